From an optimization exercise on the open Yosys and OpenROAD flow, aimed at small area; shortcuts taken in it are not production practice.
Function was checked by simulation only, so behaviour that the tests miss may differ from the original.
Runs are listed by start time; runs that overlapped did not see each other's results, and the first one shown may already differ from the original design.
Not every run is shown, and edits may drop behaviour that the tests do not exercise.

<file path="flow/run.sh">
#!/bin/bash
# synth_recipe.tcl (not shown) runs the flow's synth.tcl, then flattens the netlist and writes it again
# the make line also repeats each setting of config.mk as NAME=value (left out here)
make -C /OpenROAD-flow-scripts/flow DESIGN_CONFIG=/design/flow/config.mk WORK_HOME=/design/flow/orfs CLKGATE_MAP_FILE= SYNTH_SCRIPT=/design/flow/synth_recipe.tcl finish
</file>
<file path="flow/config.mk">
export PLATFORM = sky130hd
export DESIGN_NAME = pe_chain
export DESIGN_NICKNAME = pe_chain
export VERILOG_FILES = /design/flow/design.v
export SDC_FILE = /design/flow/constraint.sdc
export NUM_CORES = 4
export LEC_CHECK = 0
export CAP_MARGIN = 20
export CORE_MARGIN = 2
export CORE_UTILIZATION = 40
export SLEW_MARGIN = 20
</file>
<file path="flow/constraint.sdc">
create_clock -name core_clock -period 10.0 [get_ports {clk}]
set_input_delay 2.0000 -clock core_clock [delete_from_list [all_inputs] [get_ports {clk}]]
set_output_delay 2.0000 -clock core_clock [all_outputs]
set_load 0.01 [all_outputs]
</file>
<file path="flow/design.v">
module PE #(
    parameter DATA_WIDTH = 8,
    parameter PSUM_WIDTH = 32
    )
    (
    input   clk,
    input   rst_n,
    input   [DATA_WIDTH-1:0]        ifmap_i,
    input   [DATA_WIDTH-1:0]        weight_i,
    input   [PSUM_WIDTH-1:0]        psum_i,
    input                           ifmap_en_i,
    input                           weight_en_i,
    input                           psum_en_i,
    output  [DATA_WIDTH-1:0]        ifmap_o,
    output  [DATA_WIDTH-1:0]        weight_o,
    output  [PSUM_WIDTH-1:0]        psum_o,
    output                          weight_en_o,
    output                          psum_en_o
    );
    reg     [DATA_WIDTH-1:0]        ifmap_r;
    reg     [DATA_WIDTH-1:0]        weight_r;
    reg     [PSUM_WIDTH-1:0]        psum_r;
    reg     [(DATA_WIDTH*2)-1:0]    product_r;       
    reg                             weight_en_r;
    reg                             psum_en_r;
    always @(posedge clk, negedge rst_n) begin
        if (!rst_n) begin
            weight_en_r <= 1'b0;
            psum_en_r   <= 1'b0;
        end else begin
            weight_en_r <= weight_en_i;
            psum_en_r   <= psum_en_i;
        end
    end
    always @(posedge clk, negedge rst_n) begin
        if (!rst_n) begin
            ifmap_r <= {(DATA_WIDTH){1'b0}};
        end
        else if (ifmap_en_i) begin
            ifmap_r <= ifmap_i;
        end
    end
    always @(posedge clk, negedge rst_n) begin
        if (!rst_n) begin
            weight_r <= {(DATA_WIDTH){1'b0}};
        end 
        else if (weight_en_i) begin
            weight_r <= weight_i;
        end
    end
    always @(posedge clk, negedge rst_n) begin
        if (!rst_n) begin
            psum_r <= {(PSUM_WIDTH){1'b0}};
        end
        else if (psum_en_i) begin
            psum_r <= psum_i;        
        end
    end
    always @(posedge clk, negedge rst_n) begin
        if (!rst_n) begin
            product_r <= {(DATA_WIDTH*2){1'b0}};
        end else if (weight_en_i) begin
            product_r <= ifmap_r * weight_i;
        end
    end
    assign psum_o = product_r + psum_r;
    assign ifmap_o  = ifmap_r;
    assign weight_o = weight_r;
    assign weight_en_o  = weight_en_r;
    assign psum_en_o    = psum_en_r;
endmodule
module pe_chain #(
    parameter NUM_PE     = 16,
    parameter DATA_WIDTH = 8,
    parameter PSUM_WIDTH = 32
    )
    (
    input                       clk,
    input                       rst_n,
    input  [DATA_WIDTH-1:0]     ifmap_i,
    input  [DATA_WIDTH-1:0]     weight_i,
    input  [PSUM_WIDTH-1:0]     psum_i,
    input                       ifmap_en_i,
    input                       weight_en_i,
    input                       psum_en_i,
    output [DATA_WIDTH-1:0]     ifmap_o,
    output [DATA_WIDTH-1:0]     weight_o,
    output [PSUM_WIDTH-1:0]     psum_o,
    output                      weight_en_o,
    output                      psum_en_o
    );
    wire [DATA_WIDTH-1:0] ifmap_w  [0:NUM_PE];
    wire [DATA_WIDTH-1:0] weight_w [0:NUM_PE];
    wire [PSUM_WIDTH-1:0] psum_w   [0:NUM_PE];
    wire                  wen_w    [0:NUM_PE];
    wire                  pen_w    [0:NUM_PE];
    assign ifmap_w[0]  = ifmap_i;
    assign weight_w[0] = weight_i;
    assign psum_w[0]   = psum_i;
    assign wen_w[0]    = weight_en_i;
    assign pen_w[0]    = psum_en_i;
    genvar g;
    generate
        for (g = 0; g < NUM_PE; g = g + 1) begin : g_pe
            PE #(
                .DATA_WIDTH  ( DATA_WIDTH ),
                .PSUM_WIDTH  ( PSUM_WIDTH )
            ) u_pe (
                .clk         ( clk          ),
                .rst_n       ( rst_n        ),
                .ifmap_i     ( ifmap_w[g]   ),
                .weight_i    ( weight_w[g]  ),
                .psum_i      ( psum_w[g]    ),
                .ifmap_en_i  ( ifmap_en_i   ),
                .weight_en_i ( wen_w[g]     ),
                .psum_en_i   ( pen_w[g]     ),
                .ifmap_o     ( ifmap_w[g+1] ),
                .weight_o    ( weight_w[g+1]),
                .psum_o      ( psum_w[g+1]  ),
                .weight_en_o ( wen_w[g+1]   ),
                .psum_en_o   ( pen_w[g+1]   )
            );
        end
    endgenerate
    assign ifmap_o     = ifmap_w[NUM_PE];
    assign weight_o    = weight_w[NUM_PE];
    assign psum_o      = psum_w[NUM_PE];
    assign weight_en_o = wen_w[NUM_PE];
    assign psum_en_o   = pen_w[NUM_PE];
endmodule
</file>
==> run summary, run 1 <==
Fin. Hold Viols=0; Tightest Pin Transition=1074 ps; most frequent CP cell=o21ai_0; wire length per cell=17.30 µm; WP buf/inv=2; FP Rows=172; unrepaired setup endpoints after global routing=false; startpoint class of the critical path=register; number of synthesized flops with an enable pin=0; Clock Skew=48.34 ps; CP endpoint kind=output port; Worst Path Max Fanout=6; syn avg cell area=9.879 µm²; H-tree levels=3; final setup vio count=0; # Post-CTS Setup Buffers=0; post-placement cell area=91,850 µm²; largest net degree at the start of global routing=165; fillers=20.88k; die width=472.6 µm; Cells after Synth=8,890; status=timing/DRC/antenna clean; Boundary Pins=103; first-pass GRT wire length=345,300 µm; NumNets Final=10.39k; synth-to-layout area growth=9.512%; Finished Core Util=0.4394; Finished Cell Area=96,180 µm²; die area=223,300 µm²; fin crit share=0.6691; max-slew violations=0; DP HPWL=157,000 µm; DRT Pass-1 Iters=5; grt total ovfl=0; starting density of the core=0.4013; gr usage total=0.1877; Clock Pin Slew Worst Setup and Hold Paths=60 ps; post-CTS sizing=0; ratio of cells with drive above 1 in the final layout=0.1072; DIE HEIGHT=472.6 µm; CTS Buf Count=119; root buf cell=clkbuf_16; First DRT Iteration DRCs=3,950; Synth Register Bits=1,056; setup TNS=0 ps; Yosys cell types=93; Seq/Total Area, Yosys=0.3009; Post-Syn Area=87,820 µm²; Main synth FF type=dfrtp_1; later-pin clock latency in the skew report=780 ps; CTS Sinks=1,056; via count normalized by instance count=5.238; Min-Delay Path Class=register to register; Worst Path Required=8000 ps; yosys warns=2; Max Fclk=149.4 MHz; delay-heaviest family, CP=compound AO/OA/AOI/OAI gates; initial antenna violation count=3; Final Critical Period=6691 ps; relative slew slack=0.2837; CTS tree=built; count leader, synth=dfrtp_1; port bufs=102; WP data arrival=4690 ps; CP Cell Sequence=ha_1 > inv_1 > fa_1 > nor2b_1 > o21ai_0 > a21boi_0 > o2111ai_1 > a31o_2 > a211oi_1 > o21ai_0 > xnor2_1 > clkdlybuf4s50_1; Crit path largest cell delay=830 ps; GPL Wtd Cong=0.8436; largest cells by area after synthesis=dfrtp_1 (30%), fa_1 (13%), ha_1 (12%); share of the synthesized area in the top cell type=0.3009; async set or reset register ratio after synthesis=1.000; post-route ant nets=0; cts hold-fix bufs=0; Worst path slowest cell=a211oi_1; core area=218,900 µm²; vias in the first global route=64.73k; commonest cells in the netlist=dfrtp_1 (1,056), inv_1 (1,013), ha_1 (832); Synth area leader=dfrtp_1; Clock Tree Buf Depth=3; maxcap violations=0; drt drc=0; DRT Wirelength=205,700 µm; syn_nets=10.37k; via count=62.26k; kind of critical path=register to output port
[per-layer routing]
layer	GRT usage	routed length [µm]	vias to the layer above	part of all wire
met3	0.02465	7231	287	0.035
met1	0.2642	99020	31040	0.48
met2	0.3037	94260	921	0.46
met4	0.04964	5164	2	0.025
li1	-	-	30020	-
met5	0	13	-	0.000063
[path summary, 6_finish.rpt]
| path | start | end | slack, ps | cells past startpoint |
|---|---|---|---|---|
| hold / removal | g_pe[2].u_pe.psum_r[10]$_DFFE_PN0P_ | g_pe[2].u_pe.psum_r[10]$_DFFE_PN0P_ | 490 | 2 |
| max in group asynchronous | rst_n | g_pe[1].u_pe.weight_en_r$_DFF_PN0_ | 6650 | 3 |
| hold reg to reg | g_pe[2].u_pe.psum_r[10]$_DFFE_PN0P_ | g_pe[2].u_pe.psum_r[10]$_DFFE_PN0P_ | 490 | 2 |
| setup / recovery | g_pe[15].u_pe.product_r[0]$_DFFE_PN0P_ | psum_o[28] | 3310 | 12 |
| setup reg to reg | g_pe[2].u_pe.weight_r[2]$_DFFE_PN0P_ | g_pe[3].u_pe.product_r[13]$_DFFE_PN0P_ | 5290 | 15 |
| min in group asynchronous | rst_n | g_pe[10].u_pe.psum_r[29]$_DFFE_PN0P_ | 1270 | 1 |
[placed cells by master (no fill, tap or decap), drive strengths merged, types with 272 or more instances in the layout]
cell / Yosys / final
dfrtp: 1056 / 1056
inv: 1013 / 1016
ha: 832 / 832
and2: 823 / 823
mux2: 663 / 663
fa: 592 / 592
nand2: 588 / 588
a21oi: 501 / 501
nor2: 430 / 430
xnor2: 376 / 376
o21ai: 272 / 272
[state kept, by name, summed over array words and instances (netlist names)]
register and count:
g_pe.u_pe.ifmap_r 128, g_pe.u_pe.weight_en_r 16, g_pe.u_pe.psum_r 512, g_pe.u_pe.product_r 256
g_pe.u_pe.weight_r 128, g_pe.u_pe.psum_en_r 16
[metrics by stage]
stage	setup slack, ps	hold slack (ps)	std cells
6_report	3309	493.0	11890
5_1_grt	2840	512.9	11890
4_1_cts	3241	499.4	11880
3_5_place_dp	3409	484.8	11660
3_3_place_gp	3426	480.6	11660
2_1_floorplan	4415	351.9	8890
[worst reg2reg max path, stage by stage, from the launching register on]
cell	delay, ps
dfrtp_1	550
and2_1	270
fa_1	430
fa_1	490
inv_1	50
fa_1	490
fa_1	500
inv_1	50
ha_1	330
o21ai_0	130
a21oi_1	260
o211ai_1	150
a21oi_1	260
nor3_1	110
xnor2_1	330
mux2_2	230
[cell families (layout without fill, tap and decap cells)]
| logic type | count (synthesis) | in the layout | share of synthesized area |
|---|---|---|---|
| other | 0 | 1 | 0 |
| buffers and inverters | 1252 | 1376 | 0.05381 |
| multiplexers | 698 | 698 | 0.08900 |
| adder cells (fa/ha/maj) | 1424 | 1424 | 0.2535 |
| AND/OR/NAND/NOR | 2505 | 2505 | 0.1467 |
| AO/OA/AOI/OAI | 1414 | 1414 | 0.1021 |
| XOR/XNOR | 541 | 541 | 0.05395 |
| flip-flops | 1056 | 1056 | 0.3009 |
[layout make-up]
class                           instances  area [µm²]  share of cell area
Multi-Input combinational cell       6582       56670              0.5892
Sequential cell                      1056       26440              0.2749
Inverter                             1017        3817             0.03969
Tap cell                             2871        3592             0.03735
Clock buffer                          163        3387             0.03522
Timing Repair Buffer                  137        1393             0.01448
Clock inverter                         59       877.1            0.009119
Antenna cell                            1       2.502          0.00002602
Power of run 1 is not shown: default switching activity piles up to over one toggle a cycle in this logic, so the estimate is an artifact.
==> run 2, diff against run 1 <==
==> flow/design.v (replaced) <==
module PE #(
    parameter LAST = 0,      
    parameter CW   = 0,      
    parameter CWO  = 1       
    )
    (
    input               clk,
    input               rst_n,
    input  [7:0]        ifmap_i,
    input  [7:0]        weight_i,
    input  [31+CW:0]    psum_i,      
    input               ifmap_en_i,
    input               weight_en_i,
    input               psum_en_i,
    output [7:0]        ifmap_o,
    output [7:0]        weight_o,
    output [15:0]       lo_o,
    output [15:0]       hi_o,
    output [CWO-1:0]    cnt_o,
    output              c_o,
    output              weight_en_o,
    output              psum_en_o
    );
    localparam [7:0] XR = 8'h00;
    reg  [7:0]     ifmap_r;
    reg  [7:0]     xc_r;
    reg  [7:0]     weight_r;
    reg  [31+CW:0] psum_r;
    reg            weight_en_r;
    reg            psum_en_r;
    always @(posedge clk, negedge rst_n) begin
        if (!rst_n) begin
            weight_en_r <= 1'b0;
            psum_en_r   <= 1'b0;
        end else begin
            weight_en_r <= weight_en_i;
            psum_en_r   <= psum_en_i;
        end
    end
    always @(posedge clk, negedge rst_n) begin
        if (!rst_n)
            ifmap_r <= XR;
        else if (ifmap_en_i)
            ifmap_r <= ifmap_i;
    end
    always @(posedge clk, negedge rst_n) begin
        if (!rst_n)
            xc_r <= XR;
        else if (weight_en_i)
            xc_r <= ifmap_r;
    end
    generate if (LAST) begin : g_last
        always @(posedge clk, negedge rst_n) begin
            if (!rst_n) begin
                weight_r <= XR;
                psum_r   <= {(32+CW){1'b0}};
            end else begin
                if (weight_en_i) weight_r <= weight_i;
                if (psum_en_i)   psum_r   <= psum_i;
            end
        end
    end else begin : g_mid
        always @(posedge clk) begin
            if (weight_en_i) weight_r <= weight_i;
            if (psum_en_i)   psum_r   <= psum_i;
        end
    end endgenerate
    wire [15:0] lo;
    wire        c;
    pe_mac u_mac (.x(xc_r), .w(weight_r), .s(psum_r[15:0]), .lo(lo), .c(c));
    assign ifmap_o     = ifmap_r;
    assign weight_o    = weight_r;
    assign lo_o        = lo;
    assign c_o         = c;
    assign weight_en_o = weight_en_r;
    assign psum_en_o   = psum_en_r;
    assign hi_o = psum_r[31:16];
    generate if (CW == 0) begin : g_c0
        assign cnt_o = c;
    end else begin : g_cn
        wire [CW:0] k;
        assign k[0] = c;
        genvar b;
        for (b = 0; b < CW; b = b + 1) begin : g_b
            assign cnt_o[b] = psum_r[32+b] ^ k[b];
            assign k[b+1]   = psum_r[32+b] & k[b];
        end
        if (CWO > CW) begin : g_top
            assign cnt_o[CW] = k[CW];
        end
    end endgenerate
endmodule
module pe_mac (
    input  [7:0]  x,
    input  [7:0]  w,
    input  [15:0] s,
    output [15:0] lo,
    output        c
);
    wire [63:0] pp;
    genvar i, j;
    generate for (i = 0; i < 8; i = i + 1) begin : g_i
        for (j = 0; j < 8; j = j + 1) begin : g_j
            assign pp[i*8+j] = x[i] & w[j];
        end
    end endgenerate
    wire t1;
    wire t2;
    wire t3;
    wire t4;
    wire t5;
    wire t6;
    wire t7;
    wire t8;
    wire t9;
    wire t10;
    wire t11;
    wire t12;
    wire t13;
    wire t14;
    wire t15;
    wire t16;
    wire t17;
    wire t18;
    wire t19;
    wire t20;
    wire t21;
    wire t22;
    wire t23;
    wire t24;
    wire t25;
    wire t26;
    wire t27;
    wire t28;
    wire t29;
    wire t30;
    wire t31;
    wire t32;
    wire t33;
    wire t34;
    wire t35;
    wire t36;
    wire t37;
    wire t38;
    wire t39;
    wire t40;
    wire t41;
    wire t42;
    wire t43;
    wire t44;
    wire t45;
    wire t46;
    wire t47;
    wire t48;
    wire t49;
    wire t50;
    wire t51;
    wire t52;
    wire t53;
    wire t54;
    wire t55;
    wire t56;
    wire t57;
    wire t58;
    wire t59;
    wire t60;
    wire t61;
    wire t62;
    wire t63;
    wire t64;
    wire t65;
    wire t66;
    wire t67;
    wire t68;
    wire t69;
    wire t70;
    wire t71;
    wire t72;
    wire t73;
    wire t74;
    wire t75;
    wire t76;
    wire t77;
    wire t78;
    wire t79;
    wire t80;
    wire t81;
    wire t82;
    wire t83;
    wire t84;
    wire t85;
    wire t86;
    wire t87;
    wire t88;
    wire t89;
    wire t90;
    wire t91;
    wire t92;
    wire t93;
    wire t94;
    wire t95;
    wire t96;
    wire t97;
    wire t98;
    wire t99;
    wire t100;
    wire t101;
    wire t102;
    wire t103;
    wire t104;
    wire t105;
    wire t106;
    wire t107;
    wire t108;
    wire t109;
    wire t110;
    wire t111;
    wire t112;
    wire t113;
    wire t114;
    wire t115;
    wire t116;
    wire t117;
    wire t118;
    wire t119;
    wire t120;
    wire t121;
    wire t122;
    wire t123;
    wire t124;
    wire t125;
    wire t126;
    wire t127;
    wire t128;
    wire t129;
    wire t130;
    wire t131;
    wire t132;
    wire t133;
    wire t134;
    wire t135;
    wire t136;
    wire t137;
    wire t138;
    wire t139;
    wire t140;
    wire t141;
    wire t142;
    wire t143;
    wire t144;
    assign t1 = s[0] ^ pp[0];
    assign t2 = s[0] & pp[0];
    assign t3 = s[1] ^ pp[1] ^ pp[8];
    assign t4 = (s[1] & pp[1]) | (pp[8] & (s[1] ^ pp[1]));
    assign t5 = t2 ^ t3;
    assign t6 = t2 & t3;
    assign t7 = s[2] ^ pp[16] ^ pp[2];
    assign t8 = (s[2] & pp[16]) | (pp[2] & (s[2] ^ pp[16]));
    assign t9 = pp[9] ^ t4 ^ t7;
    assign t10 = (pp[9] & t4) | (t7 & (pp[9] ^ t4));
    assign t11 = t6 ^ t9;
    assign t12 = t6 & t9;
    assign t13 = s[3] ^ pp[10] ^ pp[17];
    assign t14 = (s[3] & pp[10]) | (pp[17] & (s[3] ^ pp[10]));
    assign t15 = pp[24] ^ pp[3] ^ t8;
    assign t16 = (pp[24] & pp[3]) | (t8 & (pp[24] ^ pp[3]));
    assign t17 = t13 ^ t10 ^ t15;
    assign t18 = (t13 & t10) | (t15 & (t13 ^ t10));
    assign t19 = t12 ^ t17;
    assign t20 = t12 & t17;
    assign t21 = s[4] ^ pp[11] ^ pp[18];
    assign t22 = (s[4] & pp[11]) | (pp[18] & (s[4] ^ pp[11]));
    assign t23 = pp[25] ^ pp[32] ^ pp[4];
    assign t24 = (pp[25] & pp[32]) | (pp[4] & (pp[25] ^ pp[32]));
    assign t25 = t14 ^ t21 ^ t23;
    assign t26 = (t14 & t21) | (t23 & (t14 ^ t21));
    assign t27 = t16 ^ t25 ^ t18;
    assign t28 = (t16 & t25) | (t18 & (t16 ^ t25));
    assign t29 = t20 ^ t27;
    assign t30 = t20 & t27;
    assign t31 = s[5] ^ pp[12] ^ pp[19];
    assign t32 = (s[5] & pp[12]) | (pp[19] & (s[5] ^ pp[12]));
    assign t33 = pp[26] ^ pp[33] ^ pp[40];
    assign t34 = (pp[26] & pp[33]) | (pp[40] & (pp[26] ^ pp[33]));
    assign t35 = pp[5] ^ t22 ^ t24;
    assign t36 = (pp[5] & t22) | (t24 & (pp[5] ^ t22));
    assign t37 = t31 ^ t33 ^ t26;
    assign t38 = (t31 & t33) | (t26 & (t31 ^ t33));
    assign t39 = t35 ^ t37 ^ t28;
    assign t40 = (t35 & t37) | (t28 & (t35 ^ t37));
    assign t41 = t30 ^ t39;
    assign t42 = t30 & t39;
    assign t43 = s[6] ^ pp[13] ^ pp[20];
    assign t44 = (s[6] & pp[13]) | (pp[20] & (s[6] ^ pp[13]));
    assign t45 = pp[27] ^ pp[34] ^ pp[41];
    assign t46 = (pp[27] & pp[34]) | (pp[41] & (pp[27] ^ pp[34]));
    assign t47 = pp[48] ^ pp[6] ^ t32;
    assign t48 = (pp[48] & pp[6]) | (t32 & (pp[48] ^ pp[6]));
    assign t49 = t34 ^ t43 ^ t45;
    assign t50 = (t34 & t43) | (t45 & (t34 ^ t43));
    assign t51 = t36 ^ t47 ^ t49;
    assign t52 = (t36 & t47) | (t49 & (t36 ^ t47));
    assign t53 = t38 ^ t51 ^ t40;
    assign t54 = (t38 & t51) | (t40 & (t38 ^ t51));
    assign t55 = t42 ^ t53;
    assign t56 = t42 & t53;
    assign t57 = s[7] ^ pp[14] ^ pp[21];
    assign t58 = (s[7] & pp[14]) | (pp[21] & (s[7] ^ pp[14]));
    assign t59 = pp[28] ^ pp[35] ^ pp[42];
    assign t60 = (pp[28] & pp[35]) | (pp[42] & (pp[28] ^ pp[35]));
    assign t61 = pp[49] ^ pp[56] ^ pp[7];
    assign t62 = (pp[49] & pp[56]) | (pp[7] & (pp[49] ^ pp[56]));
    assign t63 = t44 ^ t46 ^ t57;
    assign t64 = (t44 & t46) | (t57 & (t44 ^ t46));
    assign t65 = t59 ^ t61 ^ t48;
    assign t66 = (t59 & t61) | (t48 & (t59 ^ t61));
    assign t67 = t50 ^ t63 ^ t65;
    assign t68 = (t50 & t63) | (t65 & (t50 ^ t63));
    assign t69 = t52 ^ t67 ^ t54;
    assign t70 = (t52 & t67) | (t54 & (t52 ^ t67));
    assign t71 = t56 ^ t69;
    assign t72 = t56 & t69;
    assign t73 = s[8] ^ pp[15] ^ pp[22];
    assign t74 = (s[8] & pp[15]) | (pp[22] & (s[8] ^ pp[15]));
    assign t75 = pp[29] ^ pp[36] ^ pp[43];
    assign t76 = (pp[29] & pp[36]) | (pp[43] & (pp[29] ^ pp[36]));
    assign t77 = pp[50] ^ pp[57] ^ t58;
    assign t78 = (pp[50] & pp[57]) | (t58 & (pp[50] ^ pp[57]));
    assign t79 = t60 ^ t62 ^ t73;
    assign t80 = (t60 & t62) | (t73 & (t60 ^ t62));
    assign t81 = t75 ^ t64 ^ t77;
    assign t82 = (t75 & t64) | (t77 & (t75 ^ t64));
    assign t83 = t79 ^ t66 ^ t81;
    assign t84 = (t79 & t66) | (t81 & (t79 ^ t66));
    assign t85 = t68 ^ t83 ^ t70;
    assign t86 = (t68 & t83) | (t70 & (t68 ^ t83));
    assign t87 = t72 ^ t85;
    assign t88 = t72 & t85;
    assign t89 = s[9] ^ pp[23] ^ pp[30];
    assign t90 = (s[9] & pp[23]) | (pp[30] & (s[9] ^ pp[23]));
    assign t91 = pp[37] ^ pp[44] ^ pp[51];
    assign t92 = (pp[37] & pp[44]) | (pp[51] & (pp[37] ^ pp[44]));
    assign t93 = pp[58] ^ t74 ^ t76;
    assign t94 = (pp[58] & t74) | (t76 & (pp[58] ^ t74));
    assign t95 = t89 ^ t91 ^ t78;
    assign t96 = (t89 & t91) | (t78 & (t89 ^ t91));
    assign t97 = t80 ^ t93 ^ t82;
    assign t98 = (t80 & t93) | (t82 & (t80 ^ t93));
    assign t99 = t95 ^ t84 ^ t97;
    assign t100 = (t95 & t84) | (t97 & (t95 ^ t84));
    assign t101 = t99 ^ t86 ^ t88;
    assign t102 = (t99 & t86) | (t88 & (t99 ^ t86));
    assign t103 = s[10] ^ pp[31] ^ pp[38];
    assign t104 = (s[10] & pp[31]) | (pp[38] & (s[10] ^ pp[31]));
    assign t105 = pp[45] ^ pp[52] ^ pp[59];
    assign t106 = (pp[45] & pp[52]) | (pp[59] & (pp[45] ^ pp[52]));
    assign t107 = t90 ^ t92 ^ t103;
    assign t108 = (t90 & t92) | (t103 & (t90 ^ t92));
    assign t109 = t105 ^ t94 ^ t107;
    assign t110 = (t105 & t94) | (t107 & (t105 ^ t94));
    assign t111 = t96 ^ t109 ^ t98;
    assign t112 = (t96 & t109) | (t98 & (t96 ^ t109));
    assign t113 = t100 ^ t111 ^ t102;
    assign t114 = (t100 & t111) | (t102 & (t100 ^ t111));
    assign t115 = s[11] ^ pp[39] ^ pp[46];
    assign t116 = (s[11] & pp[39]) | (pp[46] & (s[11] ^ pp[39]));
    assign t117 = pp[53] ^ pp[60] ^ t104;
    assign t118 = (pp[53] & pp[60]) | (t104 & (pp[53] ^ pp[60]));
    assign t119 = t106 ^ t115 ^ t108;
    assign t120 = (t106 & t115) | (t108 & (t106 ^ t115));
    assign t121 = t117 ^ t110 ^ t119;
    assign t122 = (t117 & t110) | (t119 & (t117 ^ t110));
    assign t123 = t121 ^ t112 ^ t114;
    assign t124 = (t121 & t112) | (t114 & (t121 ^ t112));
    assign t125 = s[12] ^ pp[47] ^ pp[54];
    assign t126 = (s[12] & pp[47]) | (pp[54] & (s[12] ^ pp[47]));
    assign t127 = pp[61] ^ t116 ^ t125;
    assign t128 = (pp[61] & t116) | (t125 & (pp[61] ^ t116));
    assign t129 = t118 ^ t127 ^ t120;
    assign t130 = (t118 & t127) | (t120 & (t118 ^ t127));
    assign t131 = t122 ^ t129 ^ t124;
    assign t132 = (t122 & t129) | (t124 & (t122 ^ t129));
    assign t133 = s[13] ^ pp[55] ^ pp[62];
    assign t134 = (s[13] & pp[55]) | (pp[62] & (s[13] ^ pp[55]));
    assign t135 = t126 ^ t133 ^ t128;
    assign t136 = (t126 & t133) | (t128 & (t126 ^ t133));
    assign t137 = t135 ^ t130 ^ t132;
    assign t138 = (t135 & t130) | (t132 & (t135 ^ t130));
    assign t139 = s[14] ^ pp[63] ^ t134;
    assign t140 = (s[14] & pp[63]) | (t134 & (s[14] ^ pp[63]));
    assign t141 = t139 ^ t136 ^ t138;
    assign t142 = (t139 & t136) | (t138 & (t139 ^ t136));
    assign t143 = s[15] ^ t140 ^ t142;
    assign t144 = (s[15] & t140) | (t142 & (s[15] ^ t140));
    assign lo[0] = t1;
    assign lo[1] = t5;
    assign lo[2] = t11;
    assign lo[3] = t19;
    assign lo[4] = t29;
    assign lo[5] = t41;
    assign lo[6] = t55;
    assign lo[7] = t71;
    assign lo[8] = t87;
    assign lo[9] = t101;
    assign lo[10] = t113;
    assign lo[11] = t123;
    assign lo[12] = t131;
    assign lo[13] = t137;
    assign lo[14] = t141;
    assign lo[15] = t143;
    assign c = t144;
endmodule
module pe_chain (
    input         clk,
    input         rst_n,
    input  [7:0]  ifmap_i,
    input  [7:0]  weight_i,
    input  [31:0] psum_i,
    input         ifmap_en_i,
    input         weight_en_i,
    input         psum_en_i,
    output [7:0]  ifmap_o,
    output [7:0]  weight_o,
    output [31:0] psum_o,
    output        weight_en_o,
    output        psum_en_o
    );
    wire [7:0] if_w [0:16];
    wire [7:0] w_w  [0:16];
    wire       wen_w [0:16];
    wire       pen_w [0:16];
    assign if_w[0]  = ifmap_i;
    assign w_w[0]   = weight_i;
    assign wen_w[0] = weight_en_i;
    assign pen_w[0] = psum_en_i;
    wire [15:0] lo0, hi0;
    wire [0:0] cnt0;
    wire        c0;
    PE #(.LAST(0), .CW(0), .CWO(1)) u_pe0 (
        .clk(clk), .rst_n(rst_n),
        .ifmap_i(if_w[0]), .weight_i(w_w[0]), .psum_i(psum_i),
        .ifmap_en_i(ifmap_en_i), .weight_en_i(wen_w[0]), .psum_en_i(pen_w[0]),
        .ifmap_o(if_w[1]), .weight_o(w_w[1]), .lo_o(lo0), .hi_o(hi0), .cnt_o(cnt0), .c_o(c0),
        .weight_en_o(wen_w[1]), .psum_en_o(pen_w[1]));
    wire [15:0] lo1, hi1;
    wire [1:0] cnt1;
    wire        c1;
    PE #(.LAST(0), .CW(1), .CWO(2)) u_pe1 (
        .clk(clk), .rst_n(rst_n),
        .ifmap_i(if_w[1]), .weight_i(w_w[1]), .psum_i({cnt0[0:0], hi0, lo0}),
        .ifmap_en_i(ifmap_en_i), .weight_en_i(wen_w[1]), .psum_en_i(pen_w[1]),
        .ifmap_o(if_w[2]), .weight_o(w_w[2]), .lo_o(lo1), .hi_o(hi1), .cnt_o(cnt1), .c_o(c1),
        .weight_en_o(wen_w[2]), .psum_en_o(pen_w[2]));
    wire [15:0] lo2, hi2;
    wire [1:0] cnt2;
    wire        c2;
    PE #(.LAST(0), .CW(2), .CWO(2)) u_pe2 (
        .clk(clk), .rst_n(rst_n),
        .ifmap_i(if_w[2]), .weight_i(w_w[2]), .psum_i({cnt1[1:0], hi1, lo1}),
        .ifmap_en_i(ifmap_en_i), .weight_en_i(wen_w[2]), .psum_en_i(pen_w[2]),
        .ifmap_o(if_w[3]), .weight_o(w_w[3]), .lo_o(lo2), .hi_o(hi2), .cnt_o(cnt2), .c_o(c2),
        .weight_en_o(wen_w[3]), .psum_en_o(pen_w[3]));
    wire [15:0] lo3, hi3;
    wire [2:0] cnt3;
    wire        c3;
    PE #(.LAST(0), .CW(2), .CWO(3)) u_pe3 (
        .clk(clk), .rst_n(rst_n),
        .ifmap_i(if_w[3]), .weight_i(w_w[3]), .psum_i({cnt2[1:0], hi2, lo2}),
        .ifmap_en_i(ifmap_en_i), .weight_en_i(wen_w[3]), .psum_en_i(pen_w[3]),
        .ifmap_o(if_w[4]), .weight_o(w_w[4]), .lo_o(lo3), .hi_o(hi3), .cnt_o(cnt3), .c_o(c3),
        .weight_en_o(wen_w[4]), .psum_en_o(pen_w[4]));
    wire [15:0] lo4, hi4;
    wire [2:0] cnt4;
    wire        c4;
    PE #(.LAST(0), .CW(3), .CWO(3)) u_pe4 (
        .clk(clk), .rst_n(rst_n),
        .ifmap_i(if_w[4]), .weight_i(w_w[4]), .psum_i({cnt3[2:0], hi3, lo3}),
        .ifmap_en_i(ifmap_en_i), .weight_en_i(wen_w[4]), .psum_en_i(pen_w[4]),
        .ifmap_o(if_w[5]), .weight_o(w_w[5]), .lo_o(lo4), .hi_o(hi4), .cnt_o(cnt4), .c_o(c4),
        .weight_en_o(wen_w[5]), .psum_en_o(pen_w[5]));
    wire [15:0] lo5, hi5;
    wire [2:0] cnt5;
    wire        c5;
    PE #(.LAST(0), .CW(3), .CWO(3)) u_pe5 (
        .clk(clk), .rst_n(rst_n),
        .ifmap_i(if_w[5]), .weight_i(w_w[5]), .psum_i({cnt4[2:0], hi4, lo4}),
        .ifmap_en_i(ifmap_en_i), .weight_en_i(wen_w[5]), .psum_en_i(pen_w[5]),
        .ifmap_o(if_w[6]), .weight_o(w_w[6]), .lo_o(lo5), .hi_o(hi5), .cnt_o(cnt5), .c_o(c5),
        .weight_en_o(wen_w[6]), .psum_en_o(pen_w[6]));
    wire [15:0] lo6, hi6;
    wire [2:0] cnt6;
    wire        c6;
    PE #(.LAST(0), .CW(3), .CWO(3)) u_pe6 (
        .clk(clk), .rst_n(rst_n),
        .ifmap_i(if_w[6]), .weight_i(w_w[6]), .psum_i({cnt5[2:0], hi5, lo5}),
        .ifmap_en_i(ifmap_en_i), .weight_en_i(wen_w[6]), .psum_en_i(pen_w[6]),
        .ifmap_o(if_w[7]), .weight_o(w_w[7]), .lo_o(lo6), .hi_o(hi6), .cnt_o(cnt6), .c_o(c6),
        .weight_en_o(wen_w[7]), .psum_en_o(pen_w[7]));
    wire [15:0] lo7, hi7;
    wire [3:0] cnt7;
    wire        c7;
    PE #(.LAST(0), .CW(3), .CWO(4)) u_pe7 (
        .clk(clk), .rst_n(rst_n),
        .ifmap_i(if_w[7]), .weight_i(w_w[7]), .psum_i({cnt6[2:0], hi6, lo6}),
        .ifmap_en_i(ifmap_en_i), .weight_en_i(wen_w[7]), .psum_en_i(pen_w[7]),
        .ifmap_o(if_w[8]), .weight_o(w_w[8]), .lo_o(lo7), .hi_o(hi7), .cnt_o(cnt7), .c_o(c7),
        .weight_en_o(wen_w[8]), .psum_en_o(pen_w[8]));
    wire [15:0] lo8, hi8;
    wire [3:0] cnt8;
    wire        c8;
    PE #(.LAST(0), .CW(4), .CWO(4)) u_pe8 (
        .clk(clk), .rst_n(rst_n),
        .ifmap_i(if_w[8]), .weight_i(w_w[8]), .psum_i({cnt7[3:0], hi7, lo7}),
        .ifmap_en_i(ifmap_en_i), .weight_en_i(wen_w[8]), .psum_en_i(pen_w[8]),
        .ifmap_o(if_w[9]), .weight_o(w_w[9]), .lo_o(lo8), .hi_o(hi8), .cnt_o(cnt8), .c_o(c8),
        .weight_en_o(wen_w[9]), .psum_en_o(pen_w[9]));
    wire [15:0] lo9, hi9;
    wire [3:0] cnt9;
    wire        c9;
    PE #(.LAST(0), .CW(4), .CWO(4)) u_pe9 (
        .clk(clk), .rst_n(rst_n),
        .ifmap_i(if_w[9]), .weight_i(w_w[9]), .psum_i({cnt8[3:0], hi8, lo8}),
        .ifmap_en_i(ifmap_en_i), .weight_en_i(wen_w[9]), .psum_en_i(pen_w[9]),
        .ifmap_o(if_w[10]), .weight_o(w_w[10]), .lo_o(lo9), .hi_o(hi9), .cnt_o(cnt9), .c_o(c9),
        .weight_en_o(wen_w[10]), .psum_en_o(pen_w[10]));
    wire [15:0] lo10, hi10;
    wire [3:0] cnt10;
    wire        c10;
    PE #(.LAST(0), .CW(4), .CWO(4)) u_pe10 (
        .clk(clk), .rst_n(rst_n),
        .ifmap_i(if_w[10]), .weight_i(w_w[10]), .psum_i({cnt9[3:0], hi9, lo9}),
        .ifmap_en_i(ifmap_en_i), .weight_en_i(wen_w[10]), .psum_en_i(pen_w[10]),
        .ifmap_o(if_w[11]), .weight_o(w_w[11]), .lo_o(lo10), .hi_o(hi10), .cnt_o(cnt10), .c_o(c10),
        .weight_en_o(wen_w[11]), .psum_en_o(pen_w[11]));
    wire [15:0] lo11, hi11;
    wire [3:0] cnt11;
    wire        c11;
    PE #(.LAST(0), .CW(4), .CWO(4)) u_pe11 (
        .clk(clk), .rst_n(rst_n),
        .ifmap_i(if_w[11]), .weight_i(w_w[11]), .psum_i({cnt10[3:0], hi10, lo10}),
        .ifmap_en_i(ifmap_en_i), .weight_en_i(wen_w[11]), .psum_en_i(pen_w[11]),
        .ifmap_o(if_w[12]), .weight_o(w_w[12]), .lo_o(lo11), .hi_o(hi11), .cnt_o(cnt11), .c_o(c11),
        .weight_en_o(wen_w[12]), .psum_en_o(pen_w[12]));
    wire [15:0] lo12, hi12;
    wire [3:0] cnt12;
    wire        c12;
    PE #(.LAST(0), .CW(4), .CWO(4)) u_pe12 (
        .clk(clk), .rst_n(rst_n),
        .ifmap_i(if_w[12]), .weight_i(w_w[12]), .psum_i({cnt11[3:0], hi11, lo11}),
        .ifmap_en_i(ifmap_en_i), .weight_en_i(wen_w[12]), .psum_en_i(pen_w[12]),
        .ifmap_o(if_w[13]), .weight_o(w_w[13]), .lo_o(lo12), .hi_o(hi12), .cnt_o(cnt12), .c_o(c12),
        .weight_en_o(wen_w[13]), .psum_en_o(pen_w[13]));
    wire [15:0] lo13, hi13;
    wire [3:0] cnt13;
    wire        c13;
    PE #(.LAST(0), .CW(4), .CWO(4)) u_pe13 (
        .clk(clk), .rst_n(rst_n),
        .ifmap_i(if_w[13]), .weight_i(w_w[13]), .psum_i({cnt12[3:0], hi12, lo12}),
        .ifmap_en_i(ifmap_en_i), .weight_en_i(wen_w[13]), .psum_en_i(pen_w[13]),
        .ifmap_o(if_w[14]), .weight_o(w_w[14]), .lo_o(lo13), .hi_o(hi13), .cnt_o(cnt13), .c_o(c13),
        .weight_en_o(wen_w[14]), .psum_en_o(pen_w[14]));
    wire [15:0] lo14, hi14;
    wire [3:0] cnt14;
    wire        c14;
    PE #(.LAST(0), .CW(4), .CWO(4)) u_pe14 (
        .clk(clk), .rst_n(rst_n),
        .ifmap_i(if_w[14]), .weight_i(w_w[14]), .psum_i({cnt13[3:0], hi13, lo13}),
        .ifmap_en_i(ifmap_en_i), .weight_en_i(wen_w[14]), .psum_en_i(pen_w[14]),
        .ifmap_o(if_w[15]), .weight_o(w_w[15]), .lo_o(lo14), .hi_o(hi14), .cnt_o(cnt14), .c_o(c14),
        .weight_en_o(wen_w[15]), .psum_en_o(pen_w[15]));
    wire [15:0] lo15, hi15;
    wire [4:0] cnt15;
    wire        c15;
    PE #(.LAST(1), .CW(4), .CWO(5)) u_pe15 (
        .clk(clk), .rst_n(rst_n),
        .ifmap_i(if_w[15]), .weight_i(w_w[15]), .psum_i({cnt14[3:0], hi14, lo14}),
        .ifmap_en_i(ifmap_en_i), .weight_en_i(wen_w[15]), .psum_en_i(pen_w[15]),
        .ifmap_o(if_w[16]), .weight_o(w_w[16]), .lo_o(lo15), .hi_o(hi15), .cnt_o(cnt15), .c_o(c15),
        .weight_en_o(wen_w[16]), .psum_en_o(pen_w[16]));
    assign ifmap_o     = if_w[16];
    assign weight_o    = w_w[16];
    assign weight_en_o = wen_w[16];
    assign psum_en_o   = pen_w[16];
    assign psum_o = {hi15 + cnt15, lo15};
endmodule
==> run 2 against run 1 <==
  * The layout now fails its checks (setup timing)
  * Area after synthesis shrank 28%
  * Maximum frequency shrank 36%
  * Hold slack worse by 84 ps
  * First-iteration DRC count decreased by 64%
  * Critical path depth grew 20
  * Largest cell class unchanged
  * Cell count is 42% lower
  * Global-route usage decreased by 3.2 points
  * Flip-flop and latch count decreased by 79
==> run summary, run 2 <==
wl on met1=47,750 µm (-52%); kind of critical path=register to output port; startpoint class of the critical path=register; syn_nets=5,881 (-43%); most frequent CP cell=fa_2; Max Fclk=94.96 MHz (-36%); commonest cells after routing, fill and taps aside=fa_1 (993), inv_1 (926), nand2_1 (674), edfxtp_1 (645), and2_1 (352); Tightest Pin Transition=1024 ps (-50.37 ps); number of synthesized flops with an enable pin=645 (+645); maxcap violations=0 (unchanged); CTS tree=built; via count=32.35k (-48%); CTS Sinks=977 (-7.5%); Min-Delay Path Class=register to register; most common library cell in the layout ignoring fill and taps=fa_1; Finished Core Util=0.4493 (+0.009884); Fin. Hold Viols=0 (unchanged); metal2 WL=62,490 µm (-34%); CP endpoint kind=output port; largest net degree at the start of global routing=157 (-4.8%); Crit path largest cell delay=530 ps (-300 ps); final setup vio count=14 (+14); Synth area leader=fa_1; DRT Wirelength=116,600 µm (-43%); Cells after Synth=4,631 (-48%); status=finished with violations; later-pin clock latency in the skew report=750 ps (-30 ps); Clock Tree Buf Depth=3 (unchanged); count leader, synth=fa_1; Worst Path Max Fanout=6 (unchanged); Final Critical Period=10,530 ps (+3839 ps); first-pass GRT wire length=199,300 µm (-42%); layout check faults=setup timing; relative slew slack=0.3173 (+0.03358); Worst Path Required=8000 ps (about the same); Boundary Pins=103 (unchanged); root buf cell=clkbuf_16; share of the synthesized area in the top cell type=0.3215 (+0.02059); post-route insts no fill=6,910 (-42%); final worst setup slack=-530.8 ps (-3839 ps); Worst path slowest cell=fa_1; yosys warns=9 (+7); DIE HEIGHT=400.3 µm (-15%); Synth Register Bits=977 (-7.5%); largest cells by area after synthesis=fa_1 (32%), edfxtp_1 (31%), dfrtp_1 (13%); via count normalized by instance count=4.682 (-11%); CTS Buf Count=109 (-8.4%); Seq/Total Area, Yosys=0.4405 (+0.1396); die width=400.3 µm (-15%); max-slew violations=0 (unchanged); H-tree levels=3 (unchanged); DP HPWL=88,910 µm (-43%); vias in the first global route=37.13k (-43%); WP data arrival=8530 ps (+3840 ps); fillers=14.16k (-32%); # placed instances=6,692 (-43%); die area=160,300 µm² (-28%); async set or reset register ratio after synthesis=0.3398 (-0.6602); Yosys cell types=31 (-67%); drt drc=0 (unchanged); Clock Skew=67.86 ps (+19.52 ps); Clock Pin Slew Worst Setup and Hold Paths=60 ps (about the same); gr usage total=0.1555 (-0.03223); cts hold-fix bufs=0 (unchanged); FP Rows=145 (-16%); NumNets Final=6,006 (-42%); core area=156,000 µm² (-29%); unrepaired setup endpoints after global routing=true; Main synth FF type=edfxtp_1; Max Used Layer=met4; wire length per cell=16.87 µm (-2.5%); synth-to-layout area growth=11.58%; delay-heaviest family, CP=adder cells; fin crit share=1.053 (+0.3839); Post-Syn Area=62,830 µm² (-28%); GPL Wtd Cong=0.8213 (-2.6%); DRT Pass-1 Iters=5 (unchanged); initial antenna violation count=0 (-3); grt total ovfl=0 (unchanged); metal3 WL=3717 µm (-49%); port bufs=102 (unchanged); First DRT Iteration DRCs=1,407 (-64%); post-route ant nets=0 (unchanged); starting density of the core=0.4027 (+0.001439); Antenna Cells=0 (-1); syn avg cell area=13.57 µm² (+37%); commonest cells in the netlist=fa_1 (1,009), inv_1 (932), nand2_1 (677); ratio of cells with drive above 1 in the final layout=0.1169 (+0.009692); WP buf/inv=6 (+4)
-- run 2: cell count changes in the layout (fill, tap and decap cells not counted), moves of 100 or more --
cell,change
dfrtp_1,-718
ha_1,-654
edfxtp_1,+645
a21oi_1,-496
and2_1,-470
nor2_1,-426
fa_1,+401
mux2_2,-388
xnor2_1,-363
o21ai_0,-261
nand3_1,-173
xor2_1,-153
a21o_1,-149
nor3_1,-100
-- run 2: stage by stage --
stage	instance area [µm²]	TNS [ps]	hold WS, ps	setup WS [ps]
after floorplan	62930	0	348.7	53.53
after global placement	66230	-8065	400.2	-692.2
after detailed placement	66230	-8066	404.5	-735.3
after CTS	70040	-9964	414.4	-817.9
after global routing	70110	-10830	417.9	-861.7
final	70110	-6214	408.8	-530.8
-- run 2: cell families after synthesis --
kind of cell,synth area share
adders and majority gates,0.3589
xor gates and xnor gates,0.003485
and+or+nand+nor,0.07667
AOI/OAI and AO/OA,0.002091
muxes,0.05267
buffers and inverters,0.06569
DFF,0.4405
-- run 2: worst paths after layout --
kind / startpoint / to / slack (ps) / depth (start not counted)
max: u_pe15.xc_r[2]$_DFFE_PN0P_ / psum_o[25] / -530 / 32
min: u_pe11.psum_r[30]$_DFFE_PP_ / u_pe12.psum_r[30]$_DFFE_PP_ / 410 / 0
max reg2reg: u_pe10.weight_r[2]$_DFFE_PP_ / u_pe11.psum_r[34]$_DFFE_PP_ / 1840 / 27
min reg2reg: u_pe11.psum_r[30]$_DFFE_PP_ / u_pe12.psum_r[30]$_DFFE_PP_ / 410 / 0
max in group asynchronous: rst_n / u_pe15.weight_r[0]$_DFFE_PN0P_ / 6730 / 3
min in group asynchronous: rst_n / u_pe12.ifmap_r[1]$_DFFE_PN0P_ / 1290 / 1
-- run 2: repair_timing --
action	in CTS	in global routing
pin swaps	43	29
setup buffers	6	6
resized for setup	100	7
setup endpoints to repair	16	16
-- run 2: final cells by class --
| cell class | instances | area, µm² | area share |
|---|---|---|---|
| clock buffers | 148 | 3018 | 0.04305 |
| clock inverters | 59 | 639.4 | 0.009120 |
| inverters | 932 | 3498 | 0.04990 |
| multi-input cells | 2577 | 31270 | 0.4461 |
| flip-flops and latches | 977 | 27680 | 0.3948 |
| well taps | 2058 | 2575 | 0.03673 |
| repair buffers | 159 | 1424 | 0.02031 |
-- run 2: routing by layer --
| layer | up-vias | GRT usage |
|---|---|---|
| li1 | 14450 | - |
| met1 | 17280 | 0.1914 |
| met4 | 0 | 0.04339 |
| met2 | 444 | 0.2847 |
| met3 | 183 | 0.02138 |
| met5 | - | 0 |
Power of run 2 is left out for the same reason.
==> run 3, diff against run 2 <==
==> flow/design.v (replaced) <==
module pe_fa (input a, input b, input c, output s, output co);
    assign s  = a ^ b ^ c;
    assign co = (a & b) | (c & (a ^ b));
endmodule
module pe_ha (input a, input b, output s, output co);
    assign s  = a ^ b;
    assign co = a & b;
endmodule
module pe_nor (input a, input b, output y);
    assign y = ~(a | b);
endmodule
module pe_inc #(parameter W = 1) (input [W-1:0] a, input c, output [W:0] y);
    wire [W:0] k;
    assign k[0] = c;
    genvar b;
    generate for (b = 0; b < W; b = b + 1) begin : g_b
        pe_ha u_ha (.a(a[b]), .b(k[b]), .s(y[b]), .co(k[b+1]));
    end endgenerate
    assign y[W] = k[W];
endmodule
module PE #(
    parameter LAST = 0,      
    parameter CW   = 0,      
    parameter CWO  = 1       
    )
    (
    input               clk,
    input               rst_n,
    input  [7:0]        ifmap_n_i,
    input  [7:0]        weight_n_i,
    input  [31+CW:0]    psum_i,
    input               ifmap_en_i,
    input               weight_en_i,
    input               psum_en_i,
    output [7:0]        ifmap_n_o,
    output [7:0]        weight_n_o,
    output [15:0]       lo_o,
    output [15:0]       hi_o,
    output [CWO-1:0]    cnt_o,
    output              c_o,
    output              weight_en_o,
    output              psum_en_o
    );
    reg  [7:0]     ifmap_n_r;
    reg  [7:0]     xc_n_r;
    reg  [7:0]     weight_n_r;
    reg  [31+CW:0] psum_r;
    reg            weight_en_r;
    reg            psum_en_r;
    always @(posedge clk, negedge rst_n) begin
        if (!rst_n) begin
            weight_en_r <= 1'b0;
            psum_en_r   <= 1'b0;
        end else begin
            weight_en_r <= weight_en_i;
            psum_en_r   <= psum_en_i;
        end
    end
    always @(posedge clk, negedge rst_n) begin
        if (!rst_n)
            ifmap_n_r <= 8'hff;
        else if (ifmap_en_i)
            ifmap_n_r <= ifmap_n_i;
    end
    always @(posedge clk, negedge rst_n) begin
        if (!rst_n)
            xc_n_r <= 8'hff;
        else if (weight_en_i)
            xc_n_r <= ifmap_n_r;
    end
    generate if (LAST) begin : g_last
        always @(posedge clk, negedge rst_n) begin
            if (!rst_n) begin
                weight_n_r <= 8'hff;
                psum_r     <= {(32+CW){1'b0}};
            end else begin
                if (weight_en_i) weight_n_r <= weight_n_i;
                if (psum_en_i)   psum_r     <= psum_i;
            end
        end
    end else begin : g_mid
        always @(posedge clk) begin
            if (weight_en_i) weight_n_r <= weight_n_i;
            if (psum_en_i)   psum_r     <= psum_i;
        end
    end endgenerate
    wire [15:0] lo;
    wire        c;
    generate if (LAST) begin : g_mf
        pe_mac_fast u_mac (.xn(xc_n_r), .wn(weight_n_r), .s(psum_r[15:0]), .lo(lo), .c(c));
    end else begin : g_m
        pe_mac u_mac (.xn(xc_n_r), .wn(weight_n_r), .s(psum_r[15:0]), .lo(lo), .c(c));
    end endgenerate
    assign ifmap_n_o   = ifmap_n_r;
    assign weight_n_o  = weight_n_r;
    assign lo_o        = lo;
    assign hi_o        = psum_r[31:16];
    assign c_o         = c;
    assign weight_en_o = weight_en_r;
    assign psum_en_o   = psum_en_r;
    generate if (LAST) begin : g_cl
        assign cnt_o = psum_r[31+CW:32];
    end else if (CW == 0) begin : g_c0
        assign cnt_o = c;
    end else begin : g_cn
        wire [CW:0] y;
        pe_inc #(.W(CW)) u_inc (.a(psum_r[31+CW:32]), .c(c), .y(y));
        assign cnt_o = y[CWO-1:0];
    end endgenerate
endmodule
module pe_mac (
    input  [7:0]  xn,
    input  [7:0]  wn,
    input  [15:0] s,
    output [15:0] lo,
    output        c
);
    wire [63:0] pp;
    genvar i, j;
    generate for (i = 0; i < 8; i = i + 1) begin : g_i
        for (j = 0; j < 8; j = j + 1) begin : g_j
            pe_nor u_pp (.a(xn[i]), .b(wn[j]), .y(pp[i*8+j]));
        end
    end endgenerate
    wire t1;
    wire t2;
    wire t3;
    wire t4;
    wire t5;
    wire t6;
    wire t7;
    wire t8;
    wire t9;
    wire t10;
    wire t11;
    wire t12;
    wire t13;
    wire t14;
    wire t15;
    wire t16;
    wire t17;
    wire t18;
    wire t19;
    wire t20;
    wire t21;
    wire t22;
    wire t23;
    wire t24;
    wire t25;
    wire t26;
    wire t27;
    wire t28;
    wire t29;
    wire t30;
    wire t31;
    wire t32;
    wire t33;
    wire t34;
    wire t35;
    wire t36;
    wire t37;
    wire t38;
    wire t39;
    wire t40;
    wire t41;
    wire t42;
    wire t43;
    wire t44;
    wire t45;
    wire t46;
    wire t47;
    wire t48;
    wire t49;
    wire t50;
    wire t51;
    wire t52;
    wire t53;
    wire t54;
    wire t55;
    wire t56;
    wire t57;
    wire t58;
    wire t59;
    wire t60;
    wire t61;
    wire t62;
    wire t63;
    wire t64;
    wire t65;
    wire t66;
    wire t67;
    wire t68;
    wire t69;
    wire t70;
    wire t71;
    wire t72;
    wire t73;
    wire t74;
    wire t75;
    wire t76;
    wire t77;
    wire t78;
    wire t79;
    wire t80;
    wire t81;
    wire t82;
    wire t83;
    wire t84;
    wire t85;
    wire t86;
    wire t87;
    wire t88;
    wire t89;
    wire t90;
    wire t91;
    wire t92;
    wire t93;
    wire t94;
    wire t95;
    wire t96;
    wire t97;
    wire t98;
    wire t99;
    wire t100;
    wire t101;
    wire t102;
    wire t103;
    wire t104;
    wire t105;
    wire t106;
    wire t107;
    wire t108;
    wire t109;
    wire t110;
    wire t111;
    wire t112;
    wire t113;
    wire t114;
    wire t115;
    wire t116;
    wire t117;
    wire t118;
    wire t119;
    wire t120;
    wire t121;
    wire t122;
    wire t123;
    wire t124;
    wire t125;
    wire t126;
    wire t127;
    wire t128;
    wire t129;
    wire t130;
    wire t131;
    wire t132;
    wire t133;
    wire t134;
    wire t135;
    wire t136;
    wire t137;
    wire t138;
    wire t139;
    wire t140;
    wire t141;
    wire t142;
    wire t143;
    wire t144;
    pe_ha h1 (.a(s[0]), .b(pp[0]), .s(t1), .co(t2));
    pe_fa f1 (.a(s[1]), .b(pp[1]), .c(pp[8]), .s(t3), .co(t4));
    pe_ha h2 (.a(t2), .b(t3), .s(t5), .co(t6));
    pe_fa f2 (.a(s[2]), .b(pp[16]), .c(pp[2]), .s(t7), .co(t8));
    pe_fa f3 (.a(pp[9]), .b(t4), .c(t7), .s(t9), .co(t10));
    pe_ha h3 (.a(t6), .b(t9), .s(t11), .co(t12));
    pe_fa f4 (.a(s[3]), .b(pp[10]), .c(pp[17]), .s(t13), .co(t14));
    pe_fa f5 (.a(pp[24]), .b(pp[3]), .c(t8), .s(t15), .co(t16));
    pe_fa f6 (.a(t13), .b(t10), .c(t15), .s(t17), .co(t18));
    pe_ha h4 (.a(t12), .b(t17), .s(t19), .co(t20));
    pe_fa f7 (.a(s[4]), .b(pp[11]), .c(pp[18]), .s(t21), .co(t22));
    pe_fa f8 (.a(pp[25]), .b(pp[32]), .c(pp[4]), .s(t23), .co(t24));
    pe_fa f9 (.a(t14), .b(t21), .c(t23), .s(t25), .co(t26));
    pe_fa f10 (.a(t16), .b(t25), .c(t18), .s(t27), .co(t28));
    pe_ha h5 (.a(t20), .b(t27), .s(t29), .co(t30));
    pe_fa f11 (.a(s[5]), .b(pp[12]), .c(pp[19]), .s(t31), .co(t32));
    pe_fa f12 (.a(pp[26]), .b(pp[33]), .c(pp[40]), .s(t33), .co(t34));
    pe_fa f13 (.a(pp[5]), .b(t22), .c(t24), .s(t35), .co(t36));
    pe_fa f14 (.a(t31), .b(t33), .c(t26), .s(t37), .co(t38));
    pe_fa f15 (.a(t35), .b(t37), .c(t28), .s(t39), .co(t40));
    pe_ha h6 (.a(t30), .b(t39), .s(t41), .co(t42));
    pe_fa f16 (.a(s[6]), .b(pp[13]), .c(pp[20]), .s(t43), .co(t44));
    pe_fa f17 (.a(pp[27]), .b(pp[34]), .c(pp[41]), .s(t45), .co(t46));
    pe_fa f18 (.a(pp[48]), .b(pp[6]), .c(t32), .s(t47), .co(t48));
    pe_fa f19 (.a(t34), .b(t43), .c(t45), .s(t49), .co(t50));
    pe_fa f20 (.a(t36), .b(t47), .c(t49), .s(t51), .co(t52));
    pe_fa f21 (.a(t38), .b(t51), .c(t40), .s(t53), .co(t54));
    pe_ha h7 (.a(t42), .b(t53), .s(t55), .co(t56));
    pe_fa f22 (.a(s[7]), .b(pp[14]), .c(pp[21]), .s(t57), .co(t58));
    pe_fa f23 (.a(pp[28]), .b(pp[35]), .c(pp[42]), .s(t59), .co(t60));
    pe_fa f24 (.a(pp[49]), .b(pp[56]), .c(pp[7]), .s(t61), .co(t62));
    pe_fa f25 (.a(t44), .b(t46), .c(t57), .s(t63), .co(t64));
    pe_fa f26 (.a(t59), .b(t61), .c(t48), .s(t65), .co(t66));
    pe_fa f27 (.a(t50), .b(t63), .c(t65), .s(t67), .co(t68));
    pe_fa f28 (.a(t52), .b(t67), .c(t54), .s(t69), .co(t70));
    pe_ha h8 (.a(t56), .b(t69), .s(t71), .co(t72));
    pe_fa f29 (.a(s[8]), .b(pp[15]), .c(pp[22]), .s(t73), .co(t74));
    pe_fa f30 (.a(pp[29]), .b(pp[36]), .c(pp[43]), .s(t75), .co(t76));
    pe_fa f31 (.a(pp[50]), .b(pp[57]), .c(t58), .s(t77), .co(t78));
    pe_fa f32 (.a(t60), .b(t62), .c(t73), .s(t79), .co(t80));
    pe_fa f33 (.a(t75), .b(t64), .c(t77), .s(t81), .co(t82));
    pe_fa f34 (.a(t79), .b(t66), .c(t81), .s(t83), .co(t84));
    pe_fa f35 (.a(t68), .b(t83), .c(t70), .s(t85), .co(t86));
    pe_ha h9 (.a(t72), .b(t85), .s(t87), .co(t88));
    pe_fa f36 (.a(s[9]), .b(pp[23]), .c(pp[30]), .s(t89), .co(t90));
    pe_fa f37 (.a(pp[37]), .b(pp[44]), .c(pp[51]), .s(t91), .co(t92));
    pe_fa f38 (.a(pp[58]), .b(t74), .c(t76), .s(t93), .co(t94));
    pe_fa f39 (.a(t89), .b(t91), .c(t78), .s(t95), .co(t96));
    pe_fa f40 (.a(t80), .b(t93), .c(t82), .s(t97), .co(t98));
    pe_fa f41 (.a(t95), .b(t97), .c(t84), .s(t99), .co(t100));
    pe_fa f42 (.a(t99), .b(t86), .c(t88), .s(t101), .co(t102));
    pe_fa f43 (.a(s[10]), .b(pp[31]), .c(pp[38]), .s(t103), .co(t104));
    pe_fa f44 (.a(pp[45]), .b(pp[52]), .c(pp[59]), .s(t105), .co(t106));
    pe_fa f45 (.a(t90), .b(t92), .c(t103), .s(t107), .co(t108));
    pe_fa f46 (.a(t105), .b(t94), .c(t107), .s(t109), .co(t110));
    pe_fa f47 (.a(t96), .b(t109), .c(t98), .s(t111), .co(t112));
    pe_fa f48 (.a(t100), .b(t111), .c(t102), .s(t113), .co(t114));
    pe_fa f49 (.a(s[11]), .b(pp[39]), .c(pp[46]), .s(t115), .co(t116));
    pe_fa f50 (.a(pp[53]), .b(pp[60]), .c(t104), .s(t117), .co(t118));
    pe_fa f51 (.a(t106), .b(t115), .c(t108), .s(t119), .co(t120));
    pe_fa f52 (.a(t117), .b(t119), .c(t110), .s(t121), .co(t122));
    pe_fa f53 (.a(t121), .b(t112), .c(t114), .s(t123), .co(t124));
    pe_fa f54 (.a(s[12]), .b(pp[47]), .c(pp[54]), .s(t125), .co(t126));
    pe_fa f55 (.a(pp[61]), .b(t116), .c(t125), .s(t127), .co(t128));
    pe_fa f56 (.a(t118), .b(t127), .c(t120), .s(t129), .co(t130));
    pe_fa f57 (.a(t129), .b(t122), .c(t124), .s(t131), .co(t132));
    pe_fa f58 (.a(s[13]), .b(pp[55]), .c(pp[62]), .s(t133), .co(t134));
    pe_fa f59 (.a(t126), .b(t133), .c(t128), .s(t135), .co(t136));
    pe_fa f60 (.a(t135), .b(t130), .c(t132), .s(t137), .co(t138));
    pe_fa f61 (.a(s[14]), .b(pp[63]), .c(t134), .s(t139), .co(t140));
    pe_fa f62 (.a(t139), .b(t136), .c(t138), .s(t141), .co(t142));
    pe_fa f63 (.a(s[15]), .b(t140), .c(t142), .s(t143), .co(t144));
    assign lo[0] = t1;
    assign lo[1] = t5;
    assign lo[2] = t11;
    assign lo[3] = t19;
    assign lo[4] = t29;
    assign lo[5] = t41;
    assign lo[6] = t55;
    assign lo[7] = t71;
    assign lo[8] = t87;
    assign lo[9] = t101;
    assign lo[10] = t113;
    assign lo[11] = t123;
    assign lo[12] = t131;
    assign lo[13] = t137;
    assign lo[14] = t141;
    assign lo[15] = t143;
    assign c = t144;
endmodule
module pe_mac_fast (
    input  [7:0]  xn,
    input  [7:0]  wn,
    input  [15:0] s,
    output [15:0] lo,
    output        c
);
    wire [63:0] pp;
    genvar i, j;
    generate for (i = 0; i < 8; i = i + 1) begin : g_i
        for (j = 0; j < 8; j = j + 1) begin : g_j
            pe_nor u_pp (.a(xn[i]), .b(wn[j]), .y(pp[i*8+j]));
        end
    end endgenerate
    wire t1;
    wire t2;
    wire t3;
    wire t4;
    wire t5;
    wire t6;
    wire t7;
    wire t8;
    wire t9;
    wire t10;
    wire t11;
    wire t12;
    wire t13;
    wire t14;
    wire t15;
    wire t16;
    wire t17;
    wire t18;
    wire t19;
    wire t20;
    wire t21;
    wire t22;
    wire t23;
    wire t24;
    wire t25;
    wire t26;
    wire t27;
    wire t28;
    wire t29;
    wire t30;
    wire t31;
    wire t32;
    wire t33;
    wire t34;
    wire t35;
    wire t36;
    wire t37;
    wire t38;
    wire t39;
    wire t40;
    wire t41;
    wire t42;
    wire t43;
    wire t44;
    wire t45;
    wire t46;
    wire t47;
    wire t48;
    wire t49;
    wire t50;
    wire t51;
    wire t52;
    wire t53;
    wire t54;
    wire t55;
    wire t56;
    wire t57;
    wire t58;
    wire t59;
    wire t60;
    wire t61;
    wire t62;
    wire t63;
    wire t64;
    wire t65;
    wire t66;
    wire t67;
    wire t68;
    wire t69;
    wire t70;
    wire t71;
    wire t72;
    wire t73;
    wire t74;
    wire t75;
    wire t76;
    wire t77;
    wire t78;
    wire t79;
    wire t80;
    wire t81;
    wire t82;
    wire t83;
    wire t84;
    wire t85;
    wire t86;
    wire t87;
    wire t88;
    wire t89;
    wire t90;
    wire t91;
    wire t92;
    wire t93;
    wire t94;
    wire t95;
    wire t96;
    wire t97;
    wire t98;
    wire t99;
    wire t100;
    wire t101;
    wire t102;
    wire t103;
    wire t104;
    wire t105;
    wire t106;
    wire t107;
    wire t108;
    wire t109;
    wire t110;
    wire t111;
    wire t112;
    wire t113;
    wire t114;
    wire t115;
    wire t116;
    wire t117;
    wire t118;
    wire t119;
    wire t120;
    wire t121;
    wire t122;
    wire t123;
    wire t124;
    wire t125;
    wire t126;
    wire t127;
    wire t128;
    wire t129;
    wire t130;
    wire t131;
    wire t132;
    wire t133;
    wire t134;
    wire t135;
    wire t136;
    wire t137;
    wire t138;
    wire t139;
    wire t140;
    wire t141;
    wire t142;
    wire t143;
    wire t144;
    wire t145;
    wire t146;
    wire t147;
    wire t148;
    wire t149;
    wire t150;
    pe_fa f1 (.a(s[1]), .b(pp[1]), .c(pp[8]), .s(t1), .co(t2));
    pe_fa f2 (.a(s[2]), .b(pp[16]), .c(pp[2]), .s(t3), .co(t4));
    pe_fa f3 (.a(pp[9]), .b(t2), .c(t3), .s(t5), .co(t6));
    pe_fa f4 (.a(s[3]), .b(pp[10]), .c(pp[17]), .s(t7), .co(t8));
    pe_fa f5 (.a(pp[24]), .b(pp[3]), .c(t4), .s(t9), .co(t10));
    pe_fa f6 (.a(t7), .b(t6), .c(t9), .s(t11), .co(t12));
    pe_fa f7 (.a(s[4]), .b(pp[11]), .c(pp[18]), .s(t13), .co(t14));
    pe_fa f8 (.a(pp[25]), .b(pp[32]), .c(pp[4]), .s(t15), .co(t16));
    pe_fa f9 (.a(t8), .b(t13), .c(t15), .s(t17), .co(t18));
    pe_fa f10 (.a(t10), .b(t17), .c(t12), .s(t19), .co(t20));
    pe_fa f11 (.a(s[5]), .b(pp[12]), .c(pp[19]), .s(t21), .co(t22));
    pe_fa f12 (.a(pp[26]), .b(pp[33]), .c(pp[40]), .s(t23), .co(t24));
    pe_fa f13 (.a(pp[5]), .b(t14), .c(t16), .s(t25), .co(t26));
    pe_fa f14 (.a(t21), .b(t23), .c(t18), .s(t27), .co(t28));
    pe_fa f15 (.a(t25), .b(t27), .c(t20), .s(t29), .co(t30));
    pe_fa f16 (.a(s[6]), .b(pp[13]), .c(pp[20]), .s(t31), .co(t32));
    pe_fa f17 (.a(pp[27]), .b(pp[34]), .c(pp[41]), .s(t33), .co(t34));
    pe_fa f18 (.a(pp[48]), .b(pp[6]), .c(t22), .s(t35), .co(t36));
    pe_fa f19 (.a(t24), .b(t31), .c(t33), .s(t37), .co(t38));
    pe_fa f20 (.a(t26), .b(t35), .c(t37), .s(t39), .co(t40));
    pe_fa f21 (.a(t28), .b(t39), .c(t30), .s(t41), .co(t42));
    pe_fa f22 (.a(s[7]), .b(pp[14]), .c(pp[21]), .s(t43), .co(t44));
    pe_fa f23 (.a(pp[28]), .b(pp[35]), .c(pp[42]), .s(t45), .co(t46));
    pe_fa f24 (.a(pp[49]), .b(pp[56]), .c(pp[7]), .s(t47), .co(t48));
    pe_fa f25 (.a(t32), .b(t34), .c(t43), .s(t49), .co(t50));
    pe_fa f26 (.a(t45), .b(t47), .c(t36), .s(t51), .co(t52));
    pe_fa f27 (.a(t38), .b(t49), .c(t51), .s(t53), .co(t54));
    pe_fa f28 (.a(t40), .b(t53), .c(t42), .s(t55), .co(t56));
    pe_fa f29 (.a(s[8]), .b(pp[15]), .c(pp[22]), .s(t57), .co(t58));
    pe_fa f30 (.a(pp[29]), .b(pp[36]), .c(pp[43]), .s(t59), .co(t60));
    pe_fa f31 (.a(pp[50]), .b(pp[57]), .c(t44), .s(t61), .co(t62));
    pe_fa f32 (.a(t46), .b(t48), .c(t57), .s(t63), .co(t64));
    pe_fa f33 (.a(t59), .b(t50), .c(t61), .s(t65), .co(t66));
    pe_fa f34 (.a(t63), .b(t52), .c(t65), .s(t67), .co(t68));
    pe_fa f35 (.a(t54), .b(t67), .c(t56), .s(t69), .co(t70));
    pe_fa f36 (.a(s[9]), .b(pp[23]), .c(pp[30]), .s(t71), .co(t72));
    pe_fa f37 (.a(pp[37]), .b(pp[44]), .c(pp[51]), .s(t73), .co(t74));
    pe_fa f38 (.a(pp[58]), .b(t58), .c(t60), .s(t75), .co(t76));
    pe_fa f39 (.a(t71), .b(t73), .c(t62), .s(t77), .co(t78));
    pe_fa f40 (.a(t64), .b(t75), .c(t66), .s(t79), .co(t80));
    pe_fa f41 (.a(t77), .b(t79), .c(t68), .s(t81), .co(t82));
    pe_fa f42 (.a(s[10]), .b(pp[31]), .c(pp[38]), .s(t83), .co(t84));
    pe_fa f43 (.a(pp[45]), .b(pp[52]), .c(pp[59]), .s(t85), .co(t86));
    pe_fa f44 (.a(t72), .b(t74), .c(t83), .s(t87), .co(t88));
    pe_fa f45 (.a(t85), .b(t76), .c(t87), .s(t89), .co(t90));
    pe_fa f46 (.a(t78), .b(t89), .c(t80), .s(t91), .co(t92));
    pe_fa f47 (.a(s[11]), .b(pp[39]), .c(pp[46]), .s(t93), .co(t94));
    pe_fa f48 (.a(pp[53]), .b(pp[60]), .c(t84), .s(t95), .co(t96));
    pe_fa f49 (.a(t86), .b(t93), .c(t88), .s(t97), .co(t98));
    pe_fa f50 (.a(t95), .b(t97), .c(t90), .s(t99), .co(t100));
    pe_fa f51 (.a(s[12]), .b(pp[47]), .c(pp[54]), .s(t101), .co(t102));
    pe_fa f52 (.a(pp[61]), .b(t94), .c(t101), .s(t103), .co(t104));
    pe_fa f53 (.a(t96), .b(t103), .c(t98), .s(t105), .co(t106));
    pe_fa f54 (.a(s[13]), .b(pp[55]), .c(pp[62]), .s(t107), .co(t108));
    pe_fa f55 (.a(t102), .b(t107), .c(t104), .s(t109), .co(t110));
    pe_fa f56 (.a(s[14]), .b(pp[63]), .c(t108), .s(t111), .co(t112));
    pe_ha h1 (.a(pp[0]), .b(s[0]), .s(t113), .co(t114));
    pe_ha h2 (.a(t1), .b(t114), .s(t115), .co(t116));
    pe_ha h3 (.a(t5), .b(t116), .s(t117), .co(t118));
    pe_ha h4 (.a(t11), .b(t118), .s(t119), .co(t120));
    pe_ha h5 (.a(t19), .b(t120), .s(t121), .co(t122));
    pe_ha h6 (.a(t29), .b(t122), .s(t123), .co(t124));
    pe_ha h7 (.a(t70), .b(t81), .s(t125), .co(t126));
    pe_fa f57 (.a(t82), .b(t91), .c(t126), .s(t127), .co(t128));
    pe_ha h8 (.a(t92), .b(t99), .s(t135), .co(t136));
    pe_fa f58 (.a(t100), .b(t105), .c(t136), .s(t137), .co(t138));
    pe_fa f59 (.a(t106), .b(t109), .c(t138), .s(t139), .co(t140));
    pe_fa f60 (.a(t110), .b(t111), .c(t140), .s(t141), .co(t142));
    pe_fa f61 (.a(s[15]), .b(t112), .c(t142), .s(t143), .co(t144));
    assign lo[0] = t113;
    assign lo[1] = t115;
    assign lo[2] = t117;
    assign lo[3] = t119;
    assign lo[4] = t121;
    assign lo[5] = t123;
    assign lo[6] = t41 ^ (t124 & 1'b1);
    assign t129 = t41;
    assign lo[7] = t55 ^ (t124 & t129);
    assign t130 = t129 & t55;
    assign lo[8] = t69 ^ (t124 & t130);
    assign t131 = t130 & t69;
    assign lo[9] = t125 ^ (t124 & t131);
    assign t132 = t131 & t125;
    assign lo[10] = t127 ^ (t124 & t132);
    assign t133 = t132 & t127;
    assign t134 = t128 | (t124 & t133);
    assign lo[11] = t135 ^ (t134 & 1'b1);
    assign t145 = t135;
    assign lo[12] = t137 ^ (t134 & t145);
    assign t146 = t145 & t137;
    assign lo[13] = t139 ^ (t134 & t146);
    assign t147 = t146 & t139;
    assign lo[14] = t141 ^ (t134 & t147);
    assign t148 = t147 & t141;
    assign lo[15] = t143 ^ (t134 & t148);
    assign t149 = t148 & t143;
    assign t150 = t144 | (t134 & t149);
    assign c = t150;
endmodule
module pe_chain (
    input         clk,
    input         rst_n,
    input  [7:0]  ifmap_i,
    input  [7:0]  weight_i,
    input  [31:0] psum_i,
    input         ifmap_en_i,
    input         weight_en_i,
    input         psum_en_i,
    output [7:0]  ifmap_o,
    output [7:0]  weight_o,
    output [31:0] psum_o,
    output        weight_en_o,
    output        psum_en_o
    );
    wire [7:0] if_w  [0:16];
    wire [7:0] w_w   [0:16];
    wire       wen_w [0:16];
    wire       pen_w [0:16];
    assign if_w[0]  = ~ifmap_i;
    assign w_w[0]   = ~weight_i;
    assign wen_w[0] = weight_en_i;
    assign pen_w[0] = psum_en_i;
    wire [15:0] lo0, hi0;
    wire [0:0] cnt0;
    wire        c0;
    PE #(.LAST(0), .CW(0), .CWO(1)) u_pe0 (
        .clk(clk), .rst_n(rst_n),
        .ifmap_n_i(if_w[0]), .weight_n_i(w_w[0]), .psum_i(psum_i),
        .ifmap_en_i(ifmap_en_i), .weight_en_i(wen_w[0]), .psum_en_i(pen_w[0]),
        .ifmap_n_o(if_w[1]), .weight_n_o(w_w[1]), .lo_o(lo0), .hi_o(hi0), .cnt_o(cnt0), .c_o(c0),
        .weight_en_o(wen_w[1]), .psum_en_o(pen_w[1]));
    wire [15:0] lo1, hi1;
    wire [1:0] cnt1;
    wire        c1;
    PE #(.LAST(0), .CW(1), .CWO(2)) u_pe1 (
        .clk(clk), .rst_n(rst_n),
        .ifmap_n_i(if_w[1]), .weight_n_i(w_w[1]), .psum_i({cnt0[0:0], hi0, lo0}),
        .ifmap_en_i(ifmap_en_i), .weight_en_i(wen_w[1]), .psum_en_i(pen_w[1]),
        .ifmap_n_o(if_w[2]), .weight_n_o(w_w[2]), .lo_o(lo1), .hi_o(hi1), .cnt_o(cnt1), .c_o(c1),
        .weight_en_o(wen_w[2]), .psum_en_o(pen_w[2]));
    wire [15:0] lo2, hi2;
    wire [1:0] cnt2;
    wire        c2;
    PE #(.LAST(0), .CW(2), .CWO(2)) u_pe2 (
        .clk(clk), .rst_n(rst_n),
        .ifmap_n_i(if_w[2]), .weight_n_i(w_w[2]), .psum_i({cnt1[1:0], hi1, lo1}),
        .ifmap_en_i(ifmap_en_i), .weight_en_i(wen_w[2]), .psum_en_i(pen_w[2]),
        .ifmap_n_o(if_w[3]), .weight_n_o(w_w[3]), .lo_o(lo2), .hi_o(hi2), .cnt_o(cnt2), .c_o(c2),
        .weight_en_o(wen_w[3]), .psum_en_o(pen_w[3]));
    wire [15:0] lo3, hi3;
    wire [2:0] cnt3;
    wire        c3;
    PE #(.LAST(0), .CW(2), .CWO(3)) u_pe3 (
        .clk(clk), .rst_n(rst_n),
        .ifmap_n_i(if_w[3]), .weight_n_i(w_w[3]), .psum_i({cnt2[1:0], hi2, lo2}),
        .ifmap_en_i(ifmap_en_i), .weight_en_i(wen_w[3]), .psum_en_i(pen_w[3]),
        .ifmap_n_o(if_w[4]), .weight_n_o(w_w[4]), .lo_o(lo3), .hi_o(hi3), .cnt_o(cnt3), .c_o(c3),
        .weight_en_o(wen_w[4]), .psum_en_o(pen_w[4]));
    wire [15:0] lo4, hi4;
    wire [2:0] cnt4;
    wire        c4;
    PE #(.LAST(0), .CW(3), .CWO(3)) u_pe4 (
        .clk(clk), .rst_n(rst_n),
        .ifmap_n_i(if_w[4]), .weight_n_i(w_w[4]), .psum_i({cnt3[2:0], hi3, lo3}),
        .ifmap_en_i(ifmap_en_i), .weight_en_i(wen_w[4]), .psum_en_i(pen_w[4]),
        .ifmap_n_o(if_w[5]), .weight_n_o(w_w[5]), .lo_o(lo4), .hi_o(hi4), .cnt_o(cnt4), .c_o(c4),
        .weight_en_o(wen_w[5]), .psum_en_o(pen_w[5]));
    wire [15:0] lo5, hi5;
    wire [2:0] cnt5;
    wire        c5;
    PE #(.LAST(0), .CW(3), .CWO(3)) u_pe5 (
        .clk(clk), .rst_n(rst_n),
        .ifmap_n_i(if_w[5]), .weight_n_i(w_w[5]), .psum_i({cnt4[2:0], hi4, lo4}),
        .ifmap_en_i(ifmap_en_i), .weight_en_i(wen_w[5]), .psum_en_i(pen_w[5]),
        .ifmap_n_o(if_w[6]), .weight_n_o(w_w[6]), .lo_o(lo5), .hi_o(hi5), .cnt_o(cnt5), .c_o(c5),
        .weight_en_o(wen_w[6]), .psum_en_o(pen_w[6]));
    wire [15:0] lo6, hi6;
    wire [2:0] cnt6;
    wire        c6;
    PE #(.LAST(0), .CW(3), .CWO(3)) u_pe6 (
        .clk(clk), .rst_n(rst_n),
        .ifmap_n_i(if_w[6]), .weight_n_i(w_w[6]), .psum_i({cnt5[2:0], hi5, lo5}),
        .ifmap_en_i(ifmap_en_i), .weight_en_i(wen_w[6]), .psum_en_i(pen_w[6]),
        .ifmap_n_o(if_w[7]), .weight_n_o(w_w[7]), .lo_o(lo6), .hi_o(hi6), .cnt_o(cnt6), .c_o(c6),
        .weight_en_o(wen_w[7]), .psum_en_o(pen_w[7]));
    wire [15:0] lo7, hi7;
    wire [3:0] cnt7;
    wire        c7;
    PE #(.LAST(0), .CW(3), .CWO(4)) u_pe7 (
        .clk(clk), .rst_n(rst_n),
        .ifmap_n_i(if_w[7]), .weight_n_i(w_w[7]), .psum_i({cnt6[2:0], hi6, lo6}),
        .ifmap_en_i(ifmap_en_i), .weight_en_i(wen_w[7]), .psum_en_i(pen_w[7]),
        .ifmap_n_o(if_w[8]), .weight_n_o(w_w[8]), .lo_o(lo7), .hi_o(hi7), .cnt_o(cnt7), .c_o(c7),
        .weight_en_o(wen_w[8]), .psum_en_o(pen_w[8]));
    wire [15:0] lo8, hi8;
    wire [3:0] cnt8;
    wire        c8;
    PE #(.LAST(0), .CW(4), .CWO(4)) u_pe8 (
        .clk(clk), .rst_n(rst_n),
        .ifmap_n_i(if_w[8]), .weight_n_i(w_w[8]), .psum_i({cnt7[3:0], hi7, lo7}),
        .ifmap_en_i(ifmap_en_i), .weight_en_i(wen_w[8]), .psum_en_i(pen_w[8]),
        .ifmap_n_o(if_w[9]), .weight_n_o(w_w[9]), .lo_o(lo8), .hi_o(hi8), .cnt_o(cnt8), .c_o(c8),
        .weight_en_o(wen_w[9]), .psum_en_o(pen_w[9]));
    wire [15:0] lo9, hi9;
    wire [3:0] cnt9;
    wire        c9;
    PE #(.LAST(0), .CW(4), .CWO(4)) u_pe9 (
        .clk(clk), .rst_n(rst_n),
        .ifmap_n_i(if_w[9]), .weight_n_i(w_w[9]), .psum_i({cnt8[3:0], hi8, lo8}),
        .ifmap_en_i(ifmap_en_i), .weight_en_i(wen_w[9]), .psum_en_i(pen_w[9]),
        .ifmap_n_o(if_w[10]), .weight_n_o(w_w[10]), .lo_o(lo9), .hi_o(hi9), .cnt_o(cnt9), .c_o(c9),
        .weight_en_o(wen_w[10]), .psum_en_o(pen_w[10]));
    wire [15:0] lo10, hi10;
    wire [3:0] cnt10;
    wire        c10;
    PE #(.LAST(0), .CW(4), .CWO(4)) u_pe10 (
        .clk(clk), .rst_n(rst_n),
        .ifmap_n_i(if_w[10]), .weight_n_i(w_w[10]), .psum_i({cnt9[3:0], hi9, lo9}),
        .ifmap_en_i(ifmap_en_i), .weight_en_i(wen_w[10]), .psum_en_i(pen_w[10]),
        .ifmap_n_o(if_w[11]), .weight_n_o(w_w[11]), .lo_o(lo10), .hi_o(hi10), .cnt_o(cnt10), .c_o(c10),
        .weight_en_o(wen_w[11]), .psum_en_o(pen_w[11]));
    wire [15:0] lo11, hi11;
    wire [3:0] cnt11;
    wire        c11;
    PE #(.LAST(0), .CW(4), .CWO(4)) u_pe11 (
        .clk(clk), .rst_n(rst_n),
        .ifmap_n_i(if_w[11]), .weight_n_i(w_w[11]), .psum_i({cnt10[3:0], hi10, lo10}),
        .ifmap_en_i(ifmap_en_i), .weight_en_i(wen_w[11]), .psum_en_i(pen_w[11]),
        .ifmap_n_o(if_w[12]), .weight_n_o(w_w[12]), .lo_o(lo11), .hi_o(hi11), .cnt_o(cnt11), .c_o(c11),
        .weight_en_o(wen_w[12]), .psum_en_o(pen_w[12]));
    wire [15:0] lo12, hi12;
    wire [3:0] cnt12;
    wire        c12;
    PE #(.LAST(0), .CW(4), .CWO(4)) u_pe12 (
        .clk(clk), .rst_n(rst_n),
        .ifmap_n_i(if_w[12]), .weight_n_i(w_w[12]), .psum_i({cnt11[3:0], hi11, lo11}),
        .ifmap_en_i(ifmap_en_i), .weight_en_i(wen_w[12]), .psum_en_i(pen_w[12]),
        .ifmap_n_o(if_w[13]), .weight_n_o(w_w[13]), .lo_o(lo12), .hi_o(hi12), .cnt_o(cnt12), .c_o(c12),
        .weight_en_o(wen_w[13]), .psum_en_o(pen_w[13]));
    wire [15:0] lo13, hi13;
    wire [3:0] cnt13;
    wire        c13;
    PE #(.LAST(0), .CW(4), .CWO(4)) u_pe13 (
        .clk(clk), .rst_n(rst_n),
        .ifmap_n_i(if_w[13]), .weight_n_i(w_w[13]), .psum_i({cnt12[3:0], hi12, lo12}),
        .ifmap_en_i(ifmap_en_i), .weight_en_i(wen_w[13]), .psum_en_i(pen_w[13]),
        .ifmap_n_o(if_w[14]), .weight_n_o(w_w[14]), .lo_o(lo13), .hi_o(hi13), .cnt_o(cnt13), .c_o(c13),
        .weight_en_o(wen_w[14]), .psum_en_o(pen_w[14]));
    wire [15:0] lo14, hi14;
    wire [3:0] cnt14;
    wire        c14;
    PE #(.LAST(0), .CW(4), .CWO(4)) u_pe14 (
        .clk(clk), .rst_n(rst_n),
        .ifmap_n_i(if_w[14]), .weight_n_i(w_w[14]), .psum_i({cnt13[3:0], hi13, lo13}),
        .ifmap_en_i(ifmap_en_i), .weight_en_i(wen_w[14]), .psum_en_i(pen_w[14]),
        .ifmap_n_o(if_w[15]), .weight_n_o(w_w[15]), .lo_o(lo14), .hi_o(hi14), .cnt_o(cnt14), .c_o(c14),
        .weight_en_o(wen_w[15]), .psum_en_o(pen_w[15]));
    wire [15:0] lo15, hi15;
    wire [3:0] cnt15;
    wire        c15;
    PE #(.LAST(1), .CW(4), .CWO(4)) u_pe15 (
        .clk(clk), .rst_n(rst_n),
        .ifmap_n_i(if_w[15]), .weight_n_i(w_w[15]), .psum_i({cnt14[3:0], hi14, lo14}),
        .ifmap_en_i(ifmap_en_i), .weight_en_i(wen_w[15]), .psum_en_i(pen_w[15]),
        .ifmap_n_o(if_w[16]), .weight_n_o(w_w[16]), .lo_o(lo15), .hi_o(hi15), .cnt_o(cnt15), .c_o(c15),
        .weight_en_o(wen_w[16]), .psum_en_o(pen_w[16]));
    assign ifmap_o     = ~if_w[16];
    assign weight_o    = ~w_w[16];
    assign weight_en_o = wen_w[16];
    assign psum_en_o   = pen_w[16];
    wire [3:0] cin15 = cnt15;
    assign psum_o[15:0] = lo15;
    wire t1;
    wire t2;
    wire t3;
    wire t4;
    wire t5;
    wire t6;
    wire t7;
    wire t8;
    wire t9;
    wire t10;
    wire t11;
    wire t12;
    wire t13;
    wire t14;
    wire t15;
    wire t16;
    wire t17;
    wire t18;
    wire t19;
    wire t20;
    wire t21;
    wire t22;
    wire t23;
    wire t24;
    wire t25;
    wire t26;
    wire t27;
    wire t28;
    wire t29;
    wire t30;
    wire t31;
    wire t32;
    pe_ha h1 (.a(cin15[0]), .b(hi15[0]), .s(t1), .co(t2));
    pe_fa f1 (.a(cin15[1]), .b(hi15[1]), .c(t2), .s(t3), .co(t4));
    pe_fa f2 (.a(cin15[2]), .b(hi15[2]), .c(t4), .s(t5), .co(t6));
    pe_fa f3 (.a(cin15[3]), .b(hi15[3]), .c(t6), .s(t7), .co(t8));
    pe_ha h2 (.a(hi15[4]), .b(t8), .s(t9), .co(t10));
    pe_ha h3 (.a(hi15[5]), .b(t10), .s(t11), .co(t12));
    pe_ha h4 (.a(hi15[6]), .b(t12), .s(t13), .co(t14));
    pe_ha h5 (.a(hi15[7]), .b(t14), .s(t15), .co(t16));
    pe_ha h6 (.a(hi15[8]), .b(t16), .s(t17), .co(t18));
    pe_ha h7 (.a(hi15[9]), .b(t18), .s(t19), .co(t20));
    pe_ha h8 (.a(hi15[10]), .b(t20), .s(t21), .co(t22));
    pe_ha h9 (.a(hi15[11]), .b(t22), .s(t23), .co(t24));
    pe_ha h10 (.a(hi15[12]), .b(t24), .s(t25), .co(t26));
    pe_ha h11 (.a(hi15[13]), .b(t26), .s(t27), .co(t28));
    pe_ha h12 (.a(hi15[14]), .b(t28), .s(t29), .co(t30));
    pe_ha h13 (.a(hi15[15]), .b(t30), .s(t31), .co(t32));
    wire [15:0] t = {t31, t29, t27, t25, t23, t21, t19, t17, t15, t13, t11, t9, t7, t5, t3, t1};
    wire [15:0] p;        
    assign p[0] = 1'b1;
    genvar b;
    generate for (b = 1; b < 16; b = b + 1) begin : g_p
        assign p[b] = p[b-1] & t[b-1];
    end endgenerate
    assign psum_o[31:16] = t ^ ({16{c15}} & p);
endmodule
==> flow/flow/run.sh (new file) <==
#!/bin/bash
# The standard layout, with two changes:
# * the datapath's small cells (pe_fa, pe_ha, pe_nor in rtl/PE.v) are mapped
#   straight onto sky130 cells in the synthesis canonicalize step
#   (flow/premap.tcl); registers are synthesized exactly as in the standard flow;
# * clock tree synthesis uses small clock buffers and no dummy loads.
set -euo pipefail
export SYNTH_CANONICALIZE_TCL="$PWD/flow/premap.tcl"
P=sky130_fd_sc_hd__
export CTS_ARGS="-sink_clustering_enable -repair_clock_nets -dont_use_dummy_load -buf_list ${P}clkbuf_2 -root_buf ${P}clkbuf_8 -sink_clustering_size 10"
bash standard.sh > standard.log 2>&1
==> flow/flow/premap.tcl (new file) <==
# Run in ORFS's synthesis canonicalize step (SYNTH_CANONICALIZE_TCL), after
# hierarchy: the datapath's small cells become library cells before synthesis.
techmap -map [file dirname [info script]]/premap.v
==> flow/flow/premap.v (new file) <==
// Maps the datapath's small cells (rtl/PE.v) straight onto library cells.
(* techmap_celltype = "pe_fa" *)
module _map_pe_fa (input a, input b, input c, output s, output co);
    sky130_fd_sc_hd__fa_1 _TECHMAP_REPLACE_ (.A(a), .B(b), .CIN(c), .SUM(s), .COUT(co));
endmodule

(* techmap_celltype = "pe_ha" *)
module _map_pe_ha (input a, input b, output s, output co);
    sky130_fd_sc_hd__ha_1 _TECHMAP_REPLACE_ (.A(a), .B(b), .SUM(s), .COUT(co));
endmodule

(* techmap_celltype = "pe_nor" *)
module _map_pe_nor (input a, input b, output y);
    sky130_fd_sc_hd__nor2_1 _TECHMAP_REPLACE_ (.A(a), .B(b), .Y(y));
endmodule
==> flow/standard.sh (new file) <==
#!/bin/bash
# synth_recipe.tcl (not shown) runs the flow's synth.tcl, then flattens the netlist and writes it again
# the make line also repeats each setting of config.mk as NAME=value (left out here)
make -C /OpenROAD-flow-scripts/flow DESIGN_CONFIG=/design/flow/config.mk WORK_HOME=/design/flow/orfs CLKGATE_MAP_FILE= SYNTH_SCRIPT=/design/flow/synth_recipe.tcl "${@:-finish}"
removed: flow/run.sh
==> run 3 against run 2 <==
  * Now clean on timing, DRC and antenna
  * Via count is 7.9% lower
  * Hold slack worse by 38 ps
  * Clock skew is 24 ps higher
  * Non-clock buffer count is 40 lower
  * Register-to-register slack worse by 360 ps
  * Cell count is 14% lower
  * Wire length is 2.6% lower
  * Clock-buffer cell count is 129 higher
==> run summary, run 3 <==
die area=149,700 µm² (-6.6%); later-pin clock latency in the skew report=930 ps (+180 ps); post-synthesis compound-gate area fraction=0.002730 (+0.0006391); syn_nets=4,934 (-16%); largest cells by area after synthesis=fa_1 (34%), edfxtp_1 (33%), dfstp_2 (12%); commonest cells in the netlist=nor2_1 (1,031), fa_1 (1,009), edfxtp_1 (645); die width=387.0 µm (-3.3%); post-route ant nets=0 (unchanged); cts hold-fix bufs=0 (unchanged); worst slack, placed=1202 ps (+1937 ps); kind of critical path=register to output port; # Post-CTS Setup Buffers=0 (-6); drt drc=0 (unchanged); DRT Wirelength=113,500 µm (-2.6%); final setup vio count=0 (-14); NumNets Final=5,287 (-12%); CTS Buf Count=277 (+150%); Worst Path Max Fanout=9 (+3); Yosys cell types=30 (-3.2%); grt total ovfl=0 (unchanged); wire length per cell=19.10 µm (+13%); Synth area leader=fa_1; post-synthesis mux area share=0.05315 (+0.0004798); via count normalized by instance count=5.016 (+7.1%); syn avg cell area=15.99 µm² (+18%); Min-Delay Path Class=register to register; First DRT Iteration DRCs=1,652 (+17%); Adder-Cell Fraction of Synth Area=0.3878 (+0.02892); startpoint class of the critical path=register; DIE HEIGHT=387.0 µm (-3.3%); CTS tree=built; CP endpoint kind=output port; post-CTS sizing=0 (-100%); Seq/Total Area, Yosys=0.4774 (+0.03693); gr usage total=0.1603 (+0.004869); Boundary Pins=103 (unchanged); root buf cell=clkbuf_8; Synth Register Bits=977 (unchanged); Tightest Pin Transition=1014 ps (-10.15 ps); core area=145,600 µm² (-6.7%); Cells after Synth=3,668 (-21%); largest net degree at the start of global routing=148 (-5.7%); xor/xnor share of the synthesized area=0.003434 (-0.00005095); DP HPWL=85,610 µm (-3.7%); share of the synthesized area in the top cell type=0.3443 (+0.02285); Clock Tree Buf Depth=4 (+1); H-tree levels=5 (+2); WP data arrival=7640 ps (-890 ps); via count=29.81k (-7.9%); final worst setup slack=363.7 ps (+894.6 ps); Final Critical Period=9636 ps (-894.6 ps); maxcap violations=0 (unchanged); starting density of the core=0.4030 (about the same); CTS Sinks=977 (unchanged); status=timing/DRC/antenna clean; Main synth FF type=edfxtp_1; first-pass GRT wire length=189,700 µm (-4.8%); FP Rows=140 (-3.4%); fin crit share=0.9636 (-0.08946); Max Fclk=103.8 MHz (+9.3%); port bufs=102 (unchanged); yosys warns=9 (unchanged); GPL Wtd Cong=0.8123 (-1.1%); relative slew slack=0.3240 (+0.006764); number of synthesized flops with an enable pin=645 (unchanged); Worst Path Required=8000 ps (about the same); max-slew violations=0 (unchanged); synth-to-layout area growth=8.625%; Clock Skew=91.45 ps (+23.59 ps); async set or reset register ratio after synthesis=0.3398 (unchanged); initial antenna violation count=3 (+3); count leader, synth=nor2_1; Fin. Hold Viols=0 (unchanged); Post-Syn Area=58,660 µm² (-6.6%); simple-gate area share of the yosys netlist=0.07036 (-0.006304); commonest cells after routing, fill and taps aside=nor2_1 (1,031), fa_1 (1,009), edfxtp_1 (645), mux2_2 (276), dfstp_2 (264); Clock Pin Slew Worst Setup and Hold Paths=90 ps (+30 ps); DRT Pass-1 Iters=5 (unchanged); ratio of cells with drive above 1 in the final layout=0.2105 (+0.09364); vias in the first global route=34.46k (-7.2%); most common library cell in the layout ignoring fill and taps=nor2_1; largest family of logic cells by synthesized area=adder cells
[run 3: layout make-up]
| type | instances | area (µm²) |
|---|---|---|
| diodes | 7 | 17.52 |
| fillers | 12970 | 81840 |
| inverters | 27 | 101.3 |
| clock buffers | 277 | 1675 |
| multi-input cells | 2619 | 30360 |
| flip-flops and latches | 977 | 28010 |
| well taps | 1917 | 2399 |
| repair buffers | 119 | 1162 |
[run 3: per-layer routing]
| layer | GRT usage | share of wire | wire [µm] | vias to the layer above |
|---|---|---|---|---|
| met1 | 0.2200 | 0.44 | 49610 | 15960 |
| met5 | 0 | 0 | 0 | - |
| met2 | 0.2534 | 0.49 | 55590 | 661 |
| met4 | 0.06738 | 0.034 | 3864 | 0 |
| met3 | 0.02820 | 0.039 | 4464 | 232 |
| li1 | - | - | - | 12960 |
[run 3: worst paths after layout]
path	start	end	slack, ps	cells after the start
max	u_pe15.xc_n_r[2]$_DFFE_PN1P_	psum_o[17]	360	17
min	u_pe0.psum_r[17]$_DFFE_PP_	u_pe1.psum_r[17]$_DFFE_PP_	370	0
max reg2reg	u_pe14.weight_n_r[0]$_DFFE_PP_	u_pe15.psum_r[35]$_DFFE_PN0P_	1480	22
min reg2reg	u_pe0.psum_r[17]$_DFFE_PP_	u_pe1.psum_r[17]$_DFFE_PP_	370	0
max in group asynchronous	rst_n	u_pe7.weight_en_r$_DFF_PN0_	7360	2
min in group asynchronous	rst_n	u_pe15.psum_r[31]$_DFFE_PN0P_	1130	1
[run 3: kinds of logic (layout without fill, tap and decap cells)]
kind of cell             count (synthesis)  in the layout
buffers and inverters                   72            423
flip-flops                             977            977
adder cells (fa/ha/maj)               1213           1213
AO/OA/AOI/OAI                           25             25
AND/OR/NAND/NOR                       1081           1081
XOR/XNOR                                23             23
other                                    0              7
multiplexers                           277            277
[run 3: worst max-delay path: stages (launching register included)]
cell             delay [ps]
dfstp_2                 640
nor2_1                  100
fa_1                    480
fa_1                    400
fa_1                    420
fa_1                    390
fa_1                    390
fa_1                    390
fa_1                    390
fa_1                    400
ha_1                    230
fa_1                    490
a31o_4                  280
a41oi_4                 590
inv_2                   170
ha_1                    240
xor2_1                  150
clkdlybuf4s50_1         550
[run 3: per-stage QoR]
| step | setup TNS, ps | cells | area, µm² | util | hold WS (ps) |
|---|---|---|---|---|---|
| 6_report | 0 | 5943 | 63720 | 0.4378 | 370.6 |
| 3_3_place_gp | 0 | 5659 | 62030 | 0.4261 | 403.5 |
| 3_5_place_dp | 0 | 5659 | 62030 | 0.4261 | 404.5 |
| 5_1_grt | -7.804 | 5943 | 63720 | 0.4378 | 393.9 |
| 2_1_floorplan | 0 | 3668 | 58660 | - | 351.9 |
| 4_1_cts | 0 | 5936 | 63710 | 0.4376 | 376.8 |
Power of run 3 is left out for the same reason.
==> run 4, diff against run 3 <==
--- a/flow/design.v
+++ b/flow/design.v
@@ -81,7 +81,7 @@
     end else begin : g_mid
         always @(posedge clk) begin
             if (weight_en_i) weight_n_r <= weight_n_i;
-            if (psum_en_i)   psum_r     <= psum_i;
+            psum_r <= psum_i;
         end
     end endgenerate
     wire [15:0] lo;
==> run 4 against run 3 <==
  * Clock skew down 13 ps
  * First-iteration DRC count is 19% lower
  * Area after synthesis down 9.0%
  * Clock-buffer cell count is 1 lower
  * Setup slack better by 310 ps
  * Cell area decreased by 8.7%
  * Global-route usage decreased by 0.16 points
  * Wire length is 12% lower
==> run summary, run 4 <==
Adder-Cell Fraction of Synth Area=0.4260 (+0.03816); WP data arrival=7320 ps (-320 ps); maxcap violations=0 (unchanged); Main synth FF type=dfxtp_1; DP HPWL=75,950 µm (-11%); grt total ovfl=0 (unchanged); relative slew slack=0.3097 (-0.01433); Synth area leader=fa_1; Worst path slowest cell=dfstp_2; most frequent CP cell=fa_1; wire length per cell=17.29 µm (-9.5%); drt drc=0 (unchanged); DRT Wirelength=99,950 µm (-12%); delay-heaviest family, CP=adder cells; CP endpoint kind=output port; CTS tree=built; Worst Path Max Fanout=9 (unchanged); largest cells by area after synthesis=fa_1 (38%), dfxtp_1 (20%), dfstp_2 (13%); Yosys cell types=31 (+3.3%); H-tree levels=5 (unchanged); post-route ant nets=0 (unchanged); commonest cells in the netlist=nor2_1 (1,031), fa_1 (1,009), dfxtp_1 (525); status=timing/DRC/antenna clean; Max Fclk=107.3 MHz (+3.4%); fillers=12.06k (-7.0%); Finished Cell Area=58,180 µm² (-8.7%); startpoint class of the critical path=register; Final Critical Period=9324 ps (-312.4 ps); via count normalized by instance count=4.912 (-2.1%); initial antenna violation count=4 (+1); xor/xnor share of the synthesized area=0.003772 (+0.0003379); first-pass GRT wire length=172,300 µm (-9.2%); unrepaired setup endpoints after global routing=false; hold path cells=0 (unchanged); DRT Pass-1 Iters=5 (unchanged); fin crit share=0.9324 (-0.03124); worst hold slack=301.3 ps (-69.29 ps); simple-gate area share of the yosys netlist=0.07729 (+0.006923); die area=136,500 µm² (-8.9%); vias in the first global route=33.34k (-3.2%); later-pin clock latency in the skew report=870 ps (-60 ps); Synth Register Bits=977 (unchanged); Worst Path Required=8000 ps (about the same); Post-Syn Area=53,410 µm² (-9.0%); post-synthesis compound-gate area fraction=0.002999 (+0.0002686); ratio of cells with drive above 1 in the final layout=0.2074 (-0.003113); CP Depth=17 (unchanged); cts hold-fix bufs=0 (unchanged); FP Rows=134 (-4.3%); synth-to-layout area growth=8.933%; largest net degree at the start of global routing=95 (-36%); gr usage total=0.1587 (-0.001597); max-slew violations=0 (unchanged); post-synthesis mux area share=0.05838 (+0.005230); CP Cell Sequence=nor2_1 > fa_1 > fa_1 > fa_1 > fa_1 > fa_1 > fa_1 > fa_1 > fa_1 > ha_1 > fa_1 > a31o_4 > a41oi_4 > inv_2 > ha_1 > xor2_1 > clkdlybuf4s50_1; core area=133,000 µm² (-8.7%); NumNets Final=5,275 (-0.23%); async set or reset register ratio after synthesis=0.3398 (unchanged); syn_nets=4,934 (unchanged); most common library cell in the layout ignoring fill and taps=nor2_1; Boundary Pins=103 (unchanged); setup TNS=0 ps (unchanged); largest family of logic cells by synthesized area=adder cells; port bufs=102 (unchanged); GPL Wtd Cong=0.8449 (+4.0%); share of the synthesized area in the top cell type=0.3782 (+0.03388); die width=369.4 µm (-4.5%); final setup vio count=0 (unchanged); starting density of the core=0.4017 (-0.001303); number of synthesized flops with an enable pin=120 (-81%); syn avg cell area=14.56 µm² (-9.0%); Fin. Hold Viols=0 (unchanged); commonest cells after routing, fill and taps aside=nor2_1 (1,031), fa_1 (1,009), dfxtp_1 (525), mux2_2 (276), dfstp_2 (264); post-placement cell area=56,500 µm² (-8.9%); yosys warns=9 (unchanged); met1 usage=0.2032 (-0.01678); First DRT Iteration DRCs=1,333 (-19%); r2r worst-path depth=22 (unchanged); met2 Usage GRT=0.2657 (+0.01230); met3 GRT Util=0.03495 (+0.006755); CTS Buf Count=276 (-0.36%); Clock Tree Buf Depth=4 (unchanged); post-CTS sizing=0 (unchanged); Cells after Synth=3,668 (unchanged); Tightest Pin Transition=1035 ps (+21.50 ps); Min-Delay Path Class=register to register; # Post-CTS Setup Buffers=0 (unchanged); root buf cell=clkbuf_8; Crit path largest cell delay=640 ps (about the same); kind of critical path=register to output port; WP buf/inv=2 (unchanged); CTS Sinks=977 (unchanged); busiest grt layer=met2; Clock Skew=78.33 ps (-13.12 ps); via count=28.39k (-4.8%); Clock Pin Slew Worst Setup and Hold Paths=90 ps (about the same); DIE HEIGHT=369.4 µm (-4.5%); count leader, synth=nor2_1; Seq/Total Area, Yosys=0.4260 (-0.05142)
==> run 4: changes by cell type after synthesis, sizes merged <==
cell / delta
dfxtp: +525
edfxtp: -525
clkbuf: -1
buf: +1
==> run 4: metal layers <==
layer	share of wire	wire (µm)
met1	0.42	41570
met2	0.51	51050
met3	0.049	4860
met4	0.024	2446
met5	0.00018	18
==> run 4: per-stage QoR <==
step / utilization / setup WS (ps) / std cells
floorplan: - / 2159 / 3668
global placement: 0.4249 / 1549 / 5499
detailed placement: 0.4249 / 1497 / 5499
CTS: 0.4375 / 548.4 / 5775
global route: 0.4375 / 382.9 / 5777
finish: 0.4376 / 676.2 / 5780
==> run 4: layout make-up <==
class	instances	area, µm²	area share
clock buffers	276	1670	0.02871
diodes	5	12.51	0.0002151
flip-flops and latches	977	22750	0.3911
inverters	27	101.3	0.001742
repair buffers	108	1072	0.01843
multi-input cells	2619	30360	0.5218
well taps	1768	2212	0.03802
==> run 4: final timing paths <==
check / startpoint / endpoint / slack [ps]
max: u_pe15.xc_n_r[2]$_DFFE_PN1P_ / psum_o[17] / 680
min: u_pe12.psum_r[21]$_DFF_P_ / u_pe13.psum_r[21]$_DFF_P_ / 300
max reg2reg: u_pe14.xc_n_r[2]$_DFFE_PN1P_ / u_pe15.psum_r[35]$_DFFE_PN0P_ / 1850
min reg2reg: u_pe12.psum_r[21]$_DFF_P_ / u_pe13.psum_r[21]$_DFF_P_ / 300
max in group asynchronous: rst_n / u_pe7.weight_en_r$_DFF_PN0_ / 6700
min in group asynchronous: rst_n / u_pe15.psum_r[0]$_DFFE_PN0P_ / 1240
==> run 4: cell families after synthesis <==
group,count (synthesis)
xor+xnor,23
fa+ha+maj,1213
compound gates,25
simple gates,1081
flops,977
mux,277
buf+inv,72
==> run 4: worst register-to-register path, delay by kind of cell (launching register included) <==
kind	cells	cell delay, ps
adders and majority gates	20	7060
DFF	1	640
muxes	1	260
and+or+nand+nor	1	90
Power of run 4 is left out for the same reason.
==> run 5, diff against run 4 <==
==> flow/flow/run.sh (replaced) <==
#!/bin/bash
# The standard layout, with these changes:
# * the datapath's small cells (pe_fa, pe_ha, pe_nor in rtl/PE.v) are mapped
#   straight onto sky130 cells in the synthesis canonicalize step
#   (flow/premap.tcl); registers are synthesized exactly as in the standard flow;
# * every input and output port still gets a buffer, of the smallest kind;
# * clock tree synthesis uses small clock buffers and no dummy loads.
set -euo pipefail
export SYNTH_CANONICALIZE_TCL="$PWD/flow/premap.tcl"
P=sky130_fd_sc_hd__
export BUFFER_PORTS_ARGS="-buffer_cell ${P}buf_1"
export CTS_ARGS="-sink_clustering_enable -repair_clock_nets -dont_use_dummy_load -buf_list ${P}clkbuf_4 -root_buf ${P}clkbuf_16 -sink_clustering_size 8 -sink_clustering_max_diameter 30"
bash standard.sh > standard.log 2>&1
--- a/flow/config.mk
+++ b/flow/config.mk
@@ -7,5 +7,6 @@
 export LEC_CHECK = 0
 export CAP_MARGIN = 20
 export CORE_MARGIN = 2
-export CORE_UTILIZATION = 40
+export CORE_UTILIZATION = 65
+export PLACE_DENSITY = 0.75
 export SLEW_MARGIN = 20
==> run 5 against run 4 <==
  * Hold slack lost 39 ps
  * Largest cell class unchanged
  * Still clean on timing, DRC and antenna
  * Non-clock buffer count is the same
  * Flip-flop and latch count stayed put
  * Setup slack gained 720 ps
  * First-iteration DRC count is 8.7% lower
  * Via count down 1.3%
  * Utilization increased by 25 points
==> run summary, run 5 <==
status=timing/DRC/antenna clean; max-slew violations=0 (unchanged); starting density of the core=0.6536 (+0.2519); First DRT Iteration DRCs=1,217 (-8.7%); Synth Register Bits=977 (unchanged); DRT Pass-1 Iters=7 (+2); via count=28.01k (-1.3%); number of synthesized flops with an enable pin=120 (unchanged); Worst Path Max Fanout=9 (unchanged); Final Critical Period=8600 ps (-724.0 ps); Clock Pin Slew Worst Setup and Hold Paths=80 ps (about the same); yosys warns=9 (unchanged); largest cells by area after synthesis=fa_1 (38%), dfxtp_1 (20%), dfstp_2 (13%); later-pin clock latency in the skew report=800 ps (-70 ps); initial antenna violation count=2 (-2); cts hold-fix bufs=0 (unchanged); Tightest Pin Transition=1007 ps (-28.14 ps); commonest cells in the netlist=nor2_1 (1,031), fa_1 (1,009), dfxtp_1 (525); DP HPWL=71,520 µm (-5.8%); Clock Skew=191.1 ps (+112.8 ps); CTS Sinks=977 (unchanged); post-route ant nets=0 (unchanged); drt drc=0 (unchanged); port bufs=102 (unchanged); syn_nets=4,934 (unchanged); NumNets Final=5,182 (-1.8%); commonest cells after routing, fill and taps aside=nor2_1 (1,031), fa_1 (1,009), dfxtp_1 (525), mux2_2 (276), dfstp_2 (264); CTS tree=built; relative slew slack=0.3285 (+0.01876); Boundary Pins=103 (unchanged); Clock Tree Buf Depth=3 (-1); synth-to-layout area growth=5.611%; startpoint class of the critical path=register; first-pass GRT wire length=161,800 µm (-6.1%); grt total ovfl=0 (unchanged); most common library cell in the layout ignoring fill and taps=nor2_1; fin crit share=0.8600 (-0.07240); Max Fclk=116.3 MHz (+8.4%); share of the synthesized area in the top cell type=0.3782 (unchanged); CTS Buf Count=183 (-34%); vias in the first global route=32.16k (-3.5%); die area=84,480 µm² (-38%); unrepaired setup endpoints after global routing=false; core area=81,720 µm² (-39%); ratio of cells with drive above 1 in the final layout=0.1886 (-0.01883); CP endpoint kind=output port; Yosys cell types=31 (unchanged); via count normalized by instance count=5.613 (+14%); H-tree levels=4 (-1); gr usage total=0.2410 (+0.08224); Cells after Synth=3,668 (unchanged); root buf cell=clkbuf_16; setup TNS=0 ps (unchanged); final setup vio count=0 (unchanged); DIE HEIGHT=290.7 µm (-21%); syn avg cell area=14.56 µm² (unchanged); Main synth FF type=dfxtp_1; FP Rows=105 (-22%); GPL Wtd Cong=0.8598 (+1.8%); post-CTS sizing=0 (unchanged); Synth area leader=fa_1; # Post-CTS Setup Buffers=0 (unchanged); largest net degree at the start of global routing=145 (+53%); post-placement cell area=55,000 µm² (-2.7%); count leader, synth=nor2_1; Seq/Total Area, Yosys=0.4260 (unchanged); Post-Syn Area=53,410 µm² (unchanged); Worst Path Required=8000 ps (about the same); WP data arrival=6600 ps (-720 ps); Min-Delay Path Class=register to register; Finished Core Util=0.6903 (+0.2527); Fin. Hold Viols=0 (unchanged); wire length per cell=18.49 µm (+6.9%); die width=290.7 µm (-21%); kind of critical path=register to output port; Finished Cell Area=56,410 µm² (-3.0%); DRT Wirelength=92,280 µm (-7.7%); async set or reset register ratio after synthesis=0.3398 (unchanged); maxcap violations=0 (unchanged)
==> run 5: cell types whose count changed in the layout (fill, tap and decap cells not counted), sizes merged <==
cell,before,now
buf,8,106
clkbuf,276,185
clkdlybuf4s50,100,0
diode,5,6
==> run 5: per-stage QoR <==
stage,cells,hold WS (ps),worst slack [ps]
6_report,4990,262.8,1400
5_1_grt,4988,283.0,1084
4_1_cts,4984,255.4,1330
3_5_place_dp,4801,312.1,1810
3_3_place_gp,4801,309.5,1894
2_1_floorplan,3668,309.6,2159
==> run 5: area by class of cell <==
type / instances / area [µm²]
fill: 5649 / 25310
clock buffer: 183 / 1391
tap: 1070 / 1339
multi-input combinational: 2619 / 30360
timing repair buffer: 108 / 447.9
antenna: 6 / 15.01
sequential: 977 / 22750
inverter: 27 / 101.3
==> run 5: cell families (layout without fill, tap and decap cells) <==
| family | after synthesis | after routing | share of synthesized area |
|---|---|---|---|
| buffers and inverters | 72 | 318 | 0.005575 |
| AOI/OAI and AO/OA | 25 | 25 | 0.002999 |
| muxes | 277 | 277 | 0.05838 |
| DFF | 977 | 977 | 0.4260 |
| adders and majority gates | 1213 | 1213 | 0.4260 |
| and+or+nand+nor | 1081 | 1081 | 0.07729 |
| xor gates and xnor gates | 23 | 23 | 0.003772 |
| other | 0 | 6 | 0 |
==> run 5: final timing paths <==
path                                         startpoint  slack, ps  cells past startpoint                             to
setup / recovery           u_pe15.xc_n_r[2]$_DFFE_PN1P_       1400                     17                     psum_o[17]
hold / removal                u_pe13.psum_r[18]$_DFF_P_        260                      0      u_pe14.psum_r[18]$_DFF_P_
setup reg to reg           u_pe14.xc_n_r[2]$_DFFE_PN1P_       2020                     22  u_pe15.psum_r[35]$_DFFE_PN0P_
hold reg to reg               u_pe13.psum_r[18]$_DFF_P_        260                      0      u_pe14.psum_r[18]$_DFF_P_
max in group asynchronous                         rst_n       7130                      2  u_pe15.psum_r[31]$_DFFE_PN0P_
min in group asynchronous                         rst_n       1290                      1     u_pe10.psum_en_r$_DFF_PN0_
==> run 5: worst max-delay path, stage by stage (launching register included) <==
cell	delay, ps
dfstp_2	630
nor2_1	100
fa_1	470
fa_1	400
fa_1	410
fa_1	380
fa_1	380
fa_1	390
fa_1	390
fa_1	370
ha_1	220
fa_1	490
a31o_4	280
a41oi_4	380
inv_2	140
ha_1	220
xor2_1	140
buf_1	160
==> run 5: layer usage <==
layer	global-route usage	part of all wire
met1	0.3356	0.42
met2	0.3892	0.51
met3	0.05239	0.055
met4	0.06875	0.018
met5	0	0.000087
Power of run 5 is left out for the same reason.
==> run 6, diff against run 5 <==
--- a/flow/config.mk
+++ b/flow/config.mk
@@ -7,6 +7,6 @@
 export LEC_CHECK = 0
 export CAP_MARGIN = 20
 export CORE_MARGIN = 2
-export CORE_UTILIZATION = 65
-export PLACE_DENSITY = 0.75
+export CORE_UTILIZATION = 80
+export PLACE_DENSITY = 0.88
 export SLEW_MARGIN = 20
==> run 6 against run 5 <==
  * Area after synthesis did not move
  * Register-to-register slack got worse by 190 ps
  * Critical path type unchanged
  * Wire length rose by 29%
  * Clock skew fell by 39 ps
  * Non-clock buffer count rose by 1
  * Sequential share of layout area rose by 0.22 points
  * First-iteration DRC count rose by 120%
  * Cell count fell by 4.3%
==> run summary, run 6 <==
async set or reset register ratio after synthesis=0.3398 (unchanged); Min-Delay Path Class=register to register; FP Rows=94 (-10%); commonest cells in the netlist=nor2_1 (1,031), fa_1 (1,009), dfxtp_1 (525); Worst Path Required=8000 ps (about the same); ratio of cells with drive above 1 in the final layout=0.1871 (-0.001454); Fin. Hold Viols=0 (unchanged); Max Fclk=115.2 MHz (-0.90%); number of synthesized flops with an enable pin=120 (unchanged); syn_nets=4,934 (unchanged); Clock Pin Slew Worst Setup and Hold Paths=80 ps (about the same); core area=65,980 µm² (-19%); NumNets Final=5,175 (-0.14%); maxcap violations=0 (unchanged); wire length per cell=24.84 µm (+34%); later-pin clock latency in the skew report=820 ps (+20 ps); commonest cells after routing, fill and taps aside=nor2_1 (1,031), fa_1 (1,009), dfxtp_1 (525), mux2_2 (276), dfstp_2 (264); grt total ovfl=0 (unchanged); WP data arrival=6680 ps (+80 ps); Synth area leader=fa_1; port bufs=102 (unchanged); max-slew violations=0 (unchanged); gr usage total=0.3731 (+0.1321); largest net degree at the start of global routing=176 (+21%); share of the synthesized area in the top cell type=0.3782 (unchanged); Max Used Layer=met5; most common library cell in the layout ignoring fill and taps=nor2_1; count leader, synth=nor2_1; # placed instances=4,595 (-4.3%); DP HPWL=86,890 µm (+21%); startpoint class of the critical path=register; synth-to-layout area growth=5.027%; DRT Wirelength=118,600 µm (+29%); CTS tree=built; largest cells by area after synthesis=fa_1 (38%), dfxtp_1 (20%), dfstp_2 (13%); GPL Wtd Cong=0.8660 (+0.72%); DIE HEIGHT=262.4 µm (-9.7%); setup TNS=0 ps (unchanged); Final Critical Period=8678 ps (+78.43 ps); Boundary Pins=103 (unchanged); unrepaired setup endpoints after global routing=false; Finished Cell Area=56,090 µm² (-0.55%); Post-Syn Area=53,410 µm² (unchanged); vias in the first global route=36.18k (+13%); die width=262.4 µm (-9.7%); post-route insts no fill=4,775 (-4.3%); drt drc=0 (unchanged); First DRT Iteration DRCs=2,688 (+120%); post-placement cell area=54,740 µm² (-0.47%); worst hold slack=283.6 ps (+20.77 ps); yosys warns=9 (unchanged); cts hold-fix bufs=0 (unchanged); Yosys cell types=31 (unchanged); H-tree levels=4 (unchanged); fin crit share=0.8678 (+0.007843); metal3 WL=9885 µm (+94%); relative slew slack=0.3105 (-0.01798); Cells after Synth=3,668 (unchanged); CTS Buf Count=175 (-4.4%); Seq/Total Area, Yosys=0.4260 (unchanged); root buf cell=clkbuf_16; Worst Path Max Fanout=9 (unchanged); first-pass GRT wire length=194,400 µm (+20%); # Post-CTS Setup Buffers=0 (unchanged); wl on met1=40,740 µm (+5.0%); die area=68,840 µm² (-19%); Clock Tree Buf Depth=3 (unchanged); metal2 WL=61,370 µm (+31%); Clock Skew=152.2 ps (-38.93 ps); syn avg cell area=14.56 µm² (unchanged); final setup vio count=0 (unchanged); starting density of the core=0.8095 (+0.1559); status=timing/DRC/antenna clean; via count=30.45k (+8.7%); kind of critical path=register to output port; post-route ant nets=0 (unchanged); Main synth FF type=dfxtp_1; CP endpoint kind=output port; initial antenna violation count=3 (+1); Tightest Pin Transition=1034 ps (+26.97 ps); CTS Sinks=977 (unchanged); DRT Pass-1 Iters=8 (+1); Synth Register Bits=977 (unchanged); post-CTS sizing=0 (unchanged); via count normalized by instance count=6.378 (+14%)
## run 6: final timing paths
check                                             start                       endpoint  slack [ps]  cells after the start
max in group asynchronous                         rst_n     u_pe14.psum_en_r$_DFF_PN0_        7460                      2
min reg2reg                    u_pe3.psum_r[30]$_DFF_P_       u_pe4.psum_r[30]$_DFF_P_         280                      0
min in group asynchronous                         rst_n    u_pe0.weight_en_r$_DFF_PN0_        1220                      1
min                            u_pe3.psum_r[30]$_DFF_P_       u_pe4.psum_r[30]$_DFF_P_         280                      0
max reg2reg                u_pe14.xc_n_r[2]$_DFFE_PN1P_  u_pe15.psum_r[35]$_DFFE_PN0P_        1830                     22
max                        u_pe15.xc_n_r[2]$_DFFE_PN1P_                     psum_o[17]        1320                     17
## run 6: critical path, cell delays in order (launching register included)
cell and delay [ps]:
dfstp_2 630, nor2_1 100, fa_1 480, fa_1 400, fa_1 410, fa_1 380
fa_1 390, fa_1 390, fa_1 380, fa_1 370, ha_1 230, fa_1 490
a31o_4 280, a41oi_4 380, inv_2 140, ha_1 220, xor2_1 140, buf_1 180
## run 6: layout make-up
type	count	area (µm²)
antenna	4	10.01
clock buffer	175	1331
fill	2986	9887
inverter	27	101.3
multi-input combinational	2619	30360
sequential	977	22750
tap	864	1081
timing repair buffer	109	459.2
## run 6: logic make-up after synthesis
kind of cell               Yosys count  synth area share
muxes                              277           0.05838
buffers and inverters               72          0.005575
DFF                                977            0.4260
and+or+nand+nor                   1081           0.07729
xor gates and xnor gates            23          0.003772
adders and majority gates         1213            0.4260
AOI/OAI and AO/OA                   25          0.002999
## run 6: per-layer routing
layer | up-vias | global-route usage
li1 | 12170 | -
met2 | 1964 | 0.6236
met5 | - | 0
met3 | 579 | 0.07749
met4 | 4 | 0.1881
met1 | 15740 | 0.4730
## run 6: through the flow
step | worst slack [ps] | util
6_report | 1322 | 0.8502
5_1_grt | 1018 | 0.8501
4_1_cts | 1272 | 0.8498
3_5_place_dp | 1761 | 0.8297
3_3_place_gp | 1844 | 0.8297
2_1_floorplan | 2159 | -
Power of run 6 is left out for the same reason.

## re-timing with driven ports
How much do the figures lean on ideal ports? The routed layouts below were timed once more, with nothing changed but the port constraints. Step 1 sets driving cells, clkbuf_16 on the clock port and buf_2 on the other inputs (assumed; they add their load-dependent delay and slew). Step 2 moves the port delays by t, midway between the first and last clock arrival at a register: inputs arrive t later, outputs are due t later. That takes back most of the time a late clock gives input paths. Slacks: ideal ports / drivers / drivers and shift; pairs: ideal ports / drivers.
run | t (ns) | slack for setup (ns) | worst setup path after step 2 | worst slew at a driven data input, ns | cell pins on the clock port's net
run 1 | 0.850 | 3.309 / 3.220 / 3.357 | input to register | 0.08 | 1
run 2 | 0.791 | -0.531 / -0.609 / 0.182 | register to output | 0.07 | 1
run 3 | 0.933 | 0.364 / 0.296 / 1.229 | register to output | 0.08 | 1
run 4 | 0.873 | 0.676 / 0.611 / 1.484 | register to output | 0.08 | 1
run 5 | 0.772 | 1.400 / 1.337 / 2.023 | register to register | 0.05 | 1
run 6 | 0.781 | 1.322 / 1.252 / 1.828 | register to register | 0.07 | 1
